Source: an optimization exercise on an open RTL-to-GDS flow (aim: small area, a short achievable clock period and few clock cycles). Production flows keep margins and buffers that such runs may drop.
Function was checked by simulation only, so behaviour that the tests miss may differ from the original.
Order is by start time. A run may have started before the one above it ended, and the first run may already hold edits.
Some runs may be left out. An edit can pass the tests and still lose a function that they never use.
Power figures rest on the tool's default switching activity, not on a simulated workload.

<file path="flow/config.mk">
export PLATFORM = sky130hd
export DESIGN_NAME = cpu
export DESIGN_NICKNAME = cpu
export VERILOG_FILES = /design/flow/design.v
export SDC_FILE = /design/flow/constraint.sdc
export NUM_CORES = 4
export LEC_CHECK = 0
export CAP_MARGIN = 20
export CORE_MARGIN = 2
export CORE_UTILIZATION = 40
export SLEW_MARGIN = 20
</file>
<file path="flow/constraint.sdc">
create_clock -name core_clock -period 12.0 [get_ports {clk}]
set_input_delay 2.4000 -clock core_clock [delete_from_list [all_inputs] [get_ports {clk}]]
set_output_delay 2.4000 -clock core_clock [all_outputs]
set_load 0.01 [all_outputs]
</file>
<file path="flow/design.v">
module alu(
    input wire [31:0] a,
    input wire [31:0] b,
    input wire [3:0] alu_op,
    output reg [31:0] result,
    output wire zero
);
    parameter ALU_ADD  = 4'b0000;
    parameter ALU_SUB  = 4'b0001;
    parameter ALU_AND  = 4'b0010;
    parameter ALU_OR   = 4'b0011;
    parameter ALU_XOR  = 4'b0100;
    parameter ALU_SLL  = 4'b0101;  
    parameter ALU_SRL  = 4'b0110;  
    parameter ALU_SRA  = 4'b0111;  
    parameter ALU_SLT  = 4'b1000;  
    parameter ALU_SLTU = 4'b1001;  
    parameter ALU_LUI  = 4'b1010;  
    always @(*) begin
        case(alu_op)
            ALU_ADD:  result = a + b;
            ALU_SUB:  result = a - b;
            ALU_AND:  result = a & b;
            ALU_OR:   result = a | b;
            ALU_XOR:  result = a ^ b;
            ALU_SLL:  result = a << b[4:0];
            ALU_SRL:  result = a >> b[4:0];
            ALU_SRA:  result = $signed(a) >>> b[4:0];
            ALU_SLT:  result = ($signed(a) < $signed(b)) ? 32'b1 : 32'b0;
            ALU_SLTU: result = (a < b) ? 32'b1 : 32'b0;
            ALU_LUI:  result = b;
            default:  result = a;  
        endcase
    end
    assign zero = (result == 32'b0);
endmodule 
module control_unit(
    input wire [31:0] instruction,
    output reg reg_write,
    output reg mem_to_reg,
    output reg mem_read,
    output reg mem_write,
    output reg [3:0] alu_op,
    output reg alu_src,
    output reg branch,
    output reg jal,
    output reg jalr,
    output reg auipc
);
    wire [6:0] opcode;
    wire [2:0] funct3;
    wire [6:0] funct7;
    assign opcode = instruction[6:0];
    assign funct3 = instruction[14:12];
    assign funct7 = instruction[31:25];
    parameter OP_R_TYPE     = 7'b0110011;  
    parameter OP_I_TYPE     = 7'b0010011;  
    parameter OP_LOAD       = 7'b0000011;  
    parameter OP_STORE      = 7'b0100011;  
    parameter OP_BRANCH     = 7'b1100011;  
    parameter OP_JAL        = 7'b1101111;  
    parameter OP_JALR       = 7'b1100111;  
    parameter OP_LUI        = 7'b0110111;  
    parameter OP_AUIPC      = 7'b0010111;  
    parameter ALU_ADD  = 4'b0000;
    parameter ALU_SUB  = 4'b0001;
    parameter ALU_AND  = 4'b0010;
    parameter ALU_OR   = 4'b0011;
    parameter ALU_XOR  = 4'b0100;
    parameter ALU_SLL  = 4'b0101;
    parameter ALU_SRL  = 4'b0110;
    parameter ALU_SRA  = 4'b0111;
    parameter ALU_SLT  = 4'b1000;
    parameter ALU_SLTU = 4'b1001;
    parameter ALU_LUI  = 4'b1010;
    always @(*) begin
        reg_write = 1'b0;
        mem_to_reg = 1'b0;
        mem_read = 1'b0;
        mem_write = 1'b0;
        alu_op = ALU_ADD;
        alu_src = 1'b0;
        branch = 1'b0;
        jal = 1'b0;
        jalr = 1'b0;
        auipc = 1'b0;
        case(opcode)
            OP_R_TYPE: begin
                reg_write = 1'b1;
                alu_src = 1'b0;  
                mem_to_reg = 1'b0;  
                case(funct3)
                    3'b000: begin  
                        if (funct7 == 7'b0000000)
                            alu_op = ALU_ADD;
                        else if (funct7 == 7'b0100000)
                            alu_op = ALU_SUB;
                    end
                    3'b001: alu_op = ALU_SLL;  
                    3'b010: alu_op = ALU_SLT;  
                    3'b011: alu_op = ALU_SLTU;  
                    3'b100: alu_op = ALU_XOR;  
                    3'b101: begin  
                        if (funct7 == 7'b0000000)
                            alu_op = ALU_SRL;
                        else if (funct7 == 7'b0100000)
                            alu_op = ALU_SRA;
                    end
                    3'b110: alu_op = ALU_OR;  
                    3'b111: alu_op = ALU_AND;  
                endcase
            end
            OP_I_TYPE: begin
                reg_write = 1'b1;
                alu_src = 1'b1;  
                mem_to_reg = 1'b0;  
                case(funct3)
                    3'b000: alu_op = ALU_ADD;  
                    3'b001: alu_op = ALU_SLL;  
                    3'b010: alu_op = ALU_SLT;  
                    3'b011: alu_op = ALU_SLTU;  
                    3'b100: alu_op = ALU_XOR;  
                    3'b101: begin
                        if (funct7 == 7'b0000000)
                            alu_op = ALU_SRL;  
                        else if (funct7 == 7'b0100000)
                            alu_op = ALU_SRA;  
                    end
                    3'b110: alu_op = ALU_OR;  
                    3'b111: alu_op = ALU_AND;  
                endcase
            end
            OP_LOAD: begin
                reg_write = 1'b1;
                alu_src = 1'b1;  
                mem_to_reg = 1'b1;  
                mem_read = 1'b1;  
                alu_op = ALU_ADD;  
            end
            OP_STORE: begin
                reg_write = 1'b0;  
                alu_src = 1'b1;  
                mem_write = 1'b1;  
                alu_op = ALU_ADD;  
            end
            OP_BRANCH: begin
                reg_write = 1'b0;  
                alu_src = 1'b0;  
                branch = 1'b1;  
                case(funct3)
                    3'b000: alu_op = ALU_SUB;  
                    3'b001: alu_op = ALU_SUB;  
                    3'b100: alu_op = ALU_SLT;  
                    3'b101: alu_op = ALU_SLT;  
                    3'b110: alu_op = ALU_SLTU;  
                    3'b111: alu_op = ALU_SLTU;  
                    default: alu_op = ALU_SUB;
                endcase
            end
            OP_LUI: begin
                reg_write = 1'b1;
                alu_src = 1'b1;  
                alu_op = ALU_LUI;  
            end
            OP_AUIPC: begin
                reg_write = 1'b1;
                alu_src = 1'b1;  
                alu_op = ALU_ADD;  
                auipc = 1;
            end
            OP_JAL: begin
                reg_write = 1'b1;  
                alu_op = ALU_ADD;  
                jal = 1'b1;
            end
            OP_JALR: begin
                reg_write = 1'b1;  
                alu_src = 1'b1;  
                alu_op = ALU_ADD;  
                jalr = 1'b1;
            end
            default: begin
                reg_write = 1'b0;
                mem_to_reg = 1'b0;
                mem_read = 1'b0;
                mem_write = 1'b0;
                alu_op = ALU_ADD;
                alu_src = 1'b0;
                branch = 1'b0;
                jal = 1'b0;
                jalr = 1'b0;
            end
        endcase
    end
endmodule 
module immediate_gen(
    input wire [31:0] instruction,
    output reg [31:0] imm_ext
);
    wire [6:0] opcode;
    assign opcode = instruction[6:0];
    parameter OP_I_TYPE     = 7'b0010011;  
    parameter OP_LOAD       = 7'b0000011;  
    parameter OP_STORE      = 7'b0100011;  
    parameter OP_BRANCH     = 7'b1100011;  
    parameter OP_JAL        = 7'b1101111;  
    parameter OP_JALR       = 7'b1100111;  
    parameter OP_LUI        = 7'b0110111;  
    parameter OP_AUIPC      = 7'b0010111;  
    always @(*) begin
        case(opcode)
            OP_I_TYPE, OP_LOAD, OP_JALR: begin
                imm_ext = {{20{instruction[31]}}, instruction[31:20]};
            end
            OP_STORE: begin
                imm_ext = {{20{instruction[31]}}, instruction[31:25], instruction[11:7]};
            end
            OP_BRANCH: begin
                imm_ext = {{19{instruction[31]}}, instruction[31], instruction[7], instruction[30:25], instruction[11:8], 1'b0};
            end
            OP_LUI, OP_AUIPC: begin
                imm_ext = {instruction[31:12], 12'b0};
            end
            OP_JAL: begin
                imm_ext = {{11{instruction[31]}}, instruction[31], instruction[19:12], instruction[20], instruction[30:21], 1'b0};
            end
            default: begin
                imm_ext = 32'b0;
            end
        endcase
    end
endmodule 
module hazard_detection(
    input wire ID_EX_MemRead,
    input wire MEM_WB_RegWrite,
    input wire [4:0] ID_EX_Rd,
    input wire [4:0] IF_ID_Rs1,
    input wire [4:0] IF_ID_Rs2,
    input wire [4:0] MEM_WB_Rd,
    output reg stall
);
    always @(*) begin
        if (ID_EX_MemRead && 
            ((ID_EX_Rd == IF_ID_Rs1) || (ID_EX_Rd == IF_ID_Rs2)) && 
            (ID_EX_Rd != 0)) begin
            stall = 1'b1;  
        end
        else begin
            stall = 1'b0;  
        end
    end
endmodule 
module forwarding_unit(
    input wire EX_MEM_RegWrite,
    input wire MEM_WB_RegWrite,
    input wire [4:0] EX_MEM_Rd,
    input wire [4:0] MEM_WB_Rd,
    input wire [4:0] ID_EX_Rs1,
    input wire [4:0] ID_EX_Rs2,
    output reg [1:0] ForwardA,
    output reg [1:0] ForwardB
);
    always @(*) begin
        if (EX_MEM_RegWrite && (EX_MEM_Rd != 5'b0) && (EX_MEM_Rd == ID_EX_Rs1)) begin
            ForwardA = 2'b10;
        end
        else if (MEM_WB_RegWrite && (MEM_WB_Rd != 5'b0) && 
                 !(EX_MEM_RegWrite && (EX_MEM_Rd != 5'b0) && (EX_MEM_Rd == ID_EX_Rs1)) &&
                 (MEM_WB_Rd == ID_EX_Rs1)) begin
            ForwardA = 2'b01;
        end
        else begin
            ForwardA = 2'b00;
        end
        if (EX_MEM_RegWrite && (EX_MEM_Rd != 5'b0) && (EX_MEM_Rd == ID_EX_Rs2)) begin
            ForwardB = 2'b10;
        end
        else if (MEM_WB_RegWrite && (MEM_WB_Rd != 5'b0) && 
                 !(EX_MEM_RegWrite && (EX_MEM_Rd != 5'b0) && (EX_MEM_Rd == ID_EX_Rs2)) &&
                 (MEM_WB_Rd == ID_EX_Rs2)) begin
            ForwardB = 2'b01;
        end
        else begin
            ForwardB = 2'b00;
        end
    end
endmodule 
module register_file(
    input wire clk,
    input wire rst,
    input wire reg_write,
    input wire [4:0] read_reg1,
    input wire [4:0] read_reg2,
    input wire [4:0] write_reg,
    input wire [31:0] write_data,
    output wire [31:0] read_data1,
    output wire [31:0] read_data2
);
    reg [31:0] registers [0:31];
    integer i;
    always @(negedge clk or posedge rst) begin
        if (rst) begin
            for (i = 0; i < 32; i = i + 1) begin
                registers[i] <= 32'b0;
            end
        end else if (reg_write && write_reg != 5'b0) begin
            registers[write_reg] <= write_data;
        end
    end
    assign read_data1 = (read_reg1 == 5'b0) ? 32'b0 : registers[read_reg1];
    assign read_data2 = (read_reg2 == 5'b0) ? 32'b0 : registers[read_reg2];
endmodule 
module cpu(
    input wire clk,
    input wire rst,
    output wire [31:0] instr_addr,
    input wire [31:0] instruction,
    output wire [31:0] data_addr,
    output wire [31:0] data_out,
    input wire [31:0] data_in,
    output wire mem_write,
    output wire mem_read
);
    reg [31:0] IF_ID_PC;
    reg [31:0] IF_ID_Instruction;
    reg [31:0] ID_EX_PC;
    reg [4:0] ID_EX_Rs1;
    reg [4:0] ID_EX_Rs2;
    reg [4:0] ID_EX_Rd;
    reg [31:0] ID_EX_RegR1;
    reg [31:0] ID_EX_RegR2;
    reg [31:0] ID_EX_Imm;
    reg ID_EX_RegWrite;
    reg [1:0] ID_EX_ALUSrc;
    reg [3:0] ID_EX_ALUOp;
    reg [2:0] ID_EX_Funct3;
    reg ID_EX_MemRead;
    reg ID_EX_MemWrite;
    reg ID_EX_MemtoReg;
    reg ID_EX_Branch;
    reg ID_EX_Jal;
    reg ID_EX_Jalr;
    reg ID_EX_Auipc;
    reg [31:0] EX_MEM_BranchTarget;
    reg EX_MEM_Zero;
    reg [31:0] EX_MEM_ALUResult;
    reg [31:0] EX_MEM_RegR2;
    reg [4:0] EX_MEM_Rd;
    reg [2:0] EX_MEM_Funct3;
    reg EX_MEM_RegWrite;
    reg EX_MEM_MemRead;
    reg EX_MEM_MemWrite;
    reg EX_MEM_MemtoReg;
    reg EX_MEM_Branch;
    reg EX_MEM_Jal;
    reg EX_MEM_Jalr;
    reg [31:0] MEM_WB_ReadData;
    reg [31:0] MEM_WB_ALUResult;
    reg [4:0] MEM_WB_Rd;
    reg MEM_WB_RegWrite;
    reg MEM_WB_MemtoReg;
    reg [31:0] PC;
    wire [31:0] PC_next;
    wire branch_taken;
    wire [4:0] rs1, rs2, rd;
    wire [31:0] reg_data1, reg_data2;
    wire [31:0] imm_ext;
    wire [3:0] alu_op;
    wire reg_write, mem_to_reg, alu_src, branch, mem_read_ctrl, mem_write_ctrl;
    reg [31:0] alu_in2_fwding_mux;
    reg [31:0] alu_in1_fwding_mux;
    wire [31:0] alu_in1, alu_in2;
    wire [31:0] alu_result;
    wire zero_flag;
    wire [31:0] branch_target;
    wire [31:0] jump_target;
    wire jal;
    wire jalr;
    wire auipc;
    wire stall;
    reg flush;
    wire [1:0] forward_a, forward_b;
    reg pipeline_stall;
    assign instr_addr = PC;
    always @(posedge clk or posedge rst) begin
        if (rst) begin
            PC <= 32'b0;
        end else if (branch_taken || !pipeline_stall) begin
            PC <= PC_next;
        end
    end
    assign PC_next = branch_taken ? EX_MEM_BranchTarget : PC + 4;
    assign branch_taken = ((EX_MEM_Branch) & 
                            (((EX_MEM_Funct3 == 3'b000) & (EX_MEM_Zero == 1)) |
                            ((EX_MEM_Funct3 == 3'b001) & (EX_MEM_Zero == 0))  |
                            ((EX_MEM_Funct3 == 3'b100) & (EX_MEM_Zero == 0))  |
                            ((EX_MEM_Funct3 == 3'b101) & (EX_MEM_Zero == 1))  |
                            ((EX_MEM_Funct3 == 3'b110) & (EX_MEM_Zero == 0))  |
                            ((EX_MEM_Funct3 == 3'b111) & (EX_MEM_Zero == 1))))|
                            (EX_MEM_Jal) |
                            (EX_MEM_Jalr);
    always @(posedge clk or posedge rst) begin
        if (rst) begin
            IF_ID_PC <= 32'b0;
            IF_ID_Instruction <= 32'b0;
        end else if (flush || !pipeline_stall) begin
            if (flush) begin
                IF_ID_Instruction <= 32'b0;  
                IF_ID_PC <= 32'b0;
            end else begin
                IF_ID_PC <= PC;
                IF_ID_Instruction <= instruction;
            end
        end
    end
    control_unit control(
        .instruction(IF_ID_Instruction),
        .reg_write(reg_write),
        .mem_to_reg(mem_to_reg),
        .mem_read(mem_read_ctrl),
        .mem_write(mem_write_ctrl),
        .alu_op(alu_op),
        .alu_src(alu_src),
        .branch(branch),
        .jal(jal),
        .jalr(jalr),
        .auipc(auipc)
    );
    register_file registers(
        .clk(clk),
        .rst(rst),
        .reg_write(MEM_WB_RegWrite),
        .read_reg1(IF_ID_Instruction[19:15]),  
        .read_reg2(IF_ID_Instruction[24:20]),  
        .write_reg(MEM_WB_Rd),
        .write_data(MEM_WB_MemtoReg ? MEM_WB_ReadData : MEM_WB_ALUResult),
        .read_data1(reg_data1),
        .read_data2(reg_data2)
    );
    immediate_gen imm_gen(
        .instruction(IF_ID_Instruction),
        .imm_ext(imm_ext)
    );
    hazard_detection hazard_unit(
        .ID_EX_MemRead(ID_EX_MemRead),
        .MEM_WB_RegWrite(MEM_WB_RegWrite),
        .ID_EX_Rd(ID_EX_Rd),
        .IF_ID_Rs1(IF_ID_Instruction[19:15]),
        .IF_ID_Rs2(IF_ID_Instruction[24:20]),
        .MEM_WB_Rd(MEM_WB_Rd),
        .stall(stall)
    );
    always @(posedge clk or posedge rst) begin
        if (rst) begin
            ID_EX_PC <= 32'b0;
            ID_EX_Rs1 <= 5'b0;
            ID_EX_Rs2 <= 5'b0;
            ID_EX_Rd <= 5'b0;
            ID_EX_RegR1 <= 32'b0;
            ID_EX_RegR2 <= 32'b0;
            ID_EX_Imm <= 32'b0;
            ID_EX_RegWrite <= 1'b0;
            ID_EX_ALUSrc <= 1'b0;
            ID_EX_ALUOp <= 4'b0;
            ID_EX_MemRead <= 1'b0;
            ID_EX_MemWrite <= 1'b0;
            ID_EX_MemtoReg <= 1'b0;
            ID_EX_Branch <= 1'b0;
            ID_EX_Jal <= 1'b0;
            ID_EX_Jalr <= 1'b0;
            ID_EX_Funct3 <= 3'b0;
            ID_EX_Auipc <= 1'b0;
        end else if (flush || stall) begin
            ID_EX_PC <= 32'b0;
            ID_EX_Rs1 <= 5'b0;
            ID_EX_Rs2 <= 5'b0;
            ID_EX_Rd <= 5'b0;
            ID_EX_RegR1 <= 32'b0;
            ID_EX_RegR2 <= 32'b0;
            ID_EX_Imm <= 32'b0;
            ID_EX_RegWrite <= 1'b0;
            ID_EX_ALUSrc <= 1'b0;
            ID_EX_ALUOp <= 4'b0;
            ID_EX_MemRead <= 1'b0;
            ID_EX_MemWrite <= 1'b0;
            ID_EX_MemtoReg <= 1'b0;
            ID_EX_Branch <= 1'b0;
            ID_EX_Jal <= 1'b0;
            ID_EX_Jalr <= 1'b0;
            ID_EX_Funct3 <= 3'b0;
            ID_EX_Auipc <= 1'b0;
        end else if (!pipeline_stall) begin
            ID_EX_PC <= IF_ID_PC;
            ID_EX_Rs1 <= IF_ID_Instruction[19:15];
            ID_EX_Rs2 <= IF_ID_Instruction[24:20];
            ID_EX_Rd <= IF_ID_Instruction[11:7];
            ID_EX_RegR1 <= reg_data1;
            ID_EX_RegR2 <= reg_data2;
            ID_EX_Imm <= imm_ext;
            ID_EX_RegWrite <= reg_write;
            ID_EX_ALUSrc <= alu_src;
            ID_EX_ALUOp <= alu_op;
            ID_EX_MemRead <= mem_read_ctrl;
            ID_EX_MemWrite <= mem_write_ctrl;
            ID_EX_MemtoReg <= mem_to_reg;
            ID_EX_Branch <= branch;
            ID_EX_Jal <= jal;
            ID_EX_Jalr <= jalr;
            ID_EX_Auipc <= auipc;
            ID_EX_Funct3 <= IF_ID_Instruction[14:12];
        end
    end
    forwarding_unit forwarding(
        .EX_MEM_RegWrite(EX_MEM_RegWrite),
        .MEM_WB_RegWrite(MEM_WB_RegWrite),
        .EX_MEM_Rd(EX_MEM_Rd),
        .MEM_WB_Rd(MEM_WB_Rd),
        .ID_EX_Rs1(ID_EX_Rs1),
        .ID_EX_Rs2(ID_EX_Rs2),
        .ForwardA(forward_a),
        .ForwardB(forward_b)
    );
    always @(*) begin
        case(forward_a)
            2'b00: alu_in1_fwding_mux = ID_EX_RegR1;
            2'b01: alu_in1_fwding_mux = MEM_WB_MemtoReg ? MEM_WB_ReadData : MEM_WB_ALUResult;
            2'b10: alu_in1_fwding_mux = EX_MEM_ALUResult;
            default: alu_in1_fwding_mux = ID_EX_RegR1;
        endcase
    end
    always @(*) begin
        case(forward_b)
            2'b00: alu_in2_fwding_mux = ID_EX_RegR2;
            2'b01: alu_in2_fwding_mux = MEM_WB_MemtoReg ? MEM_WB_ReadData : MEM_WB_ALUResult;
            2'b10: alu_in2_fwding_mux = EX_MEM_ALUResult;
            default: alu_in2_fwding_mux = ID_EX_RegR2;
        endcase
    end
    assign alu_in1 = (ID_EX_Jal | ID_EX_Jalr | ID_EX_Auipc) ? ID_EX_PC: alu_in1_fwding_mux;
    assign alu_in2 = (ID_EX_Jal | ID_EX_Jalr) ? 32'd4 : (ID_EX_ALUSrc ? ID_EX_Imm : alu_in2_fwding_mux);
    alu alu_unit(
        .a(alu_in1),
        .b(alu_in2),
        .alu_op(ID_EX_ALUOp),
        .result(alu_result),
        .zero(zero_flag)
    );
    assign branch_target = ID_EX_Jalr ? ((alu_in1_fwding_mux + ID_EX_Imm) & ~32'h1) : (ID_EX_PC + ID_EX_Imm) ;
    always @(posedge clk or posedge rst) begin
        if (rst) begin
            EX_MEM_BranchTarget <= 32'b0;
            EX_MEM_Zero <= 1'b0;
            EX_MEM_ALUResult <= 32'b0;
            EX_MEM_RegR2 <= 32'b0;
            EX_MEM_Rd <= 5'b0;
            EX_MEM_RegWrite <= 1'b0;
            EX_MEM_MemRead <= 1'b0;
            EX_MEM_MemWrite <= 1'b0;
            EX_MEM_MemtoReg <= 1'b0;
            EX_MEM_Branch <= 1'b0;
            EX_MEM_Jal <= 1'b0;
            EX_MEM_Jalr <= 1'b0;
            EX_MEM_Funct3 <= 3'b0;
        end else if (flush) begin
            EX_MEM_BranchTarget <= 32'b0;
            EX_MEM_Zero <= 1'b0;
            EX_MEM_ALUResult <= 32'b0;
            EX_MEM_RegR2 <= 32'b0;
            EX_MEM_Rd <= 5'b0;
            EX_MEM_RegWrite <= 1'b0;
            EX_MEM_MemRead <= 1'b0;
            EX_MEM_MemWrite <= 1'b0;
            EX_MEM_MemtoReg <= 1'b0;
            EX_MEM_Branch <= 1'b0;
            EX_MEM_Jal <= 1'b0;
            EX_MEM_Jalr <= 1'b0;
            EX_MEM_Funct3 <= 3'b0;
        end else begin
            EX_MEM_BranchTarget <= branch_target;
            EX_MEM_Zero <= zero_flag;
            EX_MEM_ALUResult <= alu_result;
            EX_MEM_RegR2 <= alu_in2_fwding_mux;
            EX_MEM_Rd <= ID_EX_Rd;
            EX_MEM_RegWrite <= ID_EX_RegWrite;
            EX_MEM_MemRead <= ID_EX_MemRead;
            EX_MEM_MemWrite <= ID_EX_MemWrite;
            EX_MEM_MemtoReg <= ID_EX_MemtoReg;
            EX_MEM_Branch <= ID_EX_Branch;
            EX_MEM_Jal <= ID_EX_Jal;
            EX_MEM_Jalr <= ID_EX_Jalr;
            EX_MEM_Funct3 <= ID_EX_Funct3;
        end
    end
    assign data_addr = EX_MEM_ALUResult;
    assign data_out = EX_MEM_RegR2;
    assign mem_write = EX_MEM_MemWrite;
    assign mem_read = EX_MEM_MemRead;
    always @(posedge clk or posedge rst) begin
        if (rst) begin
            MEM_WB_ReadData <= 32'b0;
            MEM_WB_ALUResult <= 32'b0;
            MEM_WB_Rd <= 5'b0;
            MEM_WB_RegWrite <= 1'b0;
            MEM_WB_MemtoReg <= 1'b0;
        end else begin
            MEM_WB_ReadData <= data_in;
            MEM_WB_ALUResult <= EX_MEM_ALUResult;
            MEM_WB_Rd <= EX_MEM_Rd;
            MEM_WB_RegWrite <= EX_MEM_RegWrite;
            MEM_WB_MemtoReg <= EX_MEM_MemtoReg;
        end
    end
    always @(*) begin
        pipeline_stall = stall;
        flush = branch_taken;
    end
endmodule 
</file>
<file path="flow/run.sh">
#!/bin/bash
# synth_recipe.tcl (not shown) runs the flow's synth.tcl, then flattens the netlist and writes it again
# the make line also repeats each setting of config.mk as NAME=value (left out here)
make -C /OpenROAD-flow-scripts/flow DESIGN_CONFIG=/design/flow/config.mk WORK_HOME=/design/flow/orfs CLKGATE_MAP_FILE= SYNTH_SCRIPT=/design/flow/synth_recipe.tcl finish
</file>
==> results of run 1 <==
[cells in the mapped netlist, types with 49 or more instances]
library cell	n
sky130_fd_sc_hd__dfrtn_1	992
sky130_fd_sc_hd__nor3_1	184
sky130_fd_sc_hd__ha_1	163
sky130_fd_sc_hd__nand2b_1	69
sky130_fd_sc_hd__clkbuf_1	646
sky130_fd_sc_hd__a22oi_1	339
sky130_fd_sc_hd__dfrtp_1	436
sky130_fd_sc_hd__a21oi_1	972
sky130_fd_sc_hd__nand2_1	783
sky130_fd_sc_hd__inv_1	124
sky130_fd_sc_hd__and2_1	79
sky130_fd_sc_hd__nand4_1	138
sky130_fd_sc_hd__a211oi_1	64
sky130_fd_sc_hd__nand3_1	180
sky130_fd_sc_hd__a22o_1	259
sky130_fd_sc_hd__and3_1	110
sky130_fd_sc_hd__nor2_1	999
sky130_fd_sc_hd__mux2i_1	101
sky130_fd_sc_hd__buf_1	56
sky130_fd_sc_hd__xor2_1	54
sky130_fd_sc_hd__o211ai_1	92
sky130_fd_sc_hd__a221oi_1	278
sky130_fd_sc_hd__xnor2_1	67
sky130_fd_sc_hd__o21ai_0	592
sky130_fd_sc_hd__a222oi_1	65
sky130_fd_sc_hd__a21o_1	49
[power groups by stage]
| stage | sequential, mW | combinational [mW] | clock [mW] |
|---|---|---|---|
| 6_report | 5.59 | 2.21 | 5.12 |
| 5_1_grt | 5.61 | 2.32 | 5.35 |
| 4_1_cts | 5.57 | 2.05 | 5.13 |
| 2_1_floorplan | 5.50 | 1.21 | 0 |
| 3_3_place_gp | 5.65 | 2.01 | 0 |
| 3_5_place_dp | 5.64 | 2.05 | 0 |
[stage by stage]
step / hold slack [ps] / cell area [µm²]
after floorplan: 374.2 / 75790
after global placement: 414.0 / 80760
after detailed placement: 405.6 / 80890
final: 428.1 / 86810
after global routing: 454.8 / 86780
after CTS: 427.7 / 86340
[final timing paths]
| kind | endpoint | startpoint | slack [ps] | cells after the start |
|---|---|---|---|---|
| worst min-delay path | MEM_WB_RegWrite$_DFF_PP0_ | EX_MEM_RegWrite$_DFF_PP0_ | 430 | 0 |
| worst max-delay path | registers.registers[28][1]$_DFFE_NP0P_ | MEM_WB_Rd[0]$_DFF_PP0_ | 2630 | 5 |
| min in group asynchronous | ID_EX_RegR1[21]$_DFFE_PP0P_ | rst | 2660 | 3 |
| worst min register to register | MEM_WB_RegWrite$_DFF_PP0_ | EX_MEM_RegWrite$_DFF_PP0_ | 430 | 0 |
| worst max register to register | registers.registers[28][1]$_DFFE_NP0P_ | MEM_WB_Rd[0]$_DFF_PP0_ | 2630 | 5 |
| max in group asynchronous | registers.registers[15][21]$_DFFE_NP0P_ | rst | 2690 | 3 |
[cell families (layout without fill, tap and decap cells)]
logic type	Yosys count	after routing	synth area share (%)
mux	120	120	1.694
buf+inv	873	845	4.448
other cells	0	12	0
flops	1428	1428	47.15
fa+ha+maj	167	167	2.797
xor+xnor	121	121	1.398
compound gates	3100	3100	26.88
simple gates	2664	2664	15.63
[area by class of cell]
type | count | area (µm²) | area share, %
Tap cell | 2495 | 3122 | 3.596
Antenna cell | 12 | 30.03 | 0.03459
Clock inverter | 65 | 878.3 | 1.012
Clock buffer | 221 | 4567 | 5.261
Sequential cell | 1428 | 35740 | 41.17
Multi-Input combinational cell | 6172 | 37890 | 43.64
Inverter | 129 | 488.0 | 0.5621
Timing Repair Buffer | 430 | 4098 | 4.720
[metal layers]
layer	part of all wire [%]	routed length, µm	GRT usage [%]
met5	0.11	430	1.290
met3	14	53100	15.31
met1	36	137800	47.34
met4	9.0	34850	27.44
met2	41	159700	56.27
==> notes.md, run 1 <==
The die is 439.3 µm tall. The buffers plus inverters on the worst setup path came out at 1. The flow ran to the end and the layout has no timing, DRC or antenna violations. Including well taps, the total number of placed cells is 10.64k. The most used flip-flop cell after synthesis is sky130_fd_sc_hd__dfrtn_1. The completed layout was analyzed and its total power is 12.92 mW. In this run, synthesis produced a sequential element count of 1428. The analysis attributes to cell leakage a power of 37.77 nW.

The utilization after layout was 46.17%. The first global-routing pass estimated 539.8 mm of wire. Setup repair after global routing left no endpoint under its margin. The initialized floorplan defines 159 standard-cell rows.

TritonCTS built the clock tree. The tree is rooted in a sky130_fd_sc_hd__clkbuf_16. For the count of warnings emitted by yosys, the log shows 8. Dividing total power by cell area gives a power density of 148.9 nW/µm². For this design, the CTS-stage hold fixing added 0 buffers. The run gives 0 as the number of pins exceeding their max-slew limit in the final report. The logs give 240.5 mm for the estimated wirelength of the detail-placed design and 0 ps for the total negative slack for setup checks.

For the pin with the worst max-slew slack, the measured transition is 1327 ps. The maximum achievable frequency was 107.2 MHz; the setup slack after layout was 2628 ps. The run gives 10.81% as the headroom to the max-slew limit. Synthesis handed over a netlist of 8473 instances. The final cycle utilization of the critical path is 78.10%, and the setup-violating endpoint count in the final report is 0. The clock arrives with 132.8 ps of skew.

At the worst endpoint, the arrival time is 3900 ps. Across the run, the number of max-cap violations was 0. The number of setup buffers added after CTS is 0. Sum of routed wire length over all layers: 385.8 mm. The critical path is of the register to register type. registers.registers holds more flip-flops than any other register. The run gives 10.95k as the non-filler instance count after layout. The cell area that synthesis handed to floorplanning was 75790 µm². Sequential cell area fraction in the yosys report: 47.15%. Clock tree synthesis found a total of 1428 sinks. The tools report the final layout net count as 8552.

The proportion of total power due to net switching works out to 31.47%. In this run the number of H-tree levels came out at 4. The number of synthesized flops with an enable pin came out at 0. Walking the worst path, the cells encountered are nand2b_1, nor3b_1, nor2b_4, buf_4, a21oi_1.

The endpoint type of the worst setup path was a register. In this run the worst path has a maximum fanout of 23. The later pin in the worst-skew pair is clocked with a latency of 830 ps. The clock input transition at the sequential cells of the worst setup and hold paths came out at 60 ps.

For the post-placement setup slack, the log shows 1889 ps. In the layout the commonest cells are 992 x sky130_fd_sc_hd__dfrtn_1, 972 x sky130_fd_sc_hd__a21oi_1, 924 x sky130_fd_sc_hd__nor2_1. The final hold violation count was 0. The layout has 17.99k filler cells. The number of global-route vias before repair was 70.90k; the delay of the slowest cell on the worst path was 930 ps. The path class of the tightest hold or removal check is register to register. Share of final-layout standard cells stronger than drive strength 1: 8.917%. The floorplan die area is 193000 µm², and the total congestion overflow after global routing is 0. The detailed-routing iteration count for the pre-antenna-repair pass is 10, and the power dissipated by switching net loads is 4.068 mW.

In this run, the combinational gates consume 17.1% of the power. The async set-or-reset flop fraction in the synthesized netlist came out at 100.0%. Most common library cell in the layout ignoring fill and taps: sky130_fd_sc_hd__dfrtn_1. Per report_power, the sequential group accounts for 43.3% of the total. For this configuration, the core starts out at a cell density of 40.31%. The cell with the largest stage delay on the worst path is sky130_fd_sc_hd__nor2b_4. The number of buffers added on ports works out to 163.

Cell internal power was estimated by the tool at 8.857 mW. For the number of buffers between clock root and the deepest sink, the log shows 3. Post-CTS repair changed the size of 0 cells. The initial antenna violation count was 25; the number of different library cells in the post-synthesis netlist was 94.

The tools report the DRC violations left as 0. Ranked by total cell area, the synthesized netlist is headed by sky130_fd_sc_hd__dfrtn_1 33%, sky130_fd_sc_hd__dfrtp_1 14%, sky130_fd_sc_hd__a21oi_1 6.4%. The run gives 158 as the number of buffers created by CTS. In this run the horizontal extent of the chip is 439.3 µm. The average wire per standard cell came out at 35.23 µm.

The global placer's final weighted congestion came out at 1.043. After detailed routing, the number of vias per cell comes to 6.911. The total area inside the core boundary comes to 188000 µm². The first routing iteration left 13.13k violations.

After synthesis, the largest area contributor takes up 32.75% of total cell area. Remaining number of nets flagged by the antenna check after routing: 0. Relative to the synthesized area, the layout overhead comes to 14.54%. In the global route stage, overall resource usage came out at 38.98%. The via count of the routed design is 75.69k, and the clock share of power is 39.7%. STA puts the critical path data required time at 6530 ps. Counting I/O delays and the setup requirement, the final critical path takes 9373 ps.

After synthesis, the mean cell area works out to 8.945 µm². During I/O placement, the number of pins put on the boundary was 164. Number of flip-flops under the largest register name: 992. For the largest net degree at the start of global routing, the log shows 135. The library cell with the largest summed area after synthesis was sky130_fd_sc_hd__dfrtn_1. STA classifies the critical path startpoint as a register. The peak supply drop is 0.0001065 V.

The cell type group with the largest total delay on the critical path was simple AND/OR/NAND/NOR gates.
Testbench counts, summed over its fixed seeds: cycles 59,981.
==> run 2, diff against run 1 <==
==> flow/design.v (replaced) <==
module alu(
    input  wire [31:0] a,
    input  wire [31:0] b,
    input  wire        sub,       
    input  wire        sh_left,
    input  wire        sh_arith,
    output wire [31:0] sum,
    output wire        lt,        
    output wire        ltu,       
    output wire        eq,
    output wire [31:0] shift
);
    wire [32:0] s = {1'b0, a} + {1'b0, b ^ {32{sub}}} + {32'b0, sub};
    assign sum = s[31:0];
    assign ltu = ~s[32];
    assign lt  = (a[31] ^ b[31]) ? a[31] : s[31];
    assign eq  = (a == b);
    function [31:0] rev(input [31:0] x);
        integer k;
        for (k = 0; k < 32; k = k + 1) rev[k] = x[31-k];
    endfunction
    wire [31:0] sh_in = sh_left ? rev(a) : a;
    wire [32:0] sh_ext = {sh_arith & sh_in[31], sh_in};
    wire [32:0] sh_r = $signed(sh_ext) >>> b[4:0];
    assign shift = sh_left ? rev(sh_r[31:0]) : sh_r[31:0];
endmodule
module register_file(
    input  wire        clk,
    input  wire        rst,
    input  wire        we,
    input  wire [4:0]  wa,
    input  wire [31:0] wd,
    input  wire [4:0]  ra1,
    input  wire [4:0]  ra2,
    output reg  [31:0] rd1,
    output reg  [31:0] rd2
);
    reg [31:0] regs [1:31];
    reg [31:1] valid;
    integer i;
    always @(posedge clk or posedge rst) begin
        if (rst)
            valid <= 31'b0;
        else if (we && wa != 5'd0)
            valid[wa] <= 1'b1;
    end
    always @(posedge clk) begin
        if (we && wa != 5'd0)
            regs[wa] <= wd;
    end
    always @(*) begin
        rd1 = 32'b0;
        rd2 = 32'b0;
        for (i = 1; i < 32; i = i + 1) begin
            rd1 = rd1 | ({32{valid[i] && ra1 == i}} & regs[i]);
            rd2 = rd2 | ({32{valid[i] && ra2 == i}} & regs[i]);
        end
    end
endmodule
module cpu(
    input wire clk,
    input wire rst,
    output wire [31:0] instr_addr,
    input wire [31:0] instruction,
    output wire [31:0] data_addr,
    output wire [31:0] data_out,
    input wire [31:0] data_in,
    output wire mem_write,
    output wire mem_read
);
    reg  [31:2] pc;
    reg         ifid_valid;
    reg  [31:0] ifid_instr;
    reg  [31:2] ifid_pc;
    reg         idex_valid;
    reg         idex_we;         
    reg         idex_load;
    reg         idex_store;
    reg         idex_br;
    reg         idex_jalr;
    reg         idex_pred;       
    reg  [2:0]  idex_f3;
    reg  [4:0]  idex_rd;
    reg         idex_fwd_a;
    reg         idex_fwd_b;
    reg         idex_fwd_s;
    reg         idex_sub;
    reg         idex_sh_left;
    reg         idex_sh_arith;
    reg         idex_s_sum, idex_s_slt, idex_s_sltu, idex_s_xor, idex_s_or,
                idex_s_and, idex_s_sh, idex_s_pass;
    reg  [31:0] idex_a;          
    reg  [31:0] idex_b;          
    reg  [31:0] idex_i;          
    reg         exmem_we;
    reg         exmem_load;
    reg         exmem_store;
    reg  [4:0]  exmem_rd;
    reg  [31:0] exmem_res;
    reg  [31:0] exmem_sdata;
    assign data_addr = exmem_res;
    assign data_out  = exmem_sdata;
    assign mem_read  = exmem_load;
    assign mem_write = exmem_store;
    wire [31:0] wb_data = exmem_load ? data_in : exmem_res;
    wire [31:0] ins = ifid_instr;
    wire [4:0]  op  = ins[6:2];
    wire [2:0]  f3  = ins[14:12];
    wire [4:0]  rs1 = ins[19:15];
    wire [4:0]  rs2 = ins[24:20];
    wire [4:0]  rd  = ins[11:7];
    wire is_br    =  op[4] & ~op[0];
    wire is_jal   =  op[4] &  op[1];
    wire is_jalr  =  op[4] &  op[0] & ~op[1];
    wire is_u     = ~op[4] &  op[0];             
    wire is_lui   =  is_u  &  op[3];
    wire is_load  = ~op[4] & ~op[2] & ~op[3];
    wire is_store = ~op[4] & ~op[2] &  op[3];
    wire is_opi   = ~op[4] &  op[2] & ~op[3] & ~op[0];
    wire is_op    = ~op[4] &  op[2] &  op[3] & ~op[0];
    wire uses_rs1 = ~(is_u | is_jal);
    wire uses_rs2 = is_op | is_br | is_store;
    wire writes   = ~(is_br | is_store) & (rd != 5'd0);
    wire [31:0] imm_i = {{20{ins[31]}}, ins[31:20]};
    wire [31:0] imm_s = {{20{ins[31]}}, ins[31:25], ins[11:7]};
    wire [31:0] imm_b = {{19{ins[31]}}, ins[31], ins[7], ins[30:25], ins[11:8], 1'b0};
    wire [31:0] imm_u = {ins[31:12], 12'b0};
    wire [31:0] imm_j = {{11{ins[31]}}, ins[31], ins[19:12], ins[20], ins[30:21], 1'b0};
    wire [31:0] imm_pc = is_br ? imm_b : (is_jal ? imm_j : imm_u);
    wire [31:0] pc_rel = {ifid_pc, 2'b00} + imm_pc;      
    wire [31:2] pc_4   = ifid_pc + 30'd1;                  
    wire [31:0] rf1, rf2;
    register_file registers(
        .clk(clk), .rst(rst),
        .we(exmem_we), .wa(exmem_rd), .wd(wb_data),
        .ra1(rs1), .ra2(rs2), .rd1(rf1), .rd2(rf2)
    );
    wire [31:0] rs1_val = (exmem_we && exmem_rd == rs1) ? wb_data : rf1;
    wire [31:0] rs2_val = (exmem_we && exmem_rd == rs2) ? wb_data : rf2;
    wire hit1 = idex_valid & idex_we & (idex_rd == rs1);
    wire hit2 = idex_valid & idex_we & (idex_rd == rs2);
    wire stall = ifid_valid & idex_load &
                 ((uses_rs1 & hit1) | ((is_op | is_br) & hit2));
    wire ex_redirect;
    wire [31:2] ex_target;
    wire id_go   = ifid_valid & ~stall & ~ex_redirect;
    wire id_pred = is_jal | (is_br & ins[31]);
    wire id_redirect = id_go & id_pred;
    assign instr_addr = {pc, 2'b00};
    always @(posedge clk or posedge rst) begin
        if (rst)
            pc <= 30'b0;
        else if (ex_redirect)
            pc <= ex_target;
        else if (id_redirect)
            pc <= pc_rel[31:2];
        else if (!stall)
            pc <= pc + 30'd1;
    end
    always @(posedge clk or posedge rst) begin
        if (rst)
            ifid_valid <= 1'b0;
        else if (ex_redirect || id_redirect)
            ifid_valid <= 1'b0;
        else if (!stall)
            ifid_valid <= 1'b1;
    end
    always @(posedge clk) begin
        if (!stall) begin
            ifid_instr <= instruction;
            ifid_pc    <= pc;
        end
    end
    always @(posedge clk or posedge rst) begin
        if (rst) begin
            idex_valid <= 1'b0;
            idex_we    <= 1'b0;
            idex_load  <= 1'b0;
            idex_store <= 1'b0;
            idex_br    <= 1'b0;
            idex_jalr  <= 1'b0;
        end else begin
            idex_valid <= id_go;
            idex_we    <= id_go & writes;
            idex_load  <= id_go & is_load;
            idex_store <= id_go & is_store;
            idex_br    <= id_go & is_br;
            idex_jalr  <= id_go & is_jalr;
        end
    end
    wire arith_f3 = is_op | is_opi;
    always @(posedge clk) begin
        idex_pred     <= ins[31];
        idex_f3       <= f3;
        idex_rd       <= rd;
        idex_fwd_a    <= hit1;
        idex_fwd_b    <= hit2 & (is_op | is_br);
        idex_fwd_s    <= hit2 & is_store;
        idex_sub      <= is_br | (arith_f3 & (f3 == 3'b010 || f3 == 3'b011)) |
                         (is_op & f3 == 3'b000 & ins[30]);
        idex_sh_left  <= ~f3[2];
        idex_sh_arith <= ins[30];
        idex_s_sum    <= is_load | is_store | (arith_f3 & f3 == 3'b000);
        idex_s_slt    <= arith_f3 & f3 == 3'b010;
        idex_s_sltu   <= arith_f3 & f3 == 3'b011;
        idex_s_xor    <= arith_f3 & f3 == 3'b100;
        idex_s_or     <= arith_f3 & f3 == 3'b110;
        idex_s_and    <= arith_f3 & f3 == 3'b111;
        idex_s_sh     <= arith_f3 & f3[1:0] == 2'b01;
        idex_s_pass   <= is_u | is_jal | is_jalr;
        idex_a        <= rs1_val;
        idex_b        <= (is_op | is_br) ? rs2_val : (is_store ? imm_s : imm_i);
        idex_i        <= is_store ? rs2_val :
                         is_lui ? imm_u :
                         (is_jal | is_jalr) ? {pc_4, 2'b00} :
                         (is_br & ins[31]) ? {pc_4, 2'b00} : pc_rel;
    end
    wire [31:0] op_a = idex_fwd_a ? exmem_res : idex_a;
    wire [31:0] op_b = idex_fwd_b ? exmem_res : idex_b;
    wire [31:0] sdata = idex_fwd_s ? wb_data : idex_i;
    wire [31:0] sum, shift;
    wire lt, ltu, eq;
    alu alu_unit(
        .a(op_a), .b(op_b), .sub(idex_sub),
        .sh_left(idex_sh_left), .sh_arith(idex_sh_arith),
        .sum(sum), .lt(lt), .ltu(ltu), .eq(eq), .shift(shift)
    );
    wire cond  = idex_f3[2] ? (idex_f3[1] ? ltu : lt) : eq;
    wire taken = cond ^ idex_f3[0];
    assign ex_redirect = idex_jalr | (idex_br & (taken ^ idex_pred));
    assign ex_target   = idex_jalr ? sum[31:2] : idex_i[31:2];
    wire [31:0] result =
        ({32{idex_s_sum}}  & sum) |
        ({32{idex_s_slt}}  & {31'b0, lt}) |
        ({32{idex_s_sltu}} & {31'b0, ltu}) |
        ({32{idex_s_xor}}  & (op_a ^ op_b)) |
        ({32{idex_s_or}}   & (op_a | op_b)) |
        ({32{idex_s_and}}  & (op_a & op_b)) |
        ({32{idex_s_sh}}   & shift) |
        ({32{idex_s_pass}} & idex_i);
    always @(posedge clk or posedge rst) begin
        if (rst) begin
            exmem_we    <= 1'b0;
            exmem_load  <= 1'b0;
            exmem_store <= 1'b0;
        end else begin
            exmem_we    <= idex_we;
            exmem_load  <= idex_load;
            exmem_store <= idex_store;
        end
    end
    always @(posedge clk) begin
        exmem_rd    <= idex_rd;
        exmem_res   <= result;
        exmem_sdata <= sdata;
    end
endmodule
==> flow/flow/run.sh (new file) <==
#!/bin/bash
set -euo pipefail
MARGIN=$(cat flow/margin.txt)
bash standard.sh SETUP_SLACK_MARGIN=$MARGIN finish > standard_flow.log 2>&1
==> flow/flow/margin.txt (new file) <==
7.5
==> flow/standard.sh (new file) <==
#!/bin/bash
# synth_recipe.tcl (not shown) runs the flow's synth.tcl, then flattens the netlist and writes it again
# the make line also repeats each setting of config.mk as NAME=value (left out here)
make -C /OpenROAD-flow-scripts/flow DESIGN_CONFIG=/design/flow/config.mk WORK_HOME=/design/flow/orfs CLKGATE_MAP_FILE= SYNTH_SCRIPT=/design/flow/synth_recipe.tcl "${@:-finish}"
removed: flow/run.sh
==> run 2 against run 1 <==
Flip-flop and latch count is 117 lower. Cell count is 31% lower. Wire length is 19% lower. Register-to-register slack better by 4700 ps. Sequential share of layout area is 8.8 points higher. Largest power group unchanged. Clock power is 11% lower. Clock skew is 81 ps lower.
==> notes.md, run 2 <==
The clock input transition at the sequential cells of the worst setup and hold paths was 60 ps; the share of final-layout standard cells stronger than drive strength 1 was 15.14%. Setup repair after global routing could not meet its margin everywhere. Between clock sinks in the finished design, the worst skew comes to 51.95 ps.

Internal power: 9.613 mW. The final layout net count came out at 5537. The root buffer cell chosen for the clock tree is sky130_fd_sc_hd__clkbuf_16. The tools report the detailed-routing iteration count for the pre-antenna-repair pass as 10.

Once the floorplan was initialized, standard cells occupied 40.24% of the core. The wire-length estimate of the detail-placed layout is 183.3 mm. The number of DRC markers in iteration 0 is 12.44k, and the async set-or-reset flop fraction in the synthesized netlist is 5.416%. The Yosys step of the flow raised 3 warnings.

sky130_fd_sc_hd__edfxtp_1 is the most common cell in the netlist. For this run the aggregate overflow at the end of global routing stands at 0. Averaged over all synthesized cells, the footprint is 12.26 µm². The logs give 44.26% for the global-route met1 utilization and 830 ps for the source-to-sink clock delay at the later pin of the worst-skew pair. Counting instances in the post-synthesis netlist gives the leading cell types as 1052 x sky130_fd_sc_hd__edfxtp_1, 339 x sky130_fd_sc_hd__a22oi_1, 333 x sky130_fd_sc_hd__clkbuf_1. The logs give 15.62% for the met3 track demand over resource and 0 for the remaining number of nets flagged by the antenna check after routing. For the internal reg-to-reg setup slack, the log shows 7360 ps. The logs give 54.09% for the met2 demand-to-capacity share in global routing and 12670 ps for the endpoint required time on the critical path. For the number of global-route vias before repair, the log shows 50.99k. At the pin with the least slew margin, the transition time is 1374 ps. In the final timing run, aggregate negative setup slack is 0 ps. Input and output buffers added on the ports amount to 159. Entering global routing, the biggest net connects 72 pins. Yosys mapped the design onto 95 distinct sky130hd cell types.

The first global-routing pass estimated 418.0 mm of wire. The floorplan step defined a die boundary enclosing 162400 µm². Headroom to the max-slew limit came out at 7.711%. Post-detailed-route via-to-cell ratio: 7.376.

The most common library cell in the layout ignoring fill and taps was sky130_fd_sc_hd__edfxtp_1. The number of primary I/O pins is 164. Sequential elements use 58.33% of the synthesized area. Leaving out fill and tap cells, the most frequent cells in the layout are 1052 x sky130_fd_sc_hd__edfxtp_1, 339 x sky130_fd_sc_hd__a22oi_1, 291 x sky130_fd_sc_hd__a221oi_1, 291 x sky130_fd_sc_hd__a22o_1, 252 x sky130_fd_sc_hd__nand2_1. The H-tree level count is 4.

In this run the power density over the cells is 199.1 nW/µm². The run finished with no timing, DRC or antenna violations. The final cycle utilization of the critical path came out at 38.65%. Class of the worst hold path: register to register. For the initial antenna violation count, the log shows 21. The tools report the number of placed instances with taps included as 7147.

The routed design could run at a clock period as short as 4638 ps. In this run the power spent charging and discharging nets is 5.184 mW. The logs give 215.6 MHz for the maximum achievable frequency and 3 for the number of buffers between clock root and the deepest sink. The floorplan has 146 rows. met2 is the most crowded layer.

The tools report the final hold violation count as 0. The sequential fraction of design power is 43.0%, and the relative area change from synthesis to final layout is 16.75%. In the final routed layout, each cell accounts on average for 41.78 µm.

The share of synthesized area in the top cell type comes to 49.62%. The tools report the clock sink count as 1311. The synthesized design contains 1052 enable-type register cells. The register with the most flip-flops in the layout has 992 of them. Data arrives at the worst endpoint at 5310 ps.

Of all cell types, the one taking the most synthesized area is sky130_fd_sc_hd__edfxtp_1. The commonest register cell after synthesis was sky130_fd_sc_hd__edfxtp_1. The clock network accounts for 30.7% of the total power. Endpoint type of the worst setup path: a register. The tool flagged a number of max-cap violations equal to 0. The sort of element at the start of the critical path was a register. VDD sags by at most 0.0001389 V. The global router's overall resource usage was 37.19%; the number of buffers inserted for hold repair after clock tree synthesis was 0.

The via count of the routed design is 55.51k, and the DRC violations left is 0. Clock tree synthesis inserted a total of 139 buffers. Counting flops and latches in the post-synthesis netlist gives 1311. The number of pins exceeding their max-slew limit in the final report is 0, and the top fanout value on the critical path is 20. The core region is 158200 µm². Leakage power summed over all cells: 25.84 nW. In this run switching power makes up 35.04% of total power. After the flow finishes, the layout carries non-filler instances totaling 7526.

Summing every instance area after synthesis gives 63660 µm². From bottom edge to top edge, the die measures 402.9 µm. Sorting the synthesized cells by area gives the leading types as sky130_fd_sc_hd__edfxtp_1 50%, sky130_fd_sc_hd__dfxtp_1 5.9%, sky130_fd_sc_hd__a221oi_1 4.0%. The start-to-end type of the worst setup path was register to register. The logs give 314.4 mm for the sum of routed wire length over all layers and 5194 for the count of mapped cells out of synthesis.

At the end of routability-driven placement, the weighted congestion stood at 1.016. The die width came out at 402.9 µm. TritonCTS built the clock tree. Setup violations remaining at the end of the flow were counted as 0. Combinational logic burns 26.3% of the power.

The register bank with the most flops is registers.regs.
run 2: kinds of logic (layout without fill, tap and decap cells):
group | after synthesis | in the layout | synth area share [%]
simple gates | 1115 | 1115 | 8.744
compound gates | 1690 | 1690 | 20.11
mux | 240 | 240 | 4.505
xor+xnor | 167 | 167 | 2.298
fa+ha+maj | 141 | 141 | 2.795
other cells | 1 | 14 | 0.005891
buf+inv | 529 | 776 | 3.214
flops | 1311 | 1311 | 58.33
run 2: final timing paths:
path | cells past startpoint | start | endpoint
worst min-delay path | 0 | idex_store$_DFF_PP0_ | exmem_store$_DFF_PP0_
worst max register to register | 10 | ifid_instr[21]$_DFFE_PN_ | idex_i[3]$_DFF_P_
max in group asynchronous | 3 | rst | exmem_load$_DFF_PP0_
worst max-delay path | 10 | ifid_instr[21]$_DFFE_PN_ | idex_i[3]$_DFF_P_
worst min register to register | 0 | idex_store$_DFF_PP0_ | exmem_store$_DFF_PP0_
min in group asynchronous | 3 | rst | exmem_store$_DFF_PP0_
run 2: critical path, stage by stage (launching register included):
cell                       delay (ps)
sky130_fd_sc_hd__edfxtp_1         600
sky130_fd_sc_hd__and2_0           390
sky130_fd_sc_hd__and3_2           540
sky130_fd_sc_hd__buf_4            460
sky130_fd_sc_hd__a22o_1           320
sky130_fd_sc_hd__a221oi_1         250
sky130_fd_sc_hd__nand4_1          180
sky130_fd_sc_hd__nor3_1           910
sky130_fd_sc_hd__a21oi_1          410
sky130_fd_sc_hd__nand2_1          280
sky130_fd_sc_hd__o21ai_0          110
run 2: metrics by stage:
stage / util, % / area, µm² / hold slack (ps) / total power, mW / setup WS, ps
global placement: 42.74 / 67610 / 344.7 / 9.931 / 5582
detailed placement: 42.75 / 67620 / 342.6 / 9.947 / 5579
finish: 46.98 / 74330 / 353.3 / 14.80 / 7362
floorplan: - / 63670 / 331.2 / 8.070 / 7571
global route: 46.96 / 74300 / 366.5 / 15.10 / 7473
CTS: 46.14 / 72990 / 355.4 / 14.45 / 7493
run 2: area by class of cell:
type / instances / area, µm²
Antenna cell: 12 / 30.03
Timing Repair Buffer: 408 / 3779
Inverter: 114 / 454.2
Multi-Input combinational cell: 3355 / 25550
Clock inverter: 77 / 987.2
Timing Repair inverter: 1 / 11.26
Fill cell: 14050 / 83870
Tap cell: 2072 / 2592
Clock buffer: 176 / 3770
Sequential cell: 1311 / 37150
run 2: layer usage:
metal  wire length (µm)  up-vias
met2             130200     5803
met5                221        -
li1                   -    21200
met1             102300    26820
met4              29700       19
met3              52000     1666
run 2: repair_timing:
| action | 4_1_cts | 5_1_grt |
|---|---|---|
| pin swaps | 13 | 33 |
| setup buffers | 34 | 72 |
| setup endpoints to repair | 72 | 53 |
| resized for setup | 58 | 99 |
| cloned | 2 | 6 |
run 2: power by group through the flow:
stage | Sequential (mW) | Clock, mW | Combinational (mW)
2_1_floorplan | 6.08 | 0 | 1.99
3_3_place_gp | 6.40 | 0 | 3.53
3_5_place_dp | 6.39 | 0 | 3.55
4_1_cts | 6.30 | 4.53 | 3.61
5_1_grt | 6.36 | 4.71 | 4.03
6_report | 6.36 | 4.55 | 3.89
Testbench counts for the RTL of run 2, summed over its fixed seeds: cycles 52,264.
==> run 3, diff against run 2 <==
--- a/flow/design.v
+++ b/flow/design.v
@@ -12,6 +12,8 @@
 );
-    wire [32:0] s = {1'b0, a} + {1'b0, b ^ {32{sub}}} + {32'b0, sub};
-    assign sum = s[31:0];
-    assign ltu = ~s[32];
-    assign lt  = (a[31] ^ b[31]) ? a[31] : s[31];
+    wire co_unused, no_borrow;
+    wire [31:0] diff_unused;
+    ks_add #(32) adder(.x(a), .y(b ^ {32{sub}}), .cin(sub), .sum(sum), .cout(co_unused));
+    ks_add #(32) compare(.x(a), .y(~b), .cin(1'b1), .sum(diff_unused), .cout(no_borrow));
+    assign ltu = ~no_borrow;
+    assign lt  = (a[31] ^ b[31]) ? a[31] : ltu;
     assign eq  = (a == b);
@@ -26,2 +28,43 @@
 endmodule
+module ks_add #(parameter W = 32) (
+    input  wire [W-1:0] x,
+    input  wire [W-1:0] y,
+    input  wire         cin,
+    output wire [W-1:0] sum,
+    output wire         cout
+);
+    reg [W-1:0] g, p;
+    integer i, d;
+    always @(*) begin
+        g = x & y;
+        p = x ^ y;
+        g[0] = g[0] | (p[0] & cin);
+        for (d = 1; d < W; d = d * 2)
+            for (i = W - 1; i >= d; i = i - 1) begin
+                g[i] = g[i] | (p[i] & g[i-d]);
+                p[i] = p[i] & p[i-d];
+            end
+    end
+    assign sum  = x ^ y ^ {g[W-2:0], cin};
+    assign cout = g[W-1];
+endmodule
+module incdec #(parameter W = 30) (
+    input  wire [W-1:0] x,
+    output wire [W-1:0] inc,
+    output wire [W-1:0] dec
+);
+    reg [W-1:0] ones, zeros;      
+    integer i, d;
+    always @(*) begin
+        ones  = {x[W-2:0], 1'b1};
+        zeros = {~x[W-2:0], 1'b1};
+        for (d = 1; d < W; d = d * 2)
+            for (i = W - 1; i >= d; i = i - 1) begin
+                ones[i]  = ones[i] & ones[i-d];
+                zeros[i] = zeros[i] & zeros[i-d];
+            end
+    end
+    assign inc = x ^ ones;
+    assign dec = x ^ zeros;
+endmodule
 module register_file(
@@ -71,3 +114,5 @@
     reg  [31:2] pc;
+    reg  [15:0] bht;             
     reg         ifid_valid;
+    reg         ifid_pred;       
     reg  [31:0] ifid_instr;
@@ -78,10 +123,13 @@
     reg         idex_store;
-    reg         idex_br;
+    reg         idex_ctl;        
+    reg         idex_ctl1;       
     reg         idex_jalr;
-    reg         idex_pred;       
-    reg  [2:0]  idex_f3;
+    reg         idex_jal;
+    reg         idex_fwdbr;      
+    reg  [3:0]  idex_bidx;       
+    reg         idex_c_eq, idex_c_lt, idex_c_ltu, idex_c_one;
+    reg         idex_flip;       
+    reg         idex_inv;        
     reg  [4:0]  idex_rd;
-    reg         idex_fwd_a;
-    reg         idex_fwd_b;
-    reg         idex_fwd_s;
+    reg         idex_fwd_s;      
     reg         idex_sub;
@@ -121,3 +169,2 @@
     wire uses_rs1 = ~(is_u | is_jal);
-    wire uses_rs2 = is_op | is_br | is_store;
     wire writes   = ~(is_br | is_store) & (rd != 5'd0);
@@ -129,4 +176,8 @@
     wire [31:0] imm_pc = is_br ? imm_b : (is_jal ? imm_j : imm_u);
-    wire [31:0] pc_rel = {ifid_pc, 2'b00} + imm_pc;      
-    wire [31:2] pc_4   = ifid_pc + 30'd1;                  
+    wire [31:2] pc_rel_w, pc_4, pc_4_unused;
+    wire        pc_rel_co;
+    ks_add #(30) pc_rel_add(.x(ifid_pc), .y(imm_pc[31:2]), .cin(1'b0),
+                            .sum(pc_rel_w), .cout(pc_rel_co));
+    wire [31:0] pc_rel = {pc_rel_w, 2'b00};
+    incdec #(30) pc_4_inc(.x(ifid_pc), .inc(pc_4), .dec(pc_4_unused));   
     wire [31:0] rf1, rf2;
@@ -143,7 +194,28 @@
                  ((uses_rs1 & hit1) | ((is_op | is_br) & hit2));
+    wire [31:0] result;           
     wire ex_redirect;
+    wire ex_skip;
     wire [31:2] ex_target;
-    wire id_go   = ifid_valid & ~stall & ~ex_redirect;
-    wire id_pred = is_jal | (is_br & ins[31]);
-    wire id_redirect = id_go & id_pred;
+    wire id_go   = ifid_valid & ~stall & ~ex_redirect & ~ex_skip;
+    wire [31:0] fi = instruction;
+    wire f_s    = fi[31];                            
+    wire f_jal  = fi[6] & fi[3];
+    wire f_br   = fi[6] & ~fi[2];
+    wire f_small_j = ({fi[30], fi[20], fi[19:12]} == {10{f_s}});
+    wire f_small_b = ({fi[30], fi[7]} == {2{f_s}});
+    wire f_pred = (f_jal & f_small_j) |
+                  (f_br & f_small_b & (f_s | bht[pc[5:2]]));
+    wire [7:0]  f_off_j = fi[29:22];
+    wire [7:0]  f_off_b = {fi[29:25], fi[11:9]};
+    wire [8:0]  lo_j, lo_b;
+    ks_add #(8) lo_j_add(.x(pc[9:2]), .y(f_off_j), .cin(1'b0), .sum(lo_j[7:0]), .cout(lo_j[8]));
+    ks_add #(8) lo_b_add(.x(pc[9:2]), .y(f_off_b), .cin(1'b0), .sum(lo_b[7:0]), .cout(lo_b[8]));
+    wire [8:0]  f_lo = f_jal ? lo_j : lo_b;
+    wire [31:10] hi_inc, hi_dec;
+    incdec #(22) hi_incdec(.x(pc[31:10]), .inc(hi_inc), .dec(hi_dec));
+    wire [9:2] lo_inc, lo_dec_unused;
+    incdec #(8) lo_incdec(.x(pc[9:2]), .inc(lo_inc), .dec(lo_dec_unused));
+    wire [31:2] pc_next_seq = {(&pc[9:2]) ? hi_inc : pc[31:10], lo_inc};
+    wire [31:10] f_hi = (f_s == f_lo[8]) ? pc[31:10] : (f_lo[8] ? hi_inc : hi_dec);
+    wire [31:2] f_target = {f_hi, f_lo[7:0]};
     assign instr_addr = {pc, 2'b00};
@@ -154,6 +226,4 @@
             pc <= ex_target;
-        else if (id_redirect)
-            pc <= pc_rel[31:2];
         else if (!stall)
-            pc <= pc + 30'd1;
+            pc <= f_pred ? f_target : pc_next_seq;
     end
@@ -162,3 +232,3 @@
             ifid_valid <= 1'b0;
-        else if (ex_redirect || id_redirect)
+        else if (ex_redirect)
             ifid_valid <= 1'b0;
@@ -169,2 +239,3 @@
         if (!stall) begin
+            ifid_pred  <= f_pred;
             ifid_instr <= instruction;
@@ -173,2 +244,3 @@
     end
+    wire over1 = is_br & ~ifid_pred & (imm_b[11:0] == 12'd8) & ~f_pred;
     always @(posedge clk or posedge rst) begin
@@ -179,4 +251,6 @@
             idex_store <= 1'b0;
-            idex_br    <= 1'b0;
+            idex_ctl   <= 1'b0;
+            idex_ctl1  <= 1'b0;
             idex_jalr  <= 1'b0;
+            idex_fwdbr <= 1'b0;
         end else begin
@@ -186,4 +260,6 @@
             idex_store <= id_go & is_store;
-            idex_br    <= id_go & is_br;
+            idex_ctl   <= id_go & (is_br | is_jal) & ~over1;
+            idex_ctl1  <= id_go & over1;
             idex_jalr  <= id_go & is_jalr;
+            idex_fwdbr <= id_go & is_br & ~ins[31];
         end
@@ -192,10 +268,13 @@
     always @(posedge clk) begin
-        idex_pred     <= ins[31];
-        idex_f3       <= f3;
+        idex_jal      <= is_jal;
+        idex_bidx     <= ifid_pc[5:2];
+        idex_c_eq     <= ~f3[2];
+        idex_c_lt     <= ~is_jal & f3[2] & ~f3[1];
+        idex_c_ltu    <= ~is_jal & f3[2] &  f3[1];
+        idex_c_one    <= is_jal;
+        idex_inv      <= ~is_jal & f3[0];
+        idex_flip     <= (~is_jal & f3[0]) ^ ifid_pred;
         idex_rd       <= rd;
-        idex_fwd_a    <= hit1;
-        idex_fwd_b    <= hit2 & (is_op | is_br);
-        idex_fwd_s    <= hit2 & is_store;
-        idex_sub      <= is_br | (arith_f3 & (f3 == 3'b010 || f3 == 3'b011)) |
-                         (is_op & f3 == 3'b000 & ins[30]);
+        idex_fwd_s    <= hit2 & is_store & idex_load;
+        idex_sub      <= is_op & f3 == 3'b000 & ins[30];
         idex_sh_left  <= ~f3[2];
@@ -210,12 +289,12 @@
         idex_s_pass   <= is_u | is_jal | is_jalr;
-        idex_a        <= rs1_val;
-        idex_b        <= (is_op | is_br) ? rs2_val : (is_store ? imm_s : imm_i);
-        idex_i        <= is_store ? rs2_val :
+        idex_a        <= hit1 ? result : rs1_val;
+        idex_b        <= (is_op | is_br) ? (hit2 ? result : rs2_val) :
+                         is_jal ? pc_rel :
+                         is_store ? imm_s : imm_i;
+        idex_i        <= is_store ? (hit2 ? result : rs2_val) :
                          is_lui ? imm_u :
                          (is_jal | is_jalr) ? {pc_4, 2'b00} :
-                         (is_br & ins[31]) ? {pc_4, 2'b00} : pc_rel;
+                         (is_br & ifid_pred) ? {pc_4, 2'b00} : pc_rel;
     end
-    wire [31:0] op_a = idex_fwd_a ? exmem_res : idex_a;
-    wire [31:0] op_b = idex_fwd_b ? exmem_res : idex_b;
-    wire [31:0] sdata = idex_fwd_s ? wb_data : idex_i;
+    wire [31:0] sdata = idex_fwd_s ? data_in : idex_i;
     wire [31:0] sum, shift;
@@ -223,3 +302,3 @@
     alu alu_unit(
-        .a(op_a), .b(op_b), .sub(idex_sub),
+        .a(idex_a), .b(idex_b), .sub(idex_sub),
         .sh_left(idex_sh_left), .sh_arith(idex_sh_arith),
@@ -227,7 +306,3 @@
     );
-    wire cond  = idex_f3[2] ? (idex_f3[1] ? ltu : lt) : eq;
-    wire taken = cond ^ idex_f3[0];
-    assign ex_redirect = idex_jalr | (idex_br & (taken ^ idex_pred));
-    assign ex_target   = idex_jalr ? sum[31:2] : idex_i[31:2];
-    wire [31:0] result =
+    assign result =
         ({32{idex_s_sum}}  & sum) |
@@ -235,7 +310,19 @@
         ({32{idex_s_sltu}} & {31'b0, ltu}) |
-        ({32{idex_s_xor}}  & (op_a ^ op_b)) |
-        ({32{idex_s_or}}   & (op_a | op_b)) |
-        ({32{idex_s_and}}  & (op_a & op_b)) |
+        ({32{idex_s_xor}}  & (idex_a ^ idex_b)) |
+        ({32{idex_s_or}}   & (idex_a | idex_b)) |
+        ({32{idex_s_and}}  & (idex_a & idex_b)) |
         ({32{idex_s_sh}}   & shift) |
         ({32{idex_s_pass}} & idex_i);
+    wire cond = (idex_c_eq & eq) | (idex_c_lt & lt) | (idex_c_ltu & ltu) | idex_c_one;
+    wire wrong = cond ^ idex_flip;                   
+    assign ex_skip     = idex_ctl1 & wrong;
+    assign ex_redirect = idex_jalr | (idex_ctl & wrong);
+    assign ex_target   = idex_jalr ? sum[31:2] :
+                         idex_jal ? idex_b[31:2] : idex_i[31:2];
+    always @(posedge clk or posedge rst) begin
+        if (rst)
+            bht <= 16'b0;
+        else if (idex_fwdbr)
+            bht[idex_bidx] <= cond ^ idex_inv;
+    end
     always @(posedge clk or posedge rst) begin
==> flow/flow/margin.txt (replaced) <==
8.0
--- a/flow/config.mk
+++ b/flow/config.mk
@@ -10,2 +10,4 @@
 export CORE_UTILIZATION = 40
+export CTS_CLUSTER_DIAMETER = 100
+export CTS_CLUSTER_SIZE = 30
 export SLEW_MARGIN = 20
==> run 3 against run 2 <==
Hold slack improved by 13 ps. Sequential power is 3.5% higher. Core utilization fell by 1.5 points. First-iteration DRC count grew 4.5%. Synthesized cell count increased by 7.4%.
==> notes.md, run 3 <==
Data arrives at the worst endpoint at 5050 ps. Measured against its own limit, the worst slew margin works out to 19.23%. The number of synthesized flops with an enable pin works out to 1053. The startpoint identified for the worst hold timing path is idex_store$_DFF_PP0_. The H-tree generated during clock tree synthesis spans 2 levels.

Yosys printed 9 warnings. The library cell with the largest summed area after synthesis was sky130_fd_sc_hd__edfxtp_1. For the peak supply drop, the log shows 0.0001509 V. The run gives 70 as the largest net degree at the start of global routing.

Power spread over the standard cell area amounts to 184.2 nW/µm². Commonest register cell after synthesis: sky130_fd_sc_hd__edfxtp_1. The library cell used most frequently in the layout, excluding fill and tap cells, is sky130_fd_sc_hd__edfxtp_1. In this run, CTS created clock tree buffers numbering 54. Setup repair after global routing could not meet its margin everywhere. For the initial antenna violation count, the log shows 18. The minimum period implied by the final worst setup slack was 4399 ps; the slew at the pin closest to its max-slew limit was 1203 ps. For this run, the top clock speed supported by timing is 227.4 MHz. The number of rows created at floorplan came out at 150. TritonCTS built the clock tree. Setup violations remaining at the end of the flow were counted as 0.

For the global placer's final weighted congestion, the log shows 1.048. The worst register-to-register path begins at exmem_rd[2]$_DFF_P_. In this run the mean area of a mapped cell was 11.98 µm².

Once layout is done, the placed cells without fillers occupy 75730 µm². The tools report the instance area after placement as 71240 µm². For this block, the initial DRC count from the detailed router was 13.01k.

After synthesis, the share of flip-flops with an asynchronous set or reset is 6.677%. The most critical setup path has its startpoint at instruction[9]. The logs give 40.15% for the starting utilization of the core area and 0 for the number of buffers inserted for hold repair after clock tree synthesis. The die width came out at 412.8 µm. The logs give 0 for the remaining number of nets flagged by the antenna check after routing and 0 for the number of pins exceeding their max-slew limit in the final report.

At the placement stage, the worst setup path has a slack of 5972 ps. The first global-routing pass estimated 445.9 mm of wire. For this run, the share of the core covered by cells in the final layout is 45.49%. Clock-pin slew was measured on the worst setup and hold paths at 120 ps.

The top cell type's share of synthesized area was 47.31%. Summed over all layers, the routed wires come to 335.3 mm. The top cell types in the final layout, fill and taps aside, are 1053 x sky130_fd_sc_hd__edfxtp_1, 461 x sky130_fd_sc_hd__a22oi_1, 264 x sky130_fd_sc_hd__nand2_1. In this run the static leakage power is 26.50 nW.

Compared with the post-synthesis result, the final layout area differs by 13.31%. The share of total power dissipated in the clock network is 17.6%. For this design the total switching power over the nets is 5.497 mW. After filler insertion, the fill cell instance count of the layout stands at 15.11k. The class of the worst hold path was register to register. Synthesis produced a netlist whose cell count is 5577. Total negative slack for setup checks: 0 ps. The start-to-end type of the worst setup path was input port to register. Across the routed clock network, the largest skew measured is 70.59 ps. The final layout net count is 5911, and the number of buffers added on ports is 159. The tools report the internal power as 8.455 mW. The clock passes through at most 3 buffers.

Counting flops per register, the top entry is registers.regs. The run gives 13.95 mW as the final total power. The tools report the detailed-routing iteration count for the pre-antenna-repair pass as 11.

The buffer cell driving the clock tree root was sky130_fd_sc_hd__clkbuf_16. In the final layout, the share of cells above drive strength 1 is 16.18%. The logs give 0 for the DRC violations left and 47.1% for the sequential fraction of design power. The source-to-sink clock delay at the later pin of the worst-skew pair is 800 ps. The run finished with no timing, DRC or antenna violations. The tightest hold path in the finished design has a slack of 366.3 ps.

The clock sink count is 1333. The run gives 7664 as the number of placed instances with taps included. The final hold violation count was 0.

The run gives 0 as the number of max-cap violations. The tools report the number of global-route vias before repair as 54.06k. The post-detailed-route via-to-cell ratio is 7.451. Most frequent cell after synthesis: sky130_fd_sc_hd__edfxtp_1. In this run the cell area of the synthesized design comes to 66830 µm².

The synthesized netlist contains 106 unique library cells. The sort of element at the start of the critical path is an input port. After synthesis, flip-flops and latches occupy 56.37% of the total area. The average wire per standard cell is 42.49 µm.

The run gives 12650 ps as the endpoint required time on the critical path. Synthesis inferred 1333 register bits. After global routing the overflow that remains totals 0. The die is 412.8 µm tall. After synthesis, the cell types taking the most area are sky130_fd_sc_hd__edfxtp_1 47%, sky130_fd_sc_hd__dfxtp_1 5.7%, sky130_fd_sc_hd__a22oi_1 5.2%. The commonest cells after synthesis are 1053 x sky130_fd_sc_hd__edfxtp_1, 462 x sky130_fd_sc_hd__a22oi_1, 354 x sky130_fd_sc_hd__clkbuf_1. The proportion of total power due to net switching works out to 39.40%.

The register with the most flip-flops in the layout has 992 of them. Global routing used 37.75% of the available tracks across all layers. The top fanout value on the critical path came out at 4.

Excluding fillers, the count of instances in the completed layout stands at 7891. The HPWL after detailed placement is 198.7 mm. The number of primary I/O pins is 164, and the final cycle utilization of the critical path is 36.65%. Summing over every cut layer, the via total after detailed routing is 58.79k.

Setup slack closes at 7601 ps. In this run, the combinational gates consume 35.2% of the power. The core outline area was 166500 µm²; the floorplan die area was 170400 µm². STA classifies the critical path endpoint as a register.
## run 3: cell families after synthesis
| family | Yosys count | share of synthesized area (%) |
|---|---|---|
| compound gates | 1847 | 20.65 |
| xor+xnor | 170 | 2.239 |
| fa+ha+maj | 190 | 3.602 |
| buf+inv | 579 | 3.375 |
| flops | 1333 | 56.37 |
| mux | 215 | 4.345 |
| other cells | 1 | 0.005611 |
| simple gates | 1242 | 9.417 |
## run 3: cell type report
type | count | area (µm²) | share of cell area [%]
Sequential cell | 1333 | 37770 | 49.88
Multi-Input combinational cell | 3670 | 28870 | 38.13
Timing Repair Buffer | 455 | 4078 | 5.385
Tap cell | 2204 | 2758 | 3.642
Clock buffer | 66 | 1396 | 1.844
Inverter | 141 | 553.0 | 0.7303
Clock inverter | 15 | 280.3 | 0.3701
Antenna cell | 7 | 17.52 | 0.02313
## run 3: power groups by stage
| stage | sequential (mW) | combinational (mW) | clock (mW) |
|---|---|---|---|
| floorplan | 6.31 | 2.41 | 0 |
| global placement | 6.70 | 4.20 | 0 |
| detailed placement | 6.69 | 4.22 | 0 |
| CTS | 6.52 | 4.54 | 2.43 |
| global route | 6.57 | 5.08 | 2.59 |
| finish | 6.58 | 4.92 | 2.46 |
## run 3: worst max-delay path, cell delays in order
cell and delay [ps]:
sky130_fd_sc_hd__buf_8 100, sky130_fd_sc_hd__ha_4 150, sky130_fd_sc_hd__inv_2 50, sky130_fd_sc_hd__fa_2 200, sky130_fd_sc_hd__nor2b_1 50, sky130_fd_sc_hd__o211ai_1 370, sky130_fd_sc_hd__a311oi_4 150, sky130_fd_sc_hd__buf_6 160
sky130_fd_sc_hd__nor2_4 200, sky130_fd_sc_hd__nand3_4 110, sky130_fd_sc_hd__or4_4 540, sky130_fd_sc_hd__a21oi_4 180, sky130_fd_sc_hd__xnor2_1 130, sky130_fd_sc_hd__nand2_1 70, sky130_fd_sc_hd__a22o_1 180
## run 3: layer usage
metal  track usage, %  up-vias  wire length, µm
met5            1.131        -              502
met4            28.16       31            32790
met3            13.90     1729            51650
met2            55.36     5961           139800
met1            45.17    28640           110600
li1                 -    22430                -
## run 3: path summary, 6_finish.rpt
kind                                               to  slack (ps)  depth (start not counted)
worst min-delay path            exmem_store$_DFF_PP0_         370                          0
worst max-delay path               pc[19]$_DFFE_PP0P_        7600                         15
worst min register to register  exmem_store$_DFF_PP0_         370                          0
worst max register to register     idex_a[26]$_DFF_P_        7900                          8
min in group asynchronous       exmem_store$_DFF_PP0_        2160                          2
max in group asynchronous           pc[3]$_DFFE_PP0P_        8550                          3
## run 3: repair_timing
item	CTS	global route
buffers inserted	84	45
pin swaps	52	64
gates cloned	4	6
setup endpoints to repair	259	145
resized for setup	395	132
endpoints found under the hold margin	0	0
Testbench counts for the RTL of run 3, summed over its fixed seeds: cycles 46,517.
==> run 4, diff against run 3 <==
--- a/flow/design.v
+++ b/flow/design.v
@@ -117,2 +117,3 @@
     reg         ifid_pred;       
+    reg         ifid_br, ifid_jal;   
     reg  [31:0] ifid_instr;
@@ -175,3 +176,3 @@
     wire [31:0] imm_j = {{11{ins[31]}}, ins[31], ins[19:12], ins[20], ins[30:21], 1'b0};
-    wire [31:0] imm_pc = is_br ? imm_b : (is_jal ? imm_j : imm_u);
+    wire [31:0] imm_pc = ifid_br ? imm_b : (ifid_jal ? imm_j : imm_u);
     wire [31:2] pc_rel_w, pc_4, pc_4_unused;
@@ -199,2 +200,8 @@
     wire id_go   = ifid_valid & ~stall & ~ex_redirect & ~ex_skip;
+    wire [7:0] id_off = is_jal ? ins[29:22] : {ins[29:25], ins[11:9]};
+    wire [7:0] id_lo_unused;
+    wire       id_c;
+    ks_add #(8) id_lo_add(.x(ifid_pc[9:2]), .y(id_off), .cin(1'b0),
+                          .sum(id_lo_unused), .cout(id_c));
+    wire id_redirect = id_go & ifid_pred & (id_c ^ ins[31]);
     wire [31:0] fi = instruction;
@@ -207,8 +214,9 @@
                   (f_br & f_small_b & (f_s | bht[pc[5:2]]));
-    wire [7:0]  f_off_j = fi[29:22];
-    wire [7:0]  f_off_b = {fi[29:25], fi[11:9]};
-    wire [8:0]  lo_j, lo_b;
-    ks_add #(8) lo_j_add(.x(pc[9:2]), .y(f_off_j), .cin(1'b0), .sum(lo_j[7:0]), .cout(lo_j[8]));
-    ks_add #(8) lo_b_add(.x(pc[9:2]), .y(f_off_b), .cin(1'b0), .sum(lo_b[7:0]), .cout(lo_b[8]));
-    wire [8:0]  f_lo = f_jal ? lo_j : lo_b;
+    wire [7:0]  lo_j, lo_b;
+    wire        c_j_unused, c_b_unused;
+    ks_add #(8) lo_j_add(.x(pc[9:2]), .y(fi[29:22]), .cin(1'b0),
+                         .sum(lo_j), .cout(c_j_unused));
+    ks_add #(8) lo_b_add(.x(pc[9:2]), .y({fi[29:25], fi[11:9]}), .cin(1'b0),
+                         .sum(lo_b), .cout(c_b_unused));
+    wire [31:2] f_target = {pc[31:10], f_jal ? lo_j : lo_b};
     wire [31:10] hi_inc, hi_dec;
@@ -218,4 +226,2 @@
     wire [31:2] pc_next_seq = {(&pc[9:2]) ? hi_inc : pc[31:10], lo_inc};
-    wire [31:10] f_hi = (f_s == f_lo[8]) ? pc[31:10] : (f_lo[8] ? hi_inc : hi_dec);
-    wire [31:2] f_target = {f_hi, f_lo[7:0]};
     assign instr_addr = {pc, 2'b00};
@@ -226,2 +232,4 @@
             pc <= ex_target;
+        else if (id_redirect)
+            pc <= {id_c ? hi_inc : hi_dec, pc[9:2]};
         else if (!stall)
@@ -232,3 +240,3 @@
             ifid_valid <= 1'b0;
-        else if (ex_redirect)
+        else if (ex_redirect || id_redirect)
             ifid_valid <= 1'b0;
@@ -240,2 +248,4 @@
             ifid_pred  <= f_pred;
+            ifid_br    <= f_br;
+            ifid_jal   <= f_jal;
             ifid_instr <= instruction;
--- a/flow/config.mk
+++ b/flow/config.mk
@@ -9,5 +9,5 @@
 export CORE_MARGIN = 2
-export CORE_UTILIZATION = 40
-export CTS_CLUSTER_DIAMETER = 100
-export CTS_CLUSTER_SIZE = 30
+export CORE_UTILIZATION = 50
+export CTS_CLUSTER_DIAMETER = 80
+export CTS_CLUSTER_SIZE = 24
 export SLEW_MARGIN = 20
==> run 4 against run 3 <==
Combinational power increased by 2%. Clock-buffer cell count increased by 37. Sequential power decreased by 0.8%. Cell area increased by 0.50%. Core utilization increased by 12 points. First-iteration DRC count increased by 2.8%. Largest cell class unchanged. Largest power group unchanged.
==> notes.md, run 4 <==
The flow ran to the end and the layout has no timing, DRC or antenna violations. Per report_power, the sequential group accounts for 44.3% of the total. Setup repair after global routing could not meet its margin everywhere.

The core outline area is 133300 µm², and the number of buffers created by CTS is 80. Measured against its own limit, the worst slew margin works out to 20.12%. For the worst setup path, the data arrival time is 4800 ps. Routability-driven placement finished with a final weighted congestion of 1.030. Once detailed placement completed, the half-perimeter wirelength came to 195.7 mm. The first routing iteration left 13.37k violations. The die width was 370.3 µm; the starting utilization of the core area was 50.33%. STA puts the critical path data required time at 12690 ps.

The tools report the clock sink count as 1335. The synthesized design contains 1335 register bits. The top cell type's share of synthesized area was 47.22%.

Sorting the synthesized cells by area gives the leading types as sky130_fd_sc_hd__edfxtp_1 47%, sky130_fd_sc_hd__dfxtp_1 5.7%, sky130_fd_sc_hd__a22oi_1 5.4%. The count of warnings emitted by yosys was 9; the synthesized area divided by synthesized cell count was 11.96 µm². For this design the ratio of total power to cell area is 193.8 nW/µm².

In this run, the clock network consumes 21.8% of the power. The tools report the remaining number of nets flagged by the antenna check after routing as 0. The initial antenna violation count came out at 22.

Summing every instance area after synthesis gives 67090 µm². The number of buffers added on ports is 159, and the minimum period implied by the final worst setup slack is 4110 ps. The layout has 11.12k filler cells. The worst setup path is captured at a register. The via count of the routed design is 59.07k.

Final hold violation count: 0. The global-route wire length before repair came out at 441.6 mm. At the end of the flow the core is filled with cells to 57.10%.

Of all cell types, the one taking the most synthesized area is sky130_fd_sc_hd__edfxtp_1. Final total power: 14.75 mW. Setup total negative slack on the finished layout was measured at 0 ps.

The source-to-sink clock delay at the later pin of the worst-skew pair is 770 ps. Ranked by instance count, the synthesized netlist is headed by 1055 x sky130_fd_sc_hd__edfxtp_1, 482 x sky130_fd_sc_hd__a22oi_1, 372 x sky130_fd_sc_hd__clkbuf_1. The leakage power summed over all cells was 27.15 nW. Setup slack closes at 7890 ps. Number of pins exceeding their max-slew limit in the final report: 0. Clock skew on the completed layout was measured at 58.15 ps. The count of mapped cells out of synthesis is 5611, and the maximum achievable frequency is 243.3 MHz. The tools report the final layout net count as 5971.

The worst setup path is launched from a register. Class of the worst hold path: register to register. The number of synthesized flops with an enable pin was 1055. For the pin with the worst max-slew slack, the measured transition is 1189 ps. The register bank with the most flops was registers.regs. For the number of different library cells in the post-synthesis netlist, the log shows 101.

Number of global-route vias before repair: 54.22k. For this run, the leading register cell type out of synthesis is sky130_fd_sc_hd__edfxtp_1. CTS built an H-tree with a depth of 3. For this run, asynchronously set or reset flops after synthesis account for 6.667%.

After detailed routing, the number of vias per cell comes to 7.828. The peak supply drop is 0.0001596 V, and the part of the power in combinational logic is 33.9%. The largest net degree at the start of global routing was 73.

The setup-violating endpoint count in the final report was 0; the post-placement setup slack was 6324 ps. After detailed placement, the design holds a cell count of 7256. Leaving out filler cells and counting taps, the final layout contains 7546. The number of rows created at floorplan came out at 134. The most common library cell in the layout ignoring fill and taps is sky130_fd_sc_hd__edfxtp_1. The tools report the number of buffers between clock root and the deepest sink as 3. Along the worst hold path, the cell count comes to 0.

Of all nets on the critical path, the largest fanout is 21. The tools report the DRC violations left as 0. In the layout the commonest cells are 1055 x sky130_fd_sc_hd__edfxtp_1, 482 x sky130_fd_sc_hd__a22oi_1, 320 x sky130_fd_sc_hd__nand2_1. For the number of primary I/O pins, the log shows 164. The buffer cell driving the clock tree root is sky130_fd_sc_hd__clkbuf_16. The most common cell in the synthesized netlist is sky130_fd_sc_hd__edfxtp_1. The cell count of the worst reg-to-reg path was 9; the sequential cell area fraction in the yosys report was 56.24%. Across the run, the number of max-cap violations was 0. Of the cells placed in the final design, the portion with a size suffix greater than 1 is 16.49%. The register with the most flip-flops in the layout has 992 of them.

Global routing consumed, over all layers together, 46.58% of the routing resources. Floorplan die area: 137100 µm². Dividing the final minimum period by the clock period gives 34.25%.

The floorplan step set the die height to 370.3 µm. The clock input transition at the sequential cells of the worst setup and hold paths works out to 90 ps. The internal power of the cells totals 9.050 mW.

Net switching is 38.63% of the power. The average wire per standard cell was 43.82 µm. The detailed-routing iteration count for the pre-antenna-repair pass was 14; the relative area change from synthesis to final layout was 13.44%. The analysis attributes to net switching a power of 5.697 mW.

By startpoint and endpoint, the worst setup path is classified as register to register. TritonCTS built the clock tree. The tools report the total congestion overflow after global routing as 0.

Wires add up to 330.7 mm.
[run 4: cell count changes after synthesis, sizes merged, moves of 15 or more]
cell | before | now
a22oi | 462 | 482
a22o | 252 | 222
nor2 | 244 | 224
nand2 | 271 | 325
inv | 139 | 160
clkbuf | 354 | 372
o21ai | 225 | 207
a31oi | 22 | 37
buf | 84 | 67
[run 4: critical path: stages (launching register included)]
cell	delay, ps
sky130_fd_sc_hd__edfxtp_1	650
sky130_fd_sc_hd__inv_1	160
sky130_fd_sc_hd__nor2_1	510
sky130_fd_sc_hd__and3_2	1060
sky130_fd_sc_hd__buf_4	500
sky130_fd_sc_hd__a221oi_1	170
sky130_fd_sc_hd__nand4_1	150
sky130_fd_sc_hd__nor3_1	60
sky130_fd_sc_hd__o21ai_0	540
sky130_fd_sc_hd__o21a_1	200
[run 4: cell families after synthesis]
| family | Yosys count | share of synthesized area [%] |
|---|---|---|
| AOI/OAI and AO/OA | 1836 | 20.56 |
| DFF | 1335 | 56.24 |
| and+or+nand+nor | 1251 | 9.372 |
| buffers and inverters | 603 | 3.473 |
| muxes | 224 | 4.489 |
| adders and majority gates | 196 | 3.700 |
| xor gates and xnor gates | 165 | 2.154 |
| other | 1 | 0.005590 |
[run 4: power by group through the flow]
| stage | Sequential, mW | Combinational (mW) | Clock (mW) |
|---|---|---|---|
| after detailed placement | 6.69 | 4.30 | 0 |
| after global placement | 6.70 | 4.27 | 0 |
| after floorplan | 6.33 | 2.51 | 0 |
| after global routing | 6.54 | 5.18 | 3.34 |
| after CTS | 6.49 | 4.60 | 3.18 |
| final | 6.53 | 5.00 | 3.22 |
[run 4: through the flow]
step,hold slack (ps),instance area [µm²]
after global routing,374.9,76080
after floorplan,331.2,67240
final,354.3,76100
after global placement,336.4,70830
after detailed placement,336.4,70830
after CTS,357.1,74990
[run 4: layout make-up]
| type | count | area, µm² | area share (%) |
|---|---|---|---|
| antenna | 10 | 25.02 | 0.03288 |
| clock buffer | 103 | 2172 | 2.854 |
| clock inverter | 38 | 563.0 | 0.7398 |
| inverter | 164 | 676.9 | 0.8894 |
| multi-input combinational | 3679 | 28470 | 37.41 |
| sequential | 1335 | 37920 | 49.83 |
| tap | 1768 | 2212 | 2.907 |
| timing repair buffer | 447 | 4053 | 5.325 |
| timing repair inverter | 2 | 10.01 | 0.01315 |
[run 4: final timing paths]
path                                     startpoint                     to  slack [ps]
hold / removal                 idex_store$_DFF_PP0_  exmem_store$_DFF_PP0_         350
setup reg to reg           ifid_instr[19]$_DFFE_PN_     idex_a[30]$_DFF_P_        7890
max in group asynchronous                       rst      pc[2]$_DFFE_PP0P_        8820
setup / recovery           ifid_instr[19]$_DFFE_PN_     idex_a[30]$_DFF_P_        7890
hold reg to reg                idex_store$_DFF_PP0_  exmem_store$_DFF_PP0_         350
min in group asynchronous                       rst     bht[6]$_DFFE_PP0P_        2060
[run 4: timing repair]
item / 4_1_cts / 5_1_grt
gates resized for setup: 328 / 177
endpoints found under the setup margin: 228 / 168
hold buffers: 0 / 0
gates cloned: 10 / 8
pin swaps: 29 / 45
buffers inserted: 86 / 35
[run 4: per-layer routing]
metal	track usage [%]	vias up	share of wire (%)	routed length, µm
li1	-	22690	-	-
met1	56.58	28610	33	109400
met2	66.71	5972	41	136400
met3	17.99	1762	16	52120
met4	35.46	30	9.8	32420
met5	0.1399	-	0.095	315
Testbench counts for the RTL of run 4, summed over its fixed seeds: cycles 46,579.
==> run 5, diff against run 4 <==
--- a/flow/design.v
+++ b/flow/design.v
@@ -75,4 +75,6 @@
     input  wire [31:0] wd,
-    input  wire [4:0]  ra1,
-    input  wire [4:0]  ra2,
+    input  wire [3:0]  ra1_hi,
+    input  wire [7:0]  ra1_lo,
+    input  wire [3:0]  ra2_hi,
+    input  wire [7:0]  ra2_lo,
     output reg  [31:0] rd1,
@@ -97,4 +99,4 @@
         for (i = 1; i < 32; i = i + 1) begin
-            rd1 = rd1 | ({32{valid[i] && ra1 == i}} & regs[i]);
-            rd2 = rd2 | ({32{valid[i] && ra2 == i}} & regs[i]);
+            rd1 = rd1 | ({32{valid[i] & ra1_hi[i/8] & ra1_lo[i%8]}} & regs[i]);
+            rd2 = rd2 | ({32{valid[i] & ra2_hi[i/8] & ra2_lo[i%8]}} & regs[i]);
         end
@@ -118,2 +120,4 @@
     reg         ifid_br, ifid_jal;   
+    reg  [3:0]  ifid_r1_hi, ifid_r2_hi;  
+    reg  [7:0]  ifid_r1_lo, ifid_r2_lo;
     reg  [31:0] ifid_instr;
@@ -187,3 +191,4 @@
         .we(exmem_we), .wa(exmem_rd), .wd(wb_data),
-        .ra1(rs1), .ra2(rs2), .rd1(rf1), .rd2(rf2)
+        .ra1_hi(ifid_r1_hi), .ra1_lo(ifid_r1_lo),
+        .ra2_hi(ifid_r2_hi), .ra2_lo(ifid_r2_lo), .rd1(rf1), .rd2(rf2)
     );
@@ -249,2 +254,6 @@
             ifid_br    <= f_br;
+            ifid_r1_hi <= 4'b1 << fi[19:18];
+            ifid_r1_lo <= 8'b1 << fi[17:15];
+            ifid_r2_hi <= 4'b1 << fi[24:23];
+            ifid_r2_lo <= 8'b1 << fi[22:20];
             ifid_jal   <= f_jal;
==> run 5 against run 4 <==
Critical endpoint is now pc[17]$_DFFE_PP0P_. Still clean. Combinational power shrank about 10%. Largest cell class unchanged. Flip-flop and latch count rose by 24. Global-route usage decreased by 0.88 points. Cell area is 1.2% higher. Total power down 3.9%.
==> notes.md, run 5 <==
Headroom to the max-slew limit came out at 8.723%. The detailed-routing iteration count for the pre-antenna-repair pass was 9. For this run, the total global-route usage over all layers was measured as 45.70%. Along the worst path, the maximum fanout reaches 5. The tools report the synthesized area as 67750 µm².

Summed over all failing endpoints, the final setup total negative slack is 0 ps. Power density over the cells: 184.0 nW/µm². The die width came out at 372.1 µm. The sequential cells in the finished layout cover a total of 38590 µm². The final cycle utilization of the critical path was 34.51%. Sequential cells were found to cover 56.76% of the synthesized design area.

During placement, the flow inserted port buffers numbering 159. VDD sags by at most 0.0001270 V. The final hold violation count was 0; the async set-or-reset flop fraction in the synthesized netlist was 6.549%. The number of buffers inserted for hold repair after clock tree synthesis is 0, and the initial antenna violation count is 9. The sort of element at the start of the critical path is a register. The layout filler cell count came out at 11.11k. The leakage power summed over all cells was 27.62 nW; the count of mapped cells out of synthesis was 5620. The worst hold path belongs to the class register to register. In the final design database the tool counted 5996 nets. The biggest area contributor in the post-synthesis netlist is sky130_fd_sc_hd__edfxtp_1.

The average instance in the mapped netlist occupies 12.05 µm². Number of max-cap violations: 0. For the clock sink count, the log shows 1359. Setup repair after global routing could not meet its margin everywhere. The final route contains 59.34k vias. The tools report the sum of routed wire length over all layers as 327.9 mm. Data on the critical path arrives at its endpoint at 4810 ps. Most common library cell in the layout ignoring fill and taps: sky130_fd_sc_hd__edfxtp_1. Setup violations remaining at the end of the flow were counted as 0. For the largest net degree at the start of global routing, the log shows 66. For the number of buffers created by CTS, the log shows 82. The commonest register cell after synthesis was sky130_fd_sc_hd__edfxtp_1. The synthesized design contains 1079 enable-type register cells. The floorplan step defined a core boundary enclosing 135000 µm². In the post-synthesis netlist, the biggest area contributors are sky130_fd_sc_hd__edfxtp_1 48%, sky130_fd_sc_hd__dfxtp_1 5.6%, sky130_fd_sc_hd__a22oi_1 4.6%. The relative area change from synthesis to final layout is 13.73%, and the global placer's final weighted congestion is 1.026.

In the routed layout, each cell is associated on average with a via count of 7.826. The run finished with no timing, DRC or antenna violations. By count the netlist is led by 1079 x sky130_fd_sc_hd__edfxtp_1, 415 x sky130_fd_sc_hd__a22oi_1, 368 x sky130_fd_sc_hd__clkbuf_1. Pin placement for this block handled 164 I/O pins. By startpoint and endpoint, the worst setup path is classified as register to register. The starting utilization of the core area came out at 50.20%. The final total power came out at 14.18 mW.

Yosys instantiated no cell more often than sky130_fd_sc_hd__edfxtp_1. At the end of the flow the core is filled with cells to 57.09%. At the pin with the least slew margin, the transition time is 1366 ps. The floorplan has 135 rows.

For the number of buffers between clock root and the deepest sink, the log shows 3. After synthesis the netlist holds a flip-flop and latch count of 1359. During synthesis, Yosys emitted a total of 9 warnings.

In this run the remaining antenna-violating nets after routing total 0. Leaving out fill and tap cells, the most frequent cells in the layout are 1079 x sky130_fd_sc_hd__edfxtp_1, 415 x sky130_fd_sc_hd__a22oi_1, 266 x sky130_fd_sc_hd__nand2_1, 266 x sky130_fd_sc_hd__a221oi_1, 255 x sky130_fd_sc_hd__a22o_1. After legalization and detailed placement, the total HPWL measured 189.9 mm. The endpoint required time on the critical path came out at 12670 ps. The register with the most flip-flops in the layout has 992 of them. TritonCTS built the clock tree. The buffer cell driving the clock tree root was sky130_fd_sc_hd__clkbuf_16. After layout, the worst setup slack is 7859 ps. The logs give 3 for the H-tree level count and 90 for the number of different library cells in the post-synthesis netlist. The average wire per standard cell works out to 43.24 µm. Instance area after placement: 71550 µm². For this run, design rule violations remaining after detail routing come to 0.

Clock-pin slew was measured on the worst setup and hold paths at 100 ps. Cells with a size suffix above 1 make up 17.22% of the layout. Ranked by flip-flop count, first place goes to registers.regs. The worst path in the final design needs a cycle of 4141 ps, including I/O delays and setup. In this run the vertical extent of the chip is 372.1 µm. The top cell type's share of synthesized area is 47.83%. The number of global-route vias before repair was 53.80k. The worst clock skew is 63.24 ps. The first global-routing pass estimated 435.7 mm of wire. The number of pins exceeding their max-slew limit in the final report is 0, and the total area of multi-input combinational cells is 28590 µm². After the first detailed-routing iteration, the DRC count stood at 12.59k. The later pin in the worst-skew pair is clocked with a latency of 760 ps.

The tools report the floorplan die area as 138500 µm². The total congestion overflow after global routing was 0; the final design area excluding fillers was 77050 µm². The tools report the post-placement setup slack as 6104 ps. The maximum achievable frequency is 241.5 MHz.

STA classifies the critical path endpoint as a register.
[run 5: cell count changes after synthesis, sizes merged, moves of 18 or more]
cell | before | now
a21oi | 181 | 209
a221oi | 245 | 274
a22o | 222 | 256
a22oi | 482 | 415
edfxtp | 1055 | 1079
nand2 | 325 | 270
nand3 | 158 | 140
nor2 | 224 | 264
nor3 | 99 | 124
[run 5: report_power, final]
group	switching (mW)	total [mW]	internal, mW
sequential	0.528	6.44	5.91
combinational	2.94	4.49	1.55
clock	1.81	3.24	1.43
[run 5: critical path: stages (launching register included)]
cell and delay, ps:
sky130_fd_sc_hd__dfxtp_4 400, sky130_fd_sc_hd__inv_4 40, sky130_fd_sc_hd__ha_4 200, sky130_fd_sc_hd__or4_4 530
sky130_fd_sc_hd__or3_4 390, sky130_fd_sc_hd__a211oi_4 280, sky130_fd_sc_hd__o41ai_4 100, sky130_fd_sc_hd__buf_4 190
sky130_fd_sc_hd__a31oi_4 320, sky130_fd_sc_hd__mux2i_4 120, sky130_fd_sc_hd__buf_6 140, sky130_fd_sc_hd__buf_12 130
sky130_fd_sc_hd__buf_16 150, sky130_fd_sc_hd__buf_4 140, sky130_fd_sc_hd__o31ai_2 600, sky130_fd_sc_hd__o32ai_1 210
sky130_fd_sc_hd__o21ai_1 100
[run 5: worst paths after layout]
check	start	end	slack [ps]	cells past startpoint
max	idex_a[9]$_DFF_P_	pc[17]$_DFFE_PP0P_	7860	16
min reg2reg	idex_store$_DFF_PP0_	exmem_store$_DFF_PP0_	360	0
max reg2reg	idex_a[9]$_DFF_P_	pc[17]$_DFFE_PP0P_	7860	16
max in group asynchronous	rst	pc[2]$_DFFE_PP0P_	8410	3
min in group asynchronous	rst	registers.valid[18]$_DFFE_PP0P_	2150	2
min	idex_store$_DFF_PP0_	exmem_store$_DFF_PP0_	360	0
[run 5: repair_timing]
| item | in CTS | in global routing |
|---|---|---|
| gates cloned | 11 | 9 |
| setup endpoints to repair | 314 | 126 |
| gates resized for setup | 343 | 178 |
| buffers inserted | 90 | 43 |
| pin swaps | 21 | 53 |
[run 5: layout make-up]
cell class	count	share of cell area [%]
Antenna cell	13	0.04222
Clock buffer	93	2.772
Clock inverter	46	0.8412
Inverter	159	0.8282
Multi-Input combinational cell	3670	37.10
Sequential cell	1359	50.09
Tap cell	1781	2.892
Timing Repair Buffer	460	5.413
Timing Repair inverter	2	0.01624
[run 5: cells by family (layout without fill, tap and decap cells)]
group | Yosys count | after routing | synth area share, %
buffers and inverters | 598 | 760 | 3.398
adders and majority gates | 196 | 196 | 3.664
xor gates and xnor gates | 164 | 164 | 2.120
and+or+nand+nor | 1224 | 1229 | 9.009
AOI/OAI and AO/OA | 1836 | 1837 | 20.28
muxes | 242 | 242 | 4.767
DFF | 1359 | 1359 | 56.76
other | 1 | 15 | 0.005535
[run 5: stage by stage]
step	hold slack [ps]	cells
2_1_floorplan	331.2	5621
3_3_place_gp	341.9	7278
3_5_place_dp	342.6	7278
4_1_cts	360.8	7518
5_1_grt	369.5	7570
6_report	358.1	7583
[run 5: metal layers]
layer	vias up	part of all wire (%)	track usage [%]	wire, µm
li1	22740	-	-	-
met1	28900	33	56.55	109800
met2	6072	42	66.24	136500
met3	1619	16	16.53	51250
met4	6	9.2	32.39	30310
met5	-	0.013	0	43
Testbench counts for the RTL of run 5, summed over its fixed seeds: cycles 46,579.
==> run 6, diff against run 5 <==
==> flow/flow/margin.txt (replaced) <==
8.2
==> run 6 against run 5 <==
Flip-flop and latch count unchanged. Highest routed layer unchanged. Hold slack improved by 4.9 ps. Cell count grew 0.16%. Core utilization grew 0.27 points. Non-clock buffer count is 18 higher. Sequential share of layout area down 0.15 points. Clock power decreased by 2%. Critical endpoint is now pc[12]$_DFFE_PP0P_. Register-to-register slack better by 120 ps. Total power rose by 0.43%. Die area unchanged. Wire length hardly changed. Maximum frequency rose by 2.9%.
==> notes.md, run 6 <==
DRC violations left: 0. The class of the worst hold path is register to register. The maximum achievable frequency is 248.4 MHz, and the die width is 372.1 µm. The register with the most flip-flops in the layout has 992 of them.

The synthesized area divided by synthesized cell count is 12.05 µm². Counting cells, the worst reg-to-reg path comes to 16. After detailed routing, the total wire length is 328.2 mm. The first TritonRoute pass finished after 11 iterations.

Number of pins exceeding their max-slew limit in the final report: 0. The relative area change from synthesis to final layout is 14.26%, and the remaining number of nets flagged by the antenna check after routing is 0. The number of global-route vias before repair is 54.24k. The worst hold path passes through 0 cells.

TritonCTS built the clock tree. Clock sink count: 1359. The run gives 0 as the total congestion overflow after global routing. The number of buffers created by CTS is 81, and the number of rows created at floorplan is 135. The minimum period implied by the final worst setup slack is 4026 ps, and the worst clock skew is 64.16 ps.

After routing the design area is 77410 µm². VDD sags by at most 0.0001302 V. Number of different library cells in the post-synthesis netlist: 90. The die covers 138500 µm².

The synthesized design contains 1079 enable-type register cells. Measured along the y axis, the die boundary spans 372.1 µm. The count of mapped cells out of synthesis is 5620.

Dividing the detail-routed wire length by the instance count gives 43.21 µm. The synthesized area was 67750 µm². The source-to-sink clock delay at the later pin of the worst-skew pair was 770 ps. At the end of routability-driven placement, the weighted congestion stood at 1.054.

Setup repair after global routing could not meet its margin everywhere. Headroom to the max-slew limit came out at 14.27%. The run finished with no timing, DRC or antenna violations. Of the cells placed in the final design, the portion with a size suffix greater than 1 is 19.45%. The final total power came out at 14.24 mW. The run gives 0 as the final hold violation count. On the final layout, the worst hold slack is 363.0 ps.

The tools report the buffer cell driving the clock tree root as sky130_fd_sc_hd__clkbuf_16. The largest net degree at the start of global routing is 69. The run gives 440.3 mm as the global-route wire length before repair. In this run the cell area measured after placement is 71430 µm². The slew at the pin closest to its max-slew limit is 1283 ps. The via count of the routed design came out at 59.58k. The biggest area contributor in the post-synthesis netlist is sky130_fd_sc_hd__edfxtp_1. In the final timing run, aggregate negative setup slack is 0 ps.

The tools report the starting utilization of the core area as 50.20%. The tools report the number of DRC markers in iteration 0 as 13.24k. The register bank with the most flops was registers.regs. The library cell used most frequently in the layout, excluding fill and tap cells, is sky130_fd_sc_hd__edfxtp_1. Of all flip-flops after synthesis, the portion carrying an async set or reset was 6.549%.

After synthesis, the most frequently instantiated cells are 1079 x sky130_fd_sc_hd__edfxtp_1, 415 x sky130_fd_sc_hd__a22oi_1, 368 x sky130_fd_sc_hd__clkbuf_1. Max-cap violations in this run came to 0. Counting flops and latches in the post-synthesis netlist gives 1359. Using the TritonRoute via totals, the vias-per-cell ratio works out to 7.844.

The sort of element at the start of the critical path is a register. The tools report the utilization after layout as 57.36%. Of the post-synthesis cell area, the dominant cell type holds 47.83%. Data arrival time of the critical path: 4710 ps. During synthesis, Yosys emitted a total of 9 warnings.

During placement, the flow inserted port buffers numbering 159. In this run the number of H-tree levels came out at 3. For the global router's overall resource usage, the log shows 46.14%. By startpoint and endpoint, the worst setup path is classified as register to register. Commonest register cell after synthesis: sky130_fd_sc_hd__edfxtp_1. Ranked by total cell area, the synthesized netlist is headed by sky130_fd_sc_hd__edfxtp_1 48%, sky130_fd_sc_hd__dfxtp_1 5.6%, sky130_fd_sc_hd__a22oi_1 4.6%. The run gives 19 as the initial antenna violation count. Sequential cells were found to cover 56.76% of the synthesized design area. 164 I/O pins were placed. Leaving out fill and tap cells, the most frequent cells in the layout are 1079 x sky130_fd_sc_hd__edfxtp_1, 415 x sky130_fd_sc_hd__a22oi_1, 266 x sky130_fd_sc_hd__nand2_1. The analysis attributes to cell leakage a power of 27.59 nW. The run gives 0 as the setup-violating endpoint count in the final report.

The core region is 135000 µm². The internal reg-to-reg setup slack was 7970 ps; the final cycle utilization of the critical path was 33.55%. The final layout net count is 6013, and the number of buffers between clock root and the deepest sink is 3. The most frequent cell after synthesis was sky130_fd_sc_hd__edfxtp_1. Endpoint type of the worst setup path: a register. The top fanout value on the critical path is 8, and the estimated wirelength of the detail-placed design is 187.7 mm. After clock tree synthesis, the clock-pin slew on the worst setup and hold paths is 100 ps. Dividing total power by cell area gives a power density of 183.9 nW/µm². Data on the critical path is required at its endpoint by 12690 ps.
-- run 6: per-stage QoR --
stage	instances	worst slack (ps)
floorplan	5621	7717
global placement	7261	6111
detailed placement	7261	6060
CTS	7537	8043
global route	7587	7949
finish	7595	7974
-- run 6: logic make-up (layout without fill, tap and decap cells) --
group	count (synthesis)	in the layout	synth area share [%]
buffers and inverters	598	777	3.398
muxes	242	242	4.767
other	1	10	0.005535
xor gates and xnor gates	164	164	2.120
DFF	1359	1359	56.76
adders and majority gates	196	196	3.664
and+or+nand+nor	1224	1228	9.009
AOI/OAI and AO/OA	1836	1838	20.28
-- run 6: worst max-delay path: stages (launching register included) --
cell and delay (ps):
sky130_fd_sc_hd__dfxtp_4 490, sky130_fd_sc_hd__inv_1 90, sky130_fd_sc_hd__ha_1 380, sky130_fd_sc_hd__nor4_4 320, sky130_fd_sc_hd__and4_4 340, sky130_fd_sc_hd__nand4b_1 150, sky130_fd_sc_hd__o31ai_4 240, sky130_fd_sc_hd__buf_4 190
sky130_fd_sc_hd__a31oi_4 80, sky130_fd_sc_hd__mux2i_4 260, sky130_fd_sc_hd__buf_6 140, sky130_fd_sc_hd__buf_6 110, sky130_fd_sc_hd__buf_12 130, sky130_fd_sc_hd__buf_12 120, sky130_fd_sc_hd__buf_16 150, sky130_fd_sc_hd__o31ai_2 590
sky130_fd_sc_hd__a21o_1 150
-- run 6: what timing repair did --
action	4_1_cts	5_1_grt
pin swaps	52	65
hold buffers	0	0
buffers inserted	127	47
setup endpoints to repair	289	177
hold endpoints to repair	0	0
gates resized for setup	564	203
gates cloned	11	3
-- run 6: cell type report --
class / instances / area [µm²]
timing repair inverter: 2 / 13.76
multi-input combinational: 3670 / 28980
fill: 11060 / 57550
clock buffer: 94 / 2150
inverter: 159 / 633.1
timing repair buffer: 478 / 4167
sequential: 1359 / 38650
clock inverter: 44 / 560.5
tap: 1781 / 2228
antenna: 8 / 20.02
-- run 6: metal layers --
| metal | global-route usage [%] | share of wire [%] | vias up |
|---|---|---|---|
| met2 | 65.92 | 41 | 6117 |
| met4 | 34.33 | 10 | 26 |
| met5 | 0.8392 | 0.11 | - |
| met3 | 17.39 | 16 | 1808 |
| met1 | 56.74 | 33 | 28870 |
| li1 | - | - | 22760 |
-- run 6: power breakdown --
group          internal, mW  leakage (nW)  total (mW)  switching [mW]
combinational          1.59          13.6        4.57            2.98
clock                  1.40          1.29        3.19            1.79
sequential             5.92          12.7        6.48           0.560
total                  8.91          27.6        14.2            5.33
-- run 6: worst paths after layout --
| path | from | end |
|---|---|---|
| worst max-delay path | idex_a[31]$_DFF_P_ | pc[12]$_DFFE_PP0P_ |
| min in group asynchronous | rst | idex_we$_DFF_PP0_ |
| worst max register to register | idex_a[31]$_DFF_P_ | pc[12]$_DFFE_PP0P_ |
| worst min-delay path | idex_store$_DFF_PP0_ | exmem_store$_DFF_PP0_ |
| worst min register to register | idex_store$_DFF_PP0_ | exmem_store$_DFF_PP0_ |
| max in group asynchronous | rst | pc[3]$_DFFE_PP0P_ |
==> run 7, diff against run 6 <==
--- a/flow/config.mk
+++ b/flow/config.mk
@@ -10,4 +10,4 @@
 export CORE_UTILIZATION = 50
-export CTS_CLUSTER_DIAMETER = 80
-export CTS_CLUSTER_SIZE = 24
+export CTS_CLUSTER_DIAMETER = 90
+export CTS_CLUSTER_SIZE = 27
 export SLEW_MARGIN = 20
==> run 7 against run 6 <==
Non-clock buffer count increased by 5. Hold slack worse by 0.74 ps. Critical path type unchanged. Clock-buffer cell count decreased by 14. Maximum frequency is 0.39% higher. Cell count down 0.47%. Global-route usage grew 0.11 points. Still clean on timing, DRC and antenna. Combinational power rose by 1%. Via count down 1.0%. Die area is the same. Clock skew grew 2.7 ps.
==> notes.md, run 7 <==
Async set-or-reset flop fraction in the synthesized netlist: 6.549%. Of the synthesized area, sequential elements account for 56.76%. For the part of the power in combinational logic, the log shows 33.5%. The synthesized design contains 1359 register bits. The tools report the buffer cell driving the clock tree root as sky130_fd_sc_hd__clkbuf_16.

The core outline area is 135000 µm². The logs give 0 for the final hold violation count and 90 for the number of different library cells in the post-synthesis netlist. Leaving out fill and tap cells, the most frequent cell in the layout is sky130_fd_sc_hd__edfxtp_1. The total negative slack for setup checks was 0 ps. sky130_fd_sc_hd__edfxtp_1 is the most common cell in the netlist. Summed over all layers, the routed wires come to 328.9 mm. Buffers inserted during clock tree synthesis total 67. The count of mapped cells out of synthesis is 5620.

The initial utilization of the core area, before any placement, comes to 50.20%. The H-tree was split into 3 levels. After synthesis, the largest family of logic cells by area is compound AO/OA/AOI/OAI gates.

Per report_power, the clock group accounts for 19.9% of the total. Across every metal layer, demand over resource in global routing totals 46.25%. The library cells used most frequently in the layout, excluding fill and tap cells, are 1079 x sky130_fd_sc_hd__edfxtp_1, 415 x sky130_fd_sc_hd__a22oi_1, 272 x sky130_fd_sc_hd__buf_4. The maximum achievable frequency is 249.4 MHz, and the clock sink count is 1359. Before CTS, the worst setup slack after placement is 6060 ps. The share of synthesized area spent on multiplexers came out at 4.767%. The endpoint type of the worst setup path is a register. Power spread over the standard cell area amounts to 180.3 nW/µm². For the peak supply drop, the log shows 0.0001699 V. The number of global-route vias before repair is 54.35k.

TritonCTS built the clock tree. The vertical die dimension came out at 372.1 µm. The start-to-end type of the worst setup path is register to register. In the routed layout, each cell is associated on average with a via count of 7.803. The average wire per standard cell is 43.52 µm, and the adder-cell share of the synthesized area is 3.664%. Estimated wirelength of the detail-placed design: 187.7 mm.

In this run the count of I/O pins placed on the die edge is 164. The top cell type's share of synthesized area was 47.83%; the initial antenna violation count was 16. From left edge to right edge, the die measures 372.1 µm. The first global-routing pass estimated 441.6 mm of wire. The die covers 138500 µm². By count the netlist is led by 1079 x sky130_fd_sc_hd__edfxtp_1, 415 x sky130_fd_sc_hd__a22oi_1, 368 x sky130_fd_sc_hd__clkbuf_1. The via count of the routed design is 58.98k, and the largest net degree at the start of global routing is 69. For the number of max-cap violations, the log shows 0. The synthesized-area fraction occupied by and/or/nand/nor cells works out to 9.009%. By area the synthesized netlist is led by sky130_fd_sc_hd__edfxtp_1 48%, sky130_fd_sc_hd__dfxtp_1 5.6%, sky130_fd_sc_hd__a22oi_1 4.6%. For the pin with the worst max-slew slack, the measured transition is 1330 ps. The run gives 0 as the number of pins exceeding their max-slew limit in the final report. The tools report the instance area after placement as 71430 µm². The worst setup path is launched from a register.

The register with the most flip-flops in the layout has 992 of them. The flow ran to the end and the layout has no timing, DRC or antenna violations. At the end of the flow, the number of nets in the layout was 6004.

Share of final-layout standard cells stronger than drive strength 1: 18.53%. Data on the critical path is required at its endpoint by 12630 ps. The post-synthesis compound-gate area fraction works out to 20.28%. The pre-antenna-repair detailed-routing pass consisted of 12 iterations.

The global placer's final weighted congestion was 1.054; the share of the synthesized netlist area taken by xor and xnor gates was 2.120%. Setup repair after global routing could not meet its margin everywhere. The longest clock path from root to sink contains 3 buffers. The Yosys step of the flow raised 9 warnings. Cell internal power was estimated by the tool at 8.643 mW.

After clock tree synthesis, the clock-pin slew on the worst setup and hold paths is 110 ps. The relative area change from synthesis to final layout came out at 13.24%. In this run the tool buffered the top-level ports with 159 buffer cells.

The leakage power summed over all cells was 27.29 nW; the proportion of total power due to net switching was 37.52%. Of all cell types, the one taking the most synthesized area is sky130_fd_sc_hd__edfxtp_1. The run gives 0 as the number of buffers inserted for hold repair after clock tree synthesis. For this run, the leading register cell type out of synthesis is sky130_fd_sc_hd__edfxtp_1. The run gives 11.12% as the headroom to the max-slew limit. For this run, the share of the core covered by cells in the final layout is 56.84%. In this run the power spent charging and discharging nets is 5.189 mW. The logs give 66.85 ps for the worst clock skew and 67750 µm² for the synthesized area.

Across all setup checks in the final design, the least slack found is 7990 ps. For the worst setup path, the data arrival time is 4640 ps. For the finished layout, the period the worst path requires is 4010 ps. The logs give 11.11k for the layout filler cell count and 0 for the setup-violating endpoint count in the final report. The register bank with the most flops is registers.regs. The top fanout value on the critical path works out to 6. The logs give 780 ps for the source-to-sink clock delay at the later pin of the worst-skew pair and 0 for the remaining number of nets flagged by the antenna check after routing. The number of rows created at floorplan is 135, and the number of DRC markers in iteration 0 is 13.26k.

The min-delay analysis places its worst path in the category register to register. In this run, synthesis inferred 1079 flip-flops with an integrated enable. After detailed routing, the number of remaining DRC violations is 0. The sequential fraction of design power is 46.6%, and the total congestion overflow after global routing is 0.

After synthesis, the mean cell area works out to 12.05 µm². For the final design area excluding fillers, the log shows 76720 µm². The final cycle utilization of the critical path came out at 33.42%.
## run 7: final timing paths
check                      slack, ps                  from                         endpoint  cells after the start
max                             7990    idex_a[10]$_DFF_P_               pc[13]$_DFFE_PP0P_                     18
min                              360  idex_store$_DFF_PP0_            exmem_store$_DFF_PP0_                      0
max reg2reg                     7990    idex_a[10]$_DFF_P_               pc[13]$_DFFE_PP0P_                     18
min reg2reg                      360  idex_store$_DFF_PP0_            exmem_store$_DFF_PP0_                      0
max in group asynchronous       8450                   rst                pc[2]$_DFFE_PP0P_                      3
min in group asynchronous       2170                   rst  registers.valid[13]$_DFFE_PP0P_                      2
## run 7: per-stage QoR
step | hold WS [ps] | cells | power, mW
6_report | 362.2 | 7559 | 13.83
3_3_place_gp | 339.4 | 7261 | 10.39
2_1_floorplan | 331.2 | 5621 | 8.576
4_1_cts | 365.4 | 7502 | 13.34
5_1_grt | 366.9 | 7556 | 14.12
3_5_place_dp | 344.3 | 7261 | 10.42
## run 7: worst max-delay path: stages (launching register included)
cell and delay, ps:
sky130_fd_sc_hd__dfxtp_4 400, sky130_fd_sc_hd__inv_2 50, sky130_fd_sc_hd__ha_4 220, sky130_fd_sc_hd__or4_4 530, sky130_fd_sc_hd__or3_4 440, sky130_fd_sc_hd__a211oi_4 200, sky130_fd_sc_hd__o41ai_4 80, sky130_fd_sc_hd__buf_4 190
sky130_fd_sc_hd__a31oi_4 180, sky130_fd_sc_hd__buf_12 150, sky130_fd_sc_hd__mux2i_4 270, sky130_fd_sc_hd__buf_12 160, sky130_fd_sc_hd__o211ai_1 120, sky130_fd_sc_hd__buf_6 180, sky130_fd_sc_hd__buf_6 130, sky130_fd_sc_hd__buf_6 120
sky130_fd_sc_hd__nand2b_4 190, sky130_fd_sc_hd__a2bb2oi_2 150, sky130_fd_sc_hd__o21a_1 110
## run 7: final cells by class
cell class,count,area (µm²),share of cell area [%]
flip-flops and latches,1359,38660,50.40
multi-input cells,3671,28860,37.62
repair buffers,483,4279,5.578
well taps,1781,2228,2.905
clock buffers,80,1757,2.290
inverters,159,635.6,0.8285
clock inverters,22,280.3,0.3653
repair inverters,1,7.507,0.009786
diodes,3,7.507,0.009786
## run 7: what timing repair did
action | 4_1_cts | 5_1_grt
pin swaps | 44 | 48
gates resized for setup | 548 | 192
buffers inserted | 127 | 49
gates cloned | 12 | 4
setup endpoints to repair | 289 | 184
## run 7: power by group through the flow
stage	combinational [mW]	sequential, mW	clock [mW]
after floorplan	2.26	6.32	0
after global placement	3.76	6.63	0
after detailed placement	3.79	6.63	0
after CTS	4.18	6.43	2.73
after global routing	4.78	6.46	2.88
final	4.63	6.45	2.75
## run 7: logic make-up after synthesis
family,count (synthesis)
AND/OR/NAND/NOR,1224
buffers and inverters,598
XOR/XNOR,164
adder cells (fa/ha/maj),196
other,1
flip-flops,1359
AO/OA/AOI/OAI,1836
multiplexers,242
## run 7: per-layer routing
metal  vias up  GRT usage, %  share of wire, %
li1      22670             -                 -
met1     28500         56.93                33
met2      6014         66.32                41
met3      1778         16.91                16
met4        24         34.61                10
met5         -        0.8741              0.12
==> run 8, diff against run 7 <==
==> flow/flow/margin.txt (replaced) <==
8.35
--- a/flow/config.mk
+++ b/flow/config.mk
@@ -10,4 +10,4 @@
 export CORE_UTILIZATION = 50
-export CTS_CLUSTER_DIAMETER = 90
-export CTS_CLUSTER_SIZE = 27
+export CTS_CLUSTER_DIAMETER = 80
+export CTS_CLUSTER_SIZE = 24
 export SLEW_MARGIN = 20
==> run 8 against run 7 <==
Setup slack gained 55 ps. Non-clock buffer count grew 88. Sequential power grew 0.6%. Synthesized cell count is the same. Global-route usage grew 0.077 points. Register-to-register slack gained 50 ps. Clock power grew 14%. Wire length grew 0.84%. Still clean on timing, DRC and antenna. Combinational power grew 7.3%. Highest routed layer unchanged. Critical path type unchanged.
==> notes.md, run 8 <==
The flow ran to the end and the layout has no timing, DRC or antenna violations. Counting flops and latches in the post-synthesis netlist gives 1359. The synthesized area is 67750 µm², and the top cell type's share of synthesized area is 47.83%. sky130_fd_sc_hd__edfxtp_1 takes more of the synthesized area than any other cell.

Leaving out fill and tap cells, the most frequent cells in the layout are 1079 x sky130_fd_sc_hd__edfxtp_1, 414 x sky130_fd_sc_hd__a22oi_1, 330 x sky130_fd_sc_hd__buf_4. Core outline area: 135000 µm². Across the VDD grid, the largest voltage drop is 0.0001491 V.

Average wire per standard cell: 43.22 µm. The tightest min-delay check is of the register to register type. STA puts the critical path data arrival time at 4610 ps. Setup violations remaining at the end of the flow were counted as 0.

The commonest cells after synthesis are 1079 x sky130_fd_sc_hd__edfxtp_1, 415 x sky130_fd_sc_hd__a22oi_1, 368 x sky130_fd_sc_hd__clkbuf_1. The endpoint type of the worst setup path was a register. The final cycle utilization of the critical path works out to 32.96%. Number of max-cap violations: 0. The worst setup path is of the register to register kind. Routability-driven placement finished with a final weighted congestion of 1.044. From synthesis to final layout, the design area changed by 16.88%. The clock net in this run drives a total of 1359 sinks. The clock tree synthesis step divided the H-tree into 3 levels. The run gives 12.79k as the number of DRC markers in iteration 0. Counting along the longest clock path gives a buffer depth of 3. The global-route met1 utilization is 56.24%, and the share of final-layout standard cells stronger than drive strength 1 is 23.03%. For this run, the register share of the synthesized area comes to 56.76%. The die is 372.1 µm wide. Subtracting the final worst setup slack from the clock period gives 3955 ps. Setup repair after global routing could not meet its margin everywhere. The first global-routing pass estimated 442.2 mm of wire. The floorplan die area was 138500 µm²; the final total power was 14.58 mW. At the later pin of the worst-skew pair, clock insertion delay measures 780 ps. Global routing consumed, on the met3 layer, 16.70% of the routing resources.

Post-detailed-route via-to-cell ratio: 7.751. The layout filler cell count came out at 10.82k. By area the synthesized netlist is led by sky130_fd_sc_hd__edfxtp_1 48%, sky130_fd_sc_hd__dfxtp_1 5.6%, sky130_fd_sc_hd__a22oi_1 4.6%. Summed over all layers, the global routing overflow is 0. The slew at the pin closest to its max-slew limit is 1265 ps. The clock input transition at the sequential cells of the worst setup and hold paths is 100 ps. Counting the buffers created by CTS gives 77.

The tools report the number of global-route vias before repair as 54.94k. In this run the most used layer during global routing was met2. The count of buffers added on input and output ports is 159. Vertical die dimension: 372.1 µm. The async set-or-reset flop fraction in the synthesized netlist is 6.549%.

For the final routed database, the setup TNS stands at 0 ps. Global routing used 46.33% of the available tracks across all layers. On the final layout, the worst clock skew is 62.34 ps.

The net count of the finished layout is 6099. After technology mapping, the gate count stands at 5620. The cell count of the worst reg-to-reg path was 17. Yosys instantiated no cell more often than sky130_fd_sc_hd__edfxtp_1. In this run the clock root is driven by a sky130_fd_sc_hd__clkbuf_16. The most used flip-flop cell after synthesis is sky130_fd_sc_hd__edfxtp_1.

The leakage power summed over all cells was 28.36 nW. The maximum achievable frequency is 252.8 MHz, and the detailed-routing iteration count for the pre-antenna-repair pass is 10. The register with the most flip-flops in the layout has 992 of them. The tools report the largest net degree at the start of global routing as 72. The initial antenna violation count is 15, and the DRC violations left is 0. The logs give 0 for the number of pins exceeding their max-slew limit in the final report and 90 for the number of different library cells in the post-synthesis netlist.

The synthesized area divided by synthesized cell count is 12.05 µm². Summed over all layers, the routed wires come to 331.7 mm. STA classifies the critical path startpoint as a register. TritonCTS built the clock tree. The worst pin sits at a relative slew slack of 15.58%. The logs give 0 for the final hold violation count and 135 for the number of rows created at floorplan.

Hold repair after CTS inserted 0 buffers. The library cell used most frequently in the layout, excluding fill and tap cells, is sky130_fd_sc_hd__edfxtp_1. The detail route stage leaves a number of antenna-violating nets equal to 0. Across all layers, the routed design uses 59.48k vias. Along the worst hold path, the cell count comes to 0. The number of primary I/O pins came out at 164.

The endpoint required time on the critical path was 12660 ps; the power density over the cells was 184.2 nW/µm². During synthesis, Yosys emitted a total of 9 warnings. The multi-input combinational cells in the finished layout cover a total of 29770 µm². The number of synthesized flops with an enable pin came out at 1079. The logs give 38670 µm² for the area taken by flip-flops and latches and 50.20% for the starting utilization of the core area. In this run the worst path has a maximum fanout of 4.

The met2 demand-to-capacity share in global routing was 67.09%; the estimated wirelength of the detail-placed design was 187.5 mm. More flip-flops sit in one register than any other, and that register is registers.regs.
## run 8: per-layer routing
| layer | part of all wire (%) | wire [µm] |
|---|---|---|
| met1 | 33 | 109700 |
| met2 | 42 | 138100 |
| met3 | 15 | 50980 |
| met4 | 9.9 | 32680 |
| met5 | 0.086 | 285 |
## run 8: final timing paths
path,startpoint,end,slack [ps]
worst min-delay path,idex_store$_DFF_PP0_,exmem_store$_DFF_PP0_,360
worst max-delay path,idex_b[11]$_DFF_P_,pc[9]$_DFFE_PP0P_,8040
min in group asynchronous,rst,registers.valid[21]$_DFFE_PP0P_,1990
max in group asynchronous,rst,pc[3]$_DFFE_PP0P_,8860
worst max register to register,idex_b[11]$_DFF_P_,pc[9]$_DFFE_PP0P_,8040
worst min register to register,idex_store$_DFF_PP0_,exmem_store$_DFF_PP0_,360
## run 8: final cells by class
class / count / area share [%]
antenna: 5 / 0.01580
sequential: 1359 / 48.83
clock inverter: 38 / 0.6890
inverter: 159 / 0.7885
tap: 1781 / 2.814
multi-input combinational: 3669 / 37.59
timing repair buffer: 571 / 6.670
clock buffer: 92 / 2.596
## run 8: what timing repair did
action | in CTS | in global routing
gates resized for setup | 938 | 244
buffers inserted | 152 | 87
endpoints found under the setup margin | 357 | 198
hold endpoints to repair | 0 | 0
gates cloned | 15 | 5
pin swaps | 98 | 100
## run 8: critical path: stages, from the launching register on
cell and delay, ps:
sky130_fd_sc_hd__dfxtp_4 450, sky130_fd_sc_hd__inv_4 50, sky130_fd_sc_hd__ha_4 220, sky130_fd_sc_hd__or4_4 490
sky130_fd_sc_hd__or3_4 440, sky130_fd_sc_hd__a211oi_4 220, sky130_fd_sc_hd__o41ai_4 90, sky130_fd_sc_hd__buf_6 150
sky130_fd_sc_hd__a31oi_4 170, sky130_fd_sc_hd__buf_12 150, sky130_fd_sc_hd__mux2i_4 270, sky130_fd_sc_hd__buf_12 160
sky130_fd_sc_hd__buf_12 130, sky130_fd_sc_hd__buf_8 120, sky130_fd_sc_hd__nor3_4 40, sky130_fd_sc_hd__a21oi_4 320
sky130_fd_sc_hd__o31ai_2 120, sky130_fd_sc_hd__a22o_1 220
## run 8: kinds of logic after synthesis
family | count (synthesis) | share of synthesized area [%]
AOI/OAI and AO/OA | 1836 | 20.28
DFF | 1359 | 56.76
and+or+nand+nor | 1224 | 9.009
buffers and inverters | 598 | 3.398
muxes | 242 | 4.767
adders and majority gates | 196 | 3.664
xor gates and xnor gates | 164 | 2.120
other | 1 | 0.005535
## run 8: where the power goes
group	internal (mW)	switching, mW	leakage (nW)
Clock	1.36	1.77	1.26
Combinational	1.85	3.12	14.4
Sequential	5.92	0.570	12.7
## run 8: through the flow
stage / hold WS [ps] / util [%] / worst slack, ps / cells / cell area (µm²)
after floorplan: 331.2 / - / 7717 / 5621 / 68020
after global placement: 336.6 / 53.05 / 6066 / 7280 / 71590
after detailed placement: 343.4 / 53.06 / 6035 / 7280 / 71600
after CTS: 365.0 / 57.21 / 8132 / 7577 / 77210
after global routing: 368.8 / 58.66 / 8012 / 7669 / 79170
final: 363.3 / 58.67 / 8045 / 7674 / 79180

==> afterwards: timing with drivers on the ports <==
How much do the figures lean on ideal ports? The routed layouts below were timed once more, with nothing changed but the port constraints.
Step 1 (the two cells are an assumption about what drives the block):
set clk [get_ports {clk}]
set_driving_cell -lib_cell sky130_fd_sc_hd__clkbuf_16 $clk
set_driving_cell -lib_cell sky130_fd_sc_hd__buf_2 [delete_from_list [all_inputs] $clk]
Step 2 adds t to the input delays and takes it off the output delays; t is the mean of the earliest and latest rising clock arrival at the registers after step 1. Input paths then give back, and output paths get back, about the clock's delay inside the block.
Three values: ideal ports, drivers, drivers and shift; two values: the first two.
run | shift t [ns] | setup slack, ns | latest minus earliest clock arrival (ns)
run 2 | 0.887 | 7.362 / 7.362 / 7.214 | 0.060 / 0.061
run 3 | 0.856 | 7.601 / 7.655 / 6.799 | 0.090 / 0.090
run 4 | 0.813 | 7.890 / 7.890 / 7.201 | 0.070 / 0.070
run 5 | 0.805 | 7.859 / 7.859 / 7.207 | 0.066 / 0.066
run 6 | 0.817 | 7.974 / 7.974 / 7.288 | 0.079 / 0.078
run 7 | 0.819 | 7.990 / 7.990 / 7.278 | 0.077 / 0.077
run 8 | 0.830 | 8.045 / 8.045 / 7.328 | 0.066 / 0.066
After both steps every run listed still meets setup and hold. For run 3, which loses most, drivers alone change the setup slack by +0.054 ns; drivers and shift together by -0.802 ns.
